Background: an optimization exercise with open tools, aiming at small area. Do not read the settings as production practice. In this exercise RTL edits were held to simulation tests only and were not proved equivalent to the original. The runs stand in the order in which they began. Some may have run side by side, so a run need not build on the results above it, and the first need not be the original design. Some runs may be left out. An edit can pass the tests and still lose a function that they never use.

### design/flow/config.mk
export PLATFORM = sky130hd
export DESIGN_NAME = Tetris
export DESIGN_NICKNAME = Tetris
export VERILOG_FILES = /design/flow/design.v
export SDC_FILE = /design/flow/constraint.sdc
export NUM_CORES = 4
export LEC_CHECK = 0
export CAP_MARGIN = 20
export CORE_MARGIN = 2
export CORE_UTILIZATION = 40
export SLEW_MARGIN = 20
### design/flow/constraint.sdc
create_clock -name core_clock -period 10.0 [get_ports {clk}]
set_input_delay 2.0000 -clock core_clock [delete_from_list [all_inputs] [get_ports {clk}]]
set_output_delay 2.0000 -clock core_clock [all_outputs]
set_load 0.01 [all_outputs]
### design/flow/design.v
module Tetris(
    input wire clk,            
    input wire btn_left,       
    input wire btn_right,      
    input wire pause,          
    input wire btn_fast,       
	input wire btn_rotate,	   
	input reset,			   
    output reg [5:0] row,      
    output reg [5:0] col,      
    output reg [6:0] seg,	   
    output reg game_over,	   
    output reg LED,
    output LED_COM,
    output de1,
    output de2,
    output de3
);
    reg [2:0] dot_row;         
    reg [2:0] dot_col;         
    reg [5:0] count_0;         
    reg [1:0] count_1;         
	reg [2:0] count_2;		   
	reg [2:0] count_3;		   
    reg [5:0] state [5:0];     
    reg [2:0] scan_row;        
    reg clk_0;                 
    wire tick;                 
	reg k;					   
    reg [5:0] block_pattern[1:0];   
    reg [2:0] shape_counter;        
	reg [2:0] score;			    
	integer i;
	assign de1=1;
	assign de2=0;
	assign de3=1;
	assign LED_COM=1;
    assign tick = !pause && count_0 >= 63 && !clk_0;
    always @(posedge clk)
    begin
        if (reset)
        begin
            count_0 <= 0;
            clk_0 <= 0;
        end
        else if (!pause)
        begin
            count_0 <= count_0 + 6'b1;
            if (count_0 >= 63)
            begin
                count_0 <= 0;
                clk_0 <= ~clk_0;
			end
        end
    end
    always @(posedge clk)
	begin
		if(reset)
		begin
			state[0] <= 6'b000000;
			state[1] <= 6'b000000;
			state[2] <= 6'b000000;
			state[3] <= 6'b000000;
			state[4] <= 6'b000000;
			state[5] <= 6'b000000;
			dot_row <= 0;
			dot_col <= 3;
			score=0;
			game_over=0;
			LED <=0;
			shape_counter = 0;
			count_1 <= 0;
			count_2 <= 0;
			block_pattern[0] <= 6'b000011;
			block_pattern[1] <= 6'b000011;
			k = 0;
		end
		else if (tick)
		begin
		state[dot_row]   <= state[dot_row] | (block_pattern[0] << dot_col);
		state[dot_row+1] <= state[dot_row+1] | (block_pattern[1] << dot_col);
		count_2<=count_2+2'b1;
		if(count_2>3)
		begin
			count_1<=0;
			if(game_over)
			begin
				LED<=~LED;
			end
			if (state[2] == 6'b111111)
			begin
				score=score+1;
				for ( i=2 ;i>1 ; i=i-1)
				begin
					state[i]<=state[i-1];
				end
			end
			if (state[3] == 6'b111111)
			begin
				score=score+1;
				for ( i=3 ;i>1 ; i=i-1)
				begin
					state[i]<=state[i-1];
				end
			end
			if (state[4] == 6'b111111)
			begin
				score=score+1;
				for ( i=4 ;i>1 ; i=i-1)
				begin
					state[i]<=state[i-1];
				end
			end
			if (state[5] == 6'b111111)
			begin
				score=score+1;
				for ( i=5 ;i>1 ; i=i-1)
				begin
					state[i]<=state[i-1];
				end
			end
		end
        if (btn_left == 0 && dot_col > 0 && (state[dot_row + 1] & (block_pattern[1] << (dot_col - 1))) == 0)
		begin
			dot_col <= dot_col - 3'b1;
			state[dot_row]     <= state[dot_row]     & ~(block_pattern[0] << dot_col);
			state[dot_row + 1] <= state[dot_row + 1] & ~(block_pattern[1] << dot_col);
		end
		if (btn_right == 0 && dot_col < 4 && (state[dot_row + 1] & (block_pattern[1] << (dot_col + 1))) == 0)
		begin
			dot_col <= dot_col + 3'b1;
			state[dot_row]     <= state[dot_row]     & ~(block_pattern[0] << dot_col);
			state[dot_row + 1] <= state[dot_row + 1] & ~(block_pattern[1] << dot_col);
		end
		if(btn_rotate)
		begin
			case (shape_counter)
			1: begin  
				if(k)
				begin
					block_pattern[0] <= 6'b000001;
					block_pattern[1] <= 6'b000011;
				end
				else
				begin
					block_pattern[0] <= 6'b000010;
					block_pattern[1] <= 6'b000011;
				end
			end
			2: begin  
				if(k)
				begin
					block_pattern[0] <= 6'b000001;
					block_pattern[1] <= 6'b000001;
				end
				else
				begin
					block_pattern[0] <= 6'b000000;
					block_pattern[1] <= 6'b000011;
				end
			end
			3: begin  
				if(k)
				begin
					block_pattern[0] <= 6'b000000;
					block_pattern[1] <= 6'b000011;
				end
				else
				begin
					block_pattern[0] <= 6'b000001;
					block_pattern[1] <= 6'b000001;
				end
			end
			4: begin  
				if(k)
				begin
					block_pattern[0] <= 6'b000011;
					block_pattern[1] <= 6'b000001;
				end
				else
				begin
					block_pattern[0] <= 6'b000011;
					block_pattern[1] <= 6'b000010;
				end
			end
			endcase
			k=~k;
			state[dot_row]     <= state[dot_row]     & ~(block_pattern[0] << dot_col);
			state[dot_row + 1] <= state[dot_row + 1] & ~(block_pattern[1] << dot_col);
		end
		if(btn_fast)
		begin
			count_1<=2'b11;
		end
		else
		begin
			count_1<=count_1+2'b1;
		end
		if (count_1>=3)
		begin
			count_1<=0;
			if (dot_row <4 &&(state[dot_row + 2] & (block_pattern[1] << dot_col)) == 0)
			begin
				dot_row <= dot_row + 1;
				state[dot_row]     <= state[dot_row]     & ~(block_pattern[0] << dot_col);
				state[dot_row + 1] <= state[dot_row + 1] & ~(block_pattern[1] << dot_col);
			end
			else
			begin
				if(!dot_row)
				begin
					score=0;
					game_over=1;
				end
				dot_row <= 0;
				dot_col <= 3;
				shape_counter = (shape_counter + 3'b1) % 5;  
				k=0;
				case (shape_counter)
				0: begin  
					block_pattern[0] <= 6'b000011;
					block_pattern[1] <= 6'b000011;
				end
				1: begin  
					block_pattern[0] <= 6'b000001;
					block_pattern[1] <= 6'b000011;
				end
				2: begin  
					block_pattern[0] <= 6'b000001;
					block_pattern[1] <= 6'b000001;
				end
				3: begin  
					block_pattern[0] <= 6'b000000;
					block_pattern[1] <= 6'b000011;
				end
				4: begin  
					block_pattern[0] <= 6'b000011;
					block_pattern[1] <= 6'b000001;
				end
				endcase
			end
		end
		end
	end
	always @(score)
	begin
		case (score)  
			0 : seg = ~7'b0000001;  
			1 : seg = ~7'b1001111;
			2 : seg = ~7'b0010010;
			3 : seg = ~7'b0000110;
			4 : seg = ~7'b1001100;
			5 : seg = ~7'b0100100;
			6 : seg = ~7'b0100000;
			7 : seg = ~7'b0001111;
			8 : seg = ~7'b0000000;
			9 : seg = ~7'b0000100;
			default : seg = ~7'b1111111;
		endcase
	end
    always @(posedge clk) begin
        if (reset) begin
            row <= 0;
            col <= 0;
            scan_row <= 0;
            count_3 <= 0;
        end
        else begin
		if(&count_3) begin
			row <= 8'b1 << scan_row;    
			col <= (scan_row < 6) ? state[scan_row] : 6'b000000;     
			scan_row <= scan_row + 3'b1;
		end
		count_3 <= count_3 +3'b1;
        end
	end
endmodule
### design/flow/run.sh
#!/bin/bash
# synth_recipe.tcl (not shown) runs the flow's synth.tcl, then flattens the netlist and writes it again
# the make line also repeats each setting of config.mk as NAME=value (left out here)
make -C /OpenROAD-flow-scripts/flow DESIGN_CONFIG=/design/flow/config.mk WORK_HOME=/design/flow/orfs CLKGATE_MAP_FILE= SYNTH_SCRIPT=/design/flow/synth_recipe.tcl finish
==> qor.txt, run 1 <==
status = no timing/DRC/antenna violations
period utilization = 56.7%
clk buf depth = 2
min cycle time layout = 5670 ps
PortBufs = 27
mapped cell area = 8760 µm²
area leader, netlist = edfxtp_1
layout cells sized above 1 = 16.1%
Total Routing Usage GR = 22.7%
Routed WL = 26.3 mm
Synth area leaders = edfxtp_1, dfxtp_1, mux4_2
crit path DAT = 5750 ps
crit path capture type = register
setup tns final = 0 ps
setup repair after global routing missed its margin = false
Final ANT Viol Nets = 0
Slew headroom = 32.2%
Resized Gates After CTS = 0
CP Launch Type = input port
worst path required time = 10,090 ps
routing usage on met1 = 29.7%
DIE WIDTH = 152 µm
total CTS buffers = 17
core area = 21,700 µm²
CTS tree = done
area share of the largest cell type after synthesis = 16.5%
first-pass GRT wire length = 41.3 mm
drt drc = 0
Area Growth Syn to Fin = 11.3%
final slew viol count = 0
Starting DRT DRC Count = 883
#FFs+latches synth = 118
Die ar. = 23,100 µm²
number of H-tree levels = 4
Nets = 955
Die H = 152 µm
Root Driver = clkbuf_16
Synth Instances = 901
latest clock arrival within the worst-skew pair = 430 ps
# hold bufs at CTS = 0
largest net degree at the start of global routing = 64
sequential-to-total area share from yosys stat = 32.4%
max-cap violations = 0
initial antenna violation count = 0
Post-synth ARST share = 0%
Max FO, Critical Path = 24
wire per inst = 22.0 µm
clk_skew = 13.1 ps
count of cell types in the netlist = 84
met2 Track Usage GR = 35.4%
Vias = 7,275
Post-synth top flop = dfxtp_1
Avg Cell Area, Syn = 9.72 µm²
post-CTS setup repair buffer count = 0
clock-pin slew on the worst setup and hold paths = 60 ps
Final Wtd Congestion = 1.03
Starting Density = 40.4%
total gr overflow = 0
count of final setup violators = 0
row count = 54
I/O pin count = 32
dpl hpwl = 19.2 mm
M3 GR Usage = 6.96%
Max Clock Freq = 176 MHz
drt first pass iters = 7
Ys Warns = 2
number of synthesized flops with an enable pin = 48
DR vias/cell = 6.08
gr busiest metal = met2
most frequent cells in the layout = nor2_1, nand2_1, dfxtp_1
Final Hold Viols = 0
Clock Sink Count = 118
most common cell after layout, fill and taps aside = nor2_1
worst-margin pin slew = 1010 ps
critical path class = in2reg
worst hold path class = reg2reg
Filler cells = 2,072
number of global-route vias before repair = 7,146
[cell usage after synthesis (all sizes together) (8+ instances only)]
library cell / number
a31oi: 9
buf: 30
mux2: 25
a211oi: 10
ha: 46
nand3b: 12
nand2: 76
dfxtp: 70
xor2: 9
o22ai: 21
nor2: 99
nand3: 20
clkbuf: 25
nor3: 18
o21a: 8
inv: 32
o21ai: 33
and2: 9
nand2b: 15
mux2i: 56
a21oi: 47
xnor2: 9
edfxtp: 48
mux4: 45
nor2b: 21
[stage by stage]
step / worst slack (ps) / cells / hold WS [ps] / cell area (µm²) / util [%]
finish: 4330 / 1196 / 413 / 9750 / 45.0
global route: 4120 / 1195 / 447 / 9750 / 45.0
CTS: 4480 / 1195 / 417 / 9750 / 45.0
detailed placement: 4020 / 1163 / 408 / 9170 / 42.3
global placement: 4060 / 1163 / 399 / 9170 / 42.3
floorplan: 5340 / 903 / 390 / 8770 / -
[registers in the layout, summed over array words and instances (netlist names), 6 cells and up, named ones only]
signal         flops
seg                7
row                6
block_pattern     12
col                6
count_0            6
state             48
[path summary, 6_finish.rpt]
kind / endpoint / slack (ps) / startpoint / depth (start not counted)
hold / removal: count_3[0] / 410 / count_3[0] / 1
setup reg to reg: state[2][3] / 4370 / dot_row[0] / 13
setup / recovery: state[4][2] / 4330 / pause / 11
hold reg to reg: count_3[0] / 410 / count_3[0] / 1
[worst max-delay path: stages]
cell and delay [ps]:
clkdlybuf4s50_1 480, nand4b_1 330, nor3_2 210, buf_4 290
nand3b_1 260, nor3_1 860, a22oi_1 150, nor3_1 400
a21o_1 280, nor3_4 100, nand3b_1 380
[metal layers]
layer | share of wire [%] | routed length (µm)
met4 | 3.5 | 914
met2 | 45 | 11900
met5 | 0 | 0
met1 | 42 | 11000
met3 | 9.1 | 2400
[area by class of cell]
type / count / area [µm²] / share of cell area [%]
Clock buffer: 17 / 425 / 4.36
Multi-Input combinational cell: 696 / 5520 / 56.6
Tap cell: 280 / 350 / 3.59
Sequential cell: 118 / 2840 / 29.1
Inverter: 34 / 128 / 1.31
Clock inverter: 15 / 158 / 1.62
Antenna cell: 1 / 2.50 / 0.0257
Timing Repair Buffer: 35 / 325 / 3.34
[kinds of logic (layout without fill, tap and decap cells)]
group                      after synthesis  count (layout)  share of synthesized area [%]
adders and majority gates               46              46                           6.57
and+or+nand+nor                        313             313                           17.7
DFF                                    118             118                           32.4
other                                    2               5                         0.0857
xor gates and xnor gates                18              18                           1.80
buffers and inverters                   89             101                           4.60
muxes                                  126             126                           21.3
AOI/OAI and AO/OA                      189             189                           15.5
Power of run 1 is not shown: the default activity estimate is doubtful for this run.
==> run 2: changes to the inputs <==
==> design/flow/design.v (replaced) <==
module Tetris(
    input wire clk,            
    input wire btn_left,       
    input wire btn_right,      
    input wire pause,          
    input wire btn_fast,       
    input wire btn_rotate,     
    input reset,               
    output reg [5:0] row,      
    output reg [5:0] col,      
    output reg [6:0] seg,      
    output reg game_over,      
    output reg LED,
    output LED_COM,
    output de1,
    output de2,
    output de3
);
    assign de1 = 1'b1;
    assign de2 = 1'b0;
    assign de3 = 1'b1;
    assign LED_COM = 1'b1;
    reg [9:0] div;
    wire tick = !pause && (&div[6:0]);
    wire rm = div[9];             
    always @(posedge clk)
        if (reset)       div <= 10'd64;
        else if (!pause) div <= div + 10'd1;
    reg [5:0] scan;
    wire [2:0] scan_row = scan[5:3];
    always @(posedge clk)
        if (reset) scan <= 6'd0;
        else       scan <= scan + 6'd1;
    reg [2:0] dot_row, dot_col;
    reg [1:0] count_1;
    reg [2:0] shape;
    reg k;
    reg [2:0] score;
    reg [35:0] st;             
    wire [5:0] state [5:0];
    genvar g;
    generate
        for (g = 0; g < 6; g = g + 1) begin : view
            assign state[g] = st[6*g +: 6];
        end
    endgenerate
    reg [5:0] col_q;
    reg [1:0] p0, p1;
    always @* begin
        case (shape)
        3'd1: begin p0 = k ? 2'b10 : 2'b01; p1 = 2'b11; end
        3'd2: begin p0 = k ? 2'b00 : 2'b01; p1 = k ? 2'b11 : 2'b01; end
        3'd3: begin p0 = k ? 2'b01 : 2'b00; p1 = k ? 2'b01 : 2'b11; end
        3'd4: begin p0 = 2'b11; p1 = k ? 2'b10 : 2'b01; end
        default: begin p0 = 2'b11; p1 = 2'b11; end
        endcase
    end
    wire [5:0] m0 = {4'b0, p0} << dot_col;
    wire [5:0] m1 = {4'b0, p1} << dot_col;
    reg [5:0] r1, r2;
    always @* begin
        case (dot_row)
            3'd0: begin r1 = state[1]; r2 = state[2]; end
            3'd1: begin r1 = state[2]; r2 = state[3]; end
            3'd2: begin r1 = state[3]; r2 = state[4]; end
            3'd3: begin r1 = state[4]; r2 = state[5]; end
            default: begin r1 = state[5]; r2 = 6'd0; end
        endcase
    end
    wire blk_l = |(r1 & {1'b0, m1[5:1]});
    wire blk_r = |(r1 & {m1[4:0], 1'b0});
    wire blk_f = |(r2 & m1);
    wire mv_l = !btn_left && dot_col != 3'd0 && !blk_l;
    wire mv_r = !btn_right && dot_col != 3'd4 && !blk_r;
    wire fall = &count_1;
    wire fall_ok = fall && dot_row != 3'd4 && !blk_f;
    wire land = fall && !fall_ok;
    wire erase = mv_l || mv_r || btn_rotate || fall_ok;
    wire [5:2] full;
    assign full[2] = &state[2];
    assign full[3] = &state[3];
    assign full[4] = &state[4];
    assign full[5] = &state[5];
    wire [5:2] shift;
    assign shift[5] = rm && full[5];
    assign shift[4] = rm && (full[5] || full[4]);
    assign shift[3] = rm && (full[5] || full[4] || full[3]);
    assign shift[2] = rm && (|full);
    wire [2:0] nfull = full[2] + full[3] + full[4] + full[5];
    wire [5:0] nxt [5:0];
    generate
        for (g = 0; g < 6; g = g + 1) begin : rows
            wire s0 = dot_row == g;
            wire s1 = dot_row + 3'd1 == g;
            wire [5:0] mrow = s0 ? m0 : s1 ? m1 : 6'd0;
            if (g >= 2)
                assign nxt[g] = ((s0 || s1) && erase) ? (state[g] & ~mrow) :
                                shift[g] ? state[g-1] : (state[g] | mrow);
            else
                assign nxt[g] = ((s0 || s1) && erase) ? (state[g] & ~mrow) :
                                (state[g] | mrow);
            always @(posedge clk)
                if (reset)     st[6*g +: 6] <= 6'd0;
                else if (tick) st[6*g +: 6] <= nxt[g];
        end
    endgenerate
    always @(posedge clk) begin
        if (reset) begin
            dot_row <= 3'd0;
            dot_col <= 3'd3;
            count_1 <= 2'd0;
            shape <= 3'd0;
            k <= 1'b0;
            score <= 3'd0;
            game_over <= 1'b0;
            LED <= 1'b0;
        end else if (tick) begin
            if (rm && game_over) LED <= ~LED;
            count_1 <= fall ? 2'd0 : btn_fast ? 2'd3 : count_1 + 2'd1;
            if (land) begin
                dot_row <= 3'd0;
                dot_col <= 3'd3;
                shape <= (shape == 3'd4) ? 3'd0 : shape + 3'd1;
                k <= 1'b0;
            end else begin
                if (fall_ok) dot_row <= dot_row + 3'd1;
                if (mv_r) dot_col <= dot_col + 3'd1;
                else if (mv_l) dot_col <= dot_col - 3'd1;
                if (btn_rotate) k <= ~k;
            end
            if (land && dot_row == 3'd0) begin
                score <= 3'd0;
                game_over <= 1'b1;
            end else if (rm)
                score <= score + nfull;
        end
    end
    always @* begin
        case (score)
            3'd0: seg = ~7'b0000001;
            3'd1: seg = ~7'b1001111;
            3'd2: seg = ~7'b0010010;
            3'd3: seg = ~7'b0000110;
            3'd4: seg = ~7'b1001100;
            3'd5: seg = ~7'b0100100;
            3'd6: seg = ~7'b0100000;
            default: seg = ~7'b0001111;
        endcase
    end
    always @(posedge clk)
        if (&scan[2:0])
            col_q <= scan_row[2] ? (scan_row[0] ? state[5] : state[4]) : state[scan_row[1:0]];
    always @* begin
        case (scan_row)
            3'd1: row = 6'b000001;
            3'd2: row = 6'b000010;
            3'd3: row = 6'b000100;
            3'd4: row = 6'b001000;
            3'd5: row = 6'b010000;
            3'd6: row = 6'b100000;
            default: row = 6'b000000;
        endcase
        col = (row == 6'd0) ? 6'd0 : col_q;
    end
endmodule
==> qor.txt, run 2 <==
number of synthesized flops with an enable pin = 6
DR vias/cell = 6.17
number of H-tree levels = 3
leading post-synthesis cells by instance count = nor2_1, nand2_1, dfxtp_1
worst hold path class = reg2reg
I/O pin count = 32
Area Growth Syn to Fin = 11.7%
CTS tree = done
layout cells sized above 1 = 10.2%
Filler cells = 1,365
total CTS buffers = 9
largest net degree at the start of global routing = 56
clk_skew = 12.3 ps
Slew headroom = 30.7%
Finished Layout Cells = 878
FF/Latch Area = 1560 µm²
Synth area leaders = dfxtp_1, nor2_1, nand2_1
Total Routing Usage GR = 25.1%
total gr overflow = 0
Max Clock Freq = 225 MHz
clock-pin slew on the worst setup and hold paths = 60 ps
multi-input logic area = 3670 µm²
drt first pass iters = 6
critical path class = reg2out
Post-synth top flop = dfxtp_1
Ys Warns = 1
area share of the largest cell type after synthesis = 24.8%
worst path required time = 8000 ps
most frequent cells in the layout = nor2_1, nand2_1, dfxtp_1
setup repair after global routing missed its margin = false
latest clock arrival within the worst-skew pair = 350 ps
Starting Density = 40.5%
Post-synth ARST share = 0%
clk buf depth = 2
setup tns final = 0 ps
min cycle time layout = 4450 ps
row count = 43
post-CTS setup repair buffer count = 0
count of cell types in the netlist = 77
Root Driver = clkbuf_16
Max FO, Critical Path = 23
sequential-to-total area share from yosys stat = 28.1%
count of final setup violators = 0
status = no timing/DRC/antenna violations
ant diodes = 0
DIE WIDTH = 122 µm
Vias = 5,419
number of global-route vias before repair = 5,219
Avg Cell Area, Syn = 7.91 µm²
first-pass GRT wire length = 28.6 mm
most common cell after layout, fill and taps aside = nor2_1
Final ANT Viol Nets = 0
drt drc = 0
max-cap violations = 0
Die ar. = 14,900 µm²
wire per inst = 20.5 µm
Final Wtd Congestion = 0.972
# hold bufs at CTS = 0
Nets = 718
PortBufs = 27
initial antenna violation count = 0
Resized Gates After CTS = 0
Starting DRT DRC Count = 609
mapped cell area = 5560 µm²
area leader, netlist = dfxtp_1
Routed WL = 18.0 mm
final slew viol count = 0
most common cell in the synthesized netlist = nor2_1
Die H = 122 µm
worst-margin pin slew = 1040 ps
placed insts = 861
crit path capture type = primary output
CP Launch Type = register
period utilization = 44.5%
Clock Sink Count = 75
crit path DAT = 2450 ps
dpl hpwl = 12.9 mm
Final Hold Viols = 0
#FFs+latches synth = 75
Synth Instances = 703
core area = 13,700 µm²
## run 2: changes by cell type in the layout (fill, tap and decap cells not counted), sizes merged, moves of 10 or more
cell	change
nand3b	-10
o22ai	-10
ha	-32
nor3	+16
mux2	-23
mux2i	-36
a2111oi	+10
edfxtp	-42
inv	-15
nand2b	-11
mux4	-39
## run 2: final timing paths
check	start	to	slack, ps	depth (start not counted)
worst max-delay path	scan[3]	col[2]	5550	4
worst min-delay path	scan[0]	scan[0]	450	1
worst max register to register	dot_row[0]	st[14]	5710	11
worst min register to register	scan[0]	scan[0]	450	1
## run 2: critical path, cell delays in order, from the launching register on
cell	delay [ps]
dfxtp_1	1010
nor3_1	150
nor2_1	250
and2_1	170
clkdlybuf4s50_1	520
## run 2: logic make-up (layout without fill, tap and decap cells)
family	count (synthesis)	count (layout)	synth area share (%)
flops	75	75	28.1
fa+ha+maj	18	18	4.59
compound gates	205	205	27.9
buf+inv	81	74	6.32
mux	28	28	6.43
other cells	2	4	0.135
simple gates	279	279	24.2
xor+xnor	15	15	2.36
## run 2: through the flow
stage | area (µm²) | setup slack, ps | util, % | hold slack, ps
final | 6210 | 5550 | 45.3 | 451
after detailed placement | 5850 | 5330 | 42.6 | 441
after CTS | 6200 | 5500 | 45.2 | 455
after floorplan | 5570 | 6280 | - | 418
after global routing | 6210 | 5290 | 45.3 | 471
after global placement | 5850 | 5390 | 42.6 | 432
## run 2: area by class of cell
cell class / instances / area share (%)
repair buffers: 33 / 5.12
flip-flops and latches: 75 / 25.1
well taps: 180 / 3.63
clock inverters: 4 / 1.25
clock buffers: 12 / 4.31
inverters: 25 / 1.51
multi-input cells: 549 / 59.0
## run 2: per-layer routing
| layer | share of wire (%) | global-route usage (%) | wire length (µm) |
|---|---|---|---|
| met5 | 0 | 0 | 0 |
| met4 | 3.8 | 11.6 | 680 |
| met3 | 7.5 | 5.99 | 1350 |
| met2 | 45 | 38.8 | 8080 |
| met1 | 44 | 33.0 | 7870 |
Power of run 2 is not shown: the default activity estimate is doubtful for this run.
==> run 3: changes to the inputs <==
--- a/design/flow/design.v
+++ b/design/flow/design.v
@@ -31,7 +31,8 @@
     always @(posedge clk)
         if (reset) scan <= 6'd0;
         else       scan <= scan + 6'd1;
-    reg [2:0] dot_row, dot_col;
+    reg [4:0] dr;              
+    reg [2:0] dot_col;
     reg [1:0] count_1;
     reg [2:0] shape;
     reg k;
@@ -57,23 +58,17 @@
     end
     wire [5:0] m0 = {4'b0, p0} << dot_col;
     wire [5:0] m1 = {4'b0, p1} << dot_col;
-    reg [5:0] r1, r2;
-    always @* begin
-        case (dot_row)
-            3'd0: begin r1 = state[1]; r2 = state[2]; end
-            3'd1: begin r1 = state[2]; r2 = state[3]; end
-            3'd2: begin r1 = state[3]; r2 = state[4]; end
-            3'd3: begin r1 = state[4]; r2 = state[5]; end
-            default: begin r1 = state[5]; r2 = 6'd0; end
-        endcase
-    end
+    wire [5:0] r1 = ({6{dr[0]}} & state[1]) | ({6{dr[1]}} & state[2]) | ({6{dr[2]}} & state[3]) |
+                    ({6{dr[3]}} & state[4]) | ({6{dr[4]}} & state[5]);
+    wire [5:0] r2 = ({6{dr[0]}} & state[2]) | ({6{dr[1]}} & state[3]) | ({6{dr[2]}} & state[4]) |
+                    ({6{dr[3]}} & state[5]);
     wire blk_l = |(r1 & {1'b0, m1[5:1]});
     wire blk_r = |(r1 & {m1[4:0], 1'b0});
     wire blk_f = |(r2 & m1);
     wire mv_l = !btn_left && dot_col != 3'd0 && !blk_l;
     wire mv_r = !btn_right && dot_col != 3'd4 && !blk_r;
     wire fall = &count_1;
-    wire fall_ok = fall && dot_row != 3'd4 && !blk_f;
+    wire fall_ok = fall && !dr[4] && !blk_f;
     wire land = fall && !fall_ok;
     wire erase = mv_l || mv_r || btn_rotate || fall_ok;
     wire [5:2] full;
@@ -87,26 +82,31 @@
     assign shift[3] = rm && (full[5] || full[4] || full[3]);
     assign shift[2] = rm && (|full);
     wire [2:0] nfull = full[2] + full[3] + full[4] + full[5];
-    wire [5:0] nxt [5:0];
+    wire go = tick && !reset;
+    wire v = go && !erase;
+    genvar h;
     generate
         for (g = 0; g < 6; g = g + 1) begin : rows
-            wire s0 = dot_row == g;
-            wire s1 = dot_row + 3'd1 == g;
-            wire [5:0] mrow = s0 ? m0 : s1 ? m1 : 6'd0;
+            wire s0 = go && (g < 5 ? dr[g < 5 ? g : 0] : 1'b0);
+            wire s1 = go && (g > 0 ? dr[g > 0 ? g-1 : 0] : 1'b0);
+            wire sh;
             if (g >= 2)
-                assign nxt[g] = ((s0 || s1) && erase) ? (state[g] & ~mrow) :
-                                shift[g] ? state[g-1] : (state[g] | mrow);
+                assign sh = go && shift[g] && !((dr[g < 5 ? g : 0] && g < 5 || dr[g-1]) && erase);
             else
-                assign nxt[g] = ((s0 || s1) && erase) ? (state[g] & ~mrow) :
-                                (state[g] | mrow);
-            always @(posedge clk)
-                if (reset)     st[6*g +: 6] <= 6'd0;
-                else if (tick) st[6*g +: 6] <= nxt[g];
+                assign sh = 1'b0;
+            for (h = 0; h < 6; h = h + 1) begin : bits
+                wire m = reset || (s0 && m0[h]) || (s1 && m1[h]);
+                always @(posedge clk)
+                    if (sh)
+                        st[6*g+h] <= st[6*(g-1)+h];
+                    else if (m)
+                        st[6*g+h] <= v;
+            end
         end
     endgenerate
     always @(posedge clk) begin
         if (reset) begin
-            dot_row <= 3'd0;
+            dr <= 5'd1;
             dot_col <= 3'd3;
             count_1 <= 2'd0;
             shape <= 3'd0;
@@ -118,17 +118,17 @@
             if (rm && game_over) LED <= ~LED;
             count_1 <= fall ? 2'd0 : btn_fast ? 2'd3 : count_1 + 2'd1;
             if (land) begin
-                dot_row <= 3'd0;
+                dr <= 5'd1;
                 dot_col <= 3'd3;
                 shape <= (shape == 3'd4) ? 3'd0 : shape + 3'd1;
                 k <= 1'b0;
             end else begin
-                if (fall_ok) dot_row <= dot_row + 3'd1;
+                if (fall_ok) dr <= {dr[3:0], 1'b0};
                 if (mv_r) dot_col <= dot_col + 3'd1;
                 else if (mv_l) dot_col <= dot_col - 3'd1;
                 if (btn_rotate) k <= ~k;
             end
-            if (land && dot_row == 3'd0) begin
+            if (land && dr[0]) begin
                 score <= 3'd0;
                 game_over <= 1'b1;
             end else if (rm)
==> design/flow/flow/run.sh (new file) <==
#!/bin/bash
# Standard ORFS layout with smaller port buffers and a clock tree
# built without dummy loads.
export BUFFER_PORTS_ARGS="-buffer_cell sky130_fd_sc_hd__buf_1"
export CTS_ARGS="-sink_clustering_enable -repair_clock_nets -dont_use_dummy_load"
bash standard.sh > standard.log 2>&1
==> design/flow/standard.sh (new file) <==
#!/bin/bash
# synth_recipe.tcl (not shown) runs the flow's synth.tcl, then flattens the netlist and writes it again
# the make line also repeats each setting of config.mk as NAME=value (left out here)
make -C /OpenROAD-flow-scripts/flow DESIGN_CONFIG=/design/flow/config.mk WORK_HOME=/design/flow/orfs CLKGATE_MAP_FILE= SYNTH_SCRIPT=/design/flow/synth_recipe.tcl "${@:-finish}"
removed: design/flow/run.sh
==> qor.txt, run 3 <==
post-CTS setup repair buffer count = 0
Routed WL = 14.3 mm
crit-path max cell delay = 510 ps
count of final setup violators = 0
total gr overflow = 0
most common cell in the synthesized netlist = nor2_1
area leader, netlist = edfxtp_1
Final Wtd Congestion = 0.986
Die H = 116 µm
Ys Warns = 7
Root Driver = clkbuf_16
Clock Sink Count = 77
row count = 40
Final Hold Viols = 0
clk buf depth = 2
Vias = 4,399
final slew viol count = 0
Biggest register = st
WL met2 = 6.49 mm
leading post-synthesis cells by instance count = nor2_1, nand2_1, a22oi_1, edfxtp_1, dfxtp_1
Filler cells = 1,239
Max Clock Freq = 225 MHz
most frequent cells in the layout = nor2_1, nand2_1, a22oi_1, edfxtp_1, dfxtp_1
number of H-tree levels = 3
setup ws final = 5560 ps
number of global-route vias before repair = 4,022
clock-pin slew on the worst setup and hold paths = 60 ps
I/O pin count = 32
placed insts = 720
# hold bufs at CTS = 0
Avg Cell Area, Syn = 8.83 µm²
dpl hpwl = 10.4 mm
number of synthesized flops with an enable pin = 42
first-pass GRT wire length = 22.4 mm
pre-CTS setup slack = 5270 ps
CP Launch Type = input port
max-cap violations = 0
top sig layer = met4
clk_skew = 9.52 ps
DIE WIDTH = 116 µm
Slew headroom = 33.0%
hold depth = 1
critical-path cell list = buf_1, and4b_1, nand4_1, nor2_1, o211ai_1, o21ai_0, o21a_1, or3_1
critical path class = in2reg
metal3 WL = 955 µm
ant diodes = 0
largest net degree at the start of global routing = 49
period utilization = 44.4%
setup repair after global routing missed its margin = false
Total Routing Usage GR = 22.4%
crit path capture type = register
worst-margin pin slew = 1000 ps
Starting DRT DRC Count = 454
drt drc = 0
most common cell after layout, fill and taps aside = nor2_1
drt first pass iters = 7
Largest register FFs = 36
worst path required time = 10,070 ps
core area = 12,100 µm²
setup tns final = 0 ps
Resized Gates After CTS = 0
Area Growth Syn to Fin = 7.00%
Post-synth top flop = edfxtp_1
layout cells sized above 1 = 4.81%
latest clock arrival within the worst-skew pair = 350 ps
design area = 5340 µm²
status = no timing/DRC/antenna violations
mapped cell area = 4990 µm²
Synth area leaders = edfxtp_1, dfxtp_1, a22oi_1
initial antenna violation count = 0
min cycle time layout = 4440 ps
Post-synth ARST share = 0%
#FFs+latches synth = 77
Starting Density = 41.2%
crit path DAT = 4500 ps
DR vias/cell = 6.03
Placed Area = 5110 µm²
Synth Instances = 565
total CTS buffers = 9
wl on met1 = 6.26 mm
Worst R2R Path Depth = 9
PortBufs = 27
slowest CP cell = nor2_1
Nets = 583
Final ANT Viol Nets = 0
area share of the largest cell type after synthesis = 25.3%
worst hold path class = reg2reg
Finished Layout Cells = 729
wire per inst = 19.6 µm
count of cell types in the netlist = 63
CTS tree = done
sequential-to-total area share from yosys stat = 39.3%
Die ar. = 13,400 µm²
Max FO, Critical Path = 12
-- run 3: metrics by stage --
step | hold WS [ps] | utilization [%]
after floorplan | 418 | -
after global placement | 430 | 42.2
after detailed placement | 440 | 42.2
after CTS | 453 | 44.1
after global routing | 473 | 44.1
final | 448 | 44.1
-- run 3: path summary, 6_finish.rpt --
check        startpoint  endpoint  slack (ps)
min             scan[0]   scan[0]         450
min reg2reg     scan[0]   scan[0]         450
max               pause    st[15]        5560
max reg2reg    shape[2]    st[29]        6320
-- run 3: logic make-up after synthesis --
family / synth area share, %
xor gates and xnor gates: 2.81
muxes: 2.48
buffers and inverters: 5.52
and+or+nand+nor: 21.9
AOI/OAI and AO/OA: 24.0
adders and majority gates: 3.86
other: 0.151
DFF: 39.3
-- run 3: layout make-up --
type / count / area, µm² / share of cell area [%]
Timing Repair Buffer: 31 / 133 / 2.49
Inverter: 13 / 48.8 / 0.914
Multi-Input combinational cell: 431 / 2760 / 51.7
Clock buffer: 9 / 225 / 4.22
Sequential cell: 77 / 1960 / 36.8
Tap cell: 168 / 210 / 3.94
-- run 3: per-layer routing --
metal | GRT usage (%) | vias to the layer above
li1 | - | 2072
met3 | 3.97 | 46
met1 | 30.0 | 2077
met2 | 34.7 | 204
met5 | 0 | -
met4 | 11.7 | 0
-- run 3: worst max-delay path, delay by kind of cell --
| kind | cells | cell delay, ps |
|---|---|---|
| AOI/OAI and AO/OA | 3 | 960 |
| buffers and inverters | 1 | 140 |
| and+or+nand+nor | 4 | 1390 |
Power of run 3 is not shown: the default activity estimate is doubtful for this run.
==> run 4: changes to the inputs <==
==> design/flow/run.sh (new file) <==
#!/bin/bash
# synth_recipe.tcl (not shown) runs the flow's synth.tcl, then flattens the netlist and writes it again
# the make line also repeats each setting of config.mk as NAME=value (left out here)
make -C /OpenROAD-flow-scripts/flow DESIGN_CONFIG=/design/flow/config.mk WORK_HOME=/design/flow/orfs CLKGATE_MAP_FILE= SYNTH_SCRIPT=/design/flow/synth_recipe.tcl finish
removed: design/flow/flow/run.sh
removed: design/flow/standard.sh
==> qor.txt, run 4 <==
WP buf/inv = 1
setup ws final = 5130 ps
DIE WIDTH = 116 µm
Clock Sink Count = 77
worst-margin pin slew = 1100 ps
drt first pass iters = 5
design area = 5590 µm²
crit path capture type = register
Max Clock Freq = 205 MHz
Post-synth ARST share = 0%
clock-pin slew on the worst setup and hold paths = 60 ps
setup tns final = 0 ps
number of synthesized flops with an enable pin = 42
clk_skew = 7.29 ps
setup repair after global routing missed its margin = false
Total Routing Usage GR = 22.2%
# hold bufs at CTS = 0
Starting DRT DRC Count = 500
crit path DAT = 4940 ps
CP Launch Type = input port
mapped cell area = 4990 µm²
Nets = 581
Final Wtd Congestion = 0.924
most frequent cells in the layout = nor2_1, nand2_1, a22oi_1, edfxtp_1, dfxtp_1
DR vias/cell = 6.00
Crit path depth = 8
worst path required time = 10,070 ps
ant diodes = 0
crit-path max cell delay = 530 ps
number of global-route vias before repair = 4,155
Core Util, Final = 46.2%
Starting Density = 41.2%
max-cap violations = 0
status = no timing/DRC/antenna violations
initial antenna violation count = 0
most common cell in the synthesized netlist = nor2_1
count of final setup violators = 0
sequential-to-total area share from yosys stat = 39.3%
dpl hpwl = 10.0 mm
area leader, netlist = edfxtp_1
row count = 40
count of cell types in the netlist = 63
Filler cells = 1,177
slowest CP cell = nor2_1
Worst Hold Endpoint = scan[0]
critical path class = in2reg
Die H = 116 µm
total gr overflow = 0
first-pass GRT wire length = 22.5 mm
clk buf depth = 2
total CTS buffers = 9
hold depth = 1
Area Growth Syn to Fin = 12.1%
Placed Area = 5260 µm²
Final Hold Viols = 0
Die ar. = 13,400 µm²
Root Driver = clkbuf_16
largest net degree at the start of global routing = 49
Worst R2R Path Depth = 9
min cycle time layout = 4870 ps
Ys Warns = 7
area share of the largest cell type after synthesis = 25.3%
I/O pin count = 32
period utilization = 48.7%
core area = 12,100 µm²
launching point of the worst reg2reg path = shape[2]
Synth Instances = 565
most common cell after layout, fill and taps aside = nor2_1
number of H-tree levels = 3
drt drc = 0
Vias = 4,406
final slew viol count = 0
leading post-synthesis cells by instance count = nor2_1, nand2_1, a22oi_1, edfxtp_1, dfxtp_1
CTS tree = done
post-CTS setup repair buffer count = 0
Synth area leaders = edfxtp_1, dfxtp_1, a22oi_1
worst hold path class = reg2reg
wire per inst = 19.3 µm
pre-CTS setup slack = 4860 ps
Max FO, Critical Path = 12
worst hold start = scan[0]
Avg Cell Area, Syn = 8.83 µm²
PortBufs = 27
layout cells sized above 1 = 5.30%
#FFs+latches synth = 77
delay-heaviest family, CP = simple AND/OR/NAND/NOR gates
Routed WL = 14.1 mm
setup slack, reg-to-reg = 6270 ps
Final ANT Viol Nets = 0
reg2reg end = st[25]
Slew headroom = 26.7%
Resized Gates After CTS = 0
Largest register FFs = 36
Biggest register = st
critical-path cell list = clkdlybuf4s50_1, and4b_1, nand4_1, nor2_1, o211ai_1, o21ai_0, o21a_1, or3_1
Post-synth top flop = edfxtp_1
latest clock arrival within the worst-skew pair = 350 ps
==> run 4: cell counts after synthesis <==
No cell type changed its count.
==> run 4: worst reg2reg max path, stage by stage (launching register included) <==
cell     delay [ps]
dfxtp_1         570
inv_1            90
ha_1            290
or4_4           550
nand4_1         140
nand2_1         250
a221o_1         520
a31oi_1         600
nor2_1          240
a21o_1          240
==> run 4: final cells by class <==
cell class                 instances  area, µm²  share of cell area (%)
inverter                          13       48.8                   0.872
clock buffer                      11        275                    4.92
timing repair buffer              29        285                    5.10
multi-input combinational        431       2760                    49.3
clock inverter                     5       53.8                   0.962
sequential                        77       1960                    35.1
tap                              168        210                    3.76
==> run 4: routing by layer <==
layer  wire length, µm  track usage, %
met4               582            12.2
met3              1100            3.14
met5                 0               0
met2              6530            34.7
met1              5920            29.8
==> run 4: through the flow <==
stage	hold slack, ps	instances
floorplan	418	567
global placement	429	718
detailed placement	441	718
CTS	451	734
global route	481	734
finish	447	734
==> run 4: kinds of logic after synthesis <==
logic type                 after synthesis  share of synthesized area (%)
DFF                                     77                           39.3
AOI/OAI and AO/OA                      167                           24.0
adders and majority gates               13                           3.86
and+or+nand+nor                        220                           21.9
other                                    2                          0.151
muxes                                   11                           2.48
buffers and inverters                   59                           5.52
xor gates and xnor gates                16                           2.81
==> run 4: worst max path at each step <==
stage	startpoint	end	slack, ps
2_1_floorplan	btn_left	st[19]	6240
3_3_place_gp	pause	st[17]	4930
3_5_place_dp	pause	st[17]	4860
4_1_cts	pause	st[21]	5230
5_1_grt	pause	st[21]	4830
6_report	pause	st[17]	5130
Power of run 4 is not shown: the default activity estimate is doubtful for this run.
==> run 5: changes to the inputs <==
==> design/flow/flow/run.sh (new file) <==
#!/bin/bash
# Standard ORFS layout, with three changes in how it is made:
#  - after the standard synthesis, the combinational logic is re-mapped
#    for area (registers untouched, see remap.sh);
#  - ports are buffered with buf_1;
#  - the clock tree uses clkbuf_8 and no dummy loads.
set -euo pipefail
export BUFFER_PORTS_ARGS="-buffer_cell sky130_fd_sc_hd__buf_1"
export CTS_ARGS="-sink_clustering_enable -repair_clock_nets -dont_use_dummy_load -buf_list sky130_fd_sc_hd__clkbuf_8"
R=orfs/results/sky130hd/Tetris/base
bash standard.sh synth > synth.log 2>&1
cp $R/1_2_yosys.v standard_netlist.v
bash flow/remap.sh $PWD/standard_netlist.v $PWD/remapped.v $PWD/remap.log > remap_stdout.log 2>&1
cp remapped.v $R/1_2_yosys.v
rm -f $R/1_synth.odb $R/1_synth.sdc
bash standard.sh > layout.log 2>&1
==> design/flow/flow/remap.abc (new file) <==
strash
dch
amap
strash
dch -f
amap
strash
dch -f
amap
==> design/flow/flow/remap.sh (new file) <==
#!/bin/bash
# Re-map the combinational logic of the standard synthesis netlist for
# area. Flip-flop cells are kept as black boxes, so every register keeps
# its instance name and cell type.
# usage: remap.sh NETLIST_IN NETLIST_OUT LOG
set -euo pipefail
HERE=$(cd "$(dirname "$0")" && pwd)
PLAT=$FLOW_HOME/platforms/sky130hd
LIB=$PLAT/lib/sky130_fd_sc_hd__tt_025C_1v80.lib
YOSYS=yosys
[ -x "$FLOW_HOME/../tools/install/yosys/bin/yosys" ] && YOSYS=$FLOW_HOME/../tools/install/yosys/bin/yosys
DU=$(sed -n '/^export DONT_USE_CELLS/,/^$/p' $PLAT/config.mk | grep -o 'sky130_fd_sc_hd__[a-z0-9_]*' | sed 's/^/-dont_use /' | tr '\n' ' ')
FFS=$(grep -o 'sky130_fd_sc_hd__[a-z0-9_]*' "$1" | sort -u | grep -E '__(e?dfx|dfr|dfs|dfb|sdf|edfx|dlx|dlr)' | tr '\n' ' ')
cat > remap.ys <<EOY
read_liberty -ignore_miss_func $LIB
blackbox $FFS
read_verilog $1
hierarchy -top Tetris
flatten
opt -purge
abc -liberty $LIB $DU -script $HERE/remap.abc
opt_clean -purge
hilomap -singleton -hicell sky130_fd_sc_hd__conb_1 HI -locell sky130_fd_sc_hd__conb_1 LO
insbuf -buf sky130_fd_sc_hd__buf_4 A X
splitnets
opt_clean -purge
rename -hide w:*.*
stat -liberty $LIB
write_verilog -noattr -noexpr -nohex -nodec -selected $2
EOY
$YOSYS -l "$3" -q remap.ys
==> design/flow/standard.sh (new file) <==
#!/bin/bash
# synth_recipe.tcl (not shown) runs the flow's synth.tcl, then flattens the netlist and writes it again
# the make line also repeats each setting of config.mk as NAME=value (left out here)
make -C /OpenROAD-flow-scripts/flow DESIGN_CONFIG=/design/flow/config.mk WORK_HOME=/design/flow/orfs CLKGATE_MAP_FILE= SYNTH_SCRIPT=/design/flow/synth_recipe.tcl "${@:-finish}"
removed: design/flow/run.sh
==> qor.txt, run 5 <==
critical path class = in2reg
count of final setup violators = 0
wl on met1 = 6.04 mm
Nets = 587
Clock Sink Count = 77
Final Wtd Congestion = 0.979
wire per inst = 18.9 µm
dpl hpwl = 10.3 mm
Synth Instances = 543
launching point of the worst reg2reg path = shape[0]
largest net degree at the start of global routing = 25
setup tns final = 0 ps
CP Launch Type = input port
metal3 WL = 1.07 mm
Max FO, Critical Path = 12
# hold bufs at CTS = 0
hold depth = 1
period utilization = 55.4%
reg2reg end = st[26]
min cycle time layout = 5540 ps
max-cap violations = 0
CP Launch Point = pause
layout cells sized above 1 = 1.73%
Max Clock Freq = 181 MHz
Avg Cell Area, Syn = 7.89 µm²
DR vias/cell = 6.02
first-pass GRT wire length = 21.2 mm
WL met2 = 6.04 mm
Total Routing Usage GR = 24.3%
drt drc = 0
setup slack, reg-to-reg = 5250 ps
clk buf depth = 2
worst hold path class = reg2reg
Largest register FFs = 36
core area = 10,400 µm²
crit path capture type = register
Biggest register = st
total CTS buffers = 9
worst-margin pin slew = 1040 ps
Root Driver = clkbuf_8
final slew viol count = 0
DIE WIDTH = 108 µm
post-CTS setup repair buffer count = 0
Die H = 108 µm
Worst R2R Path Depth = 14
Starting Density = 41.3%
CTS tree = done
mapped cell area = 4290 µm²
Worst Setup EP = st[13]
status = no timing/DRC/antenna violations
setup repair after global routing missed its margin = false
crit path DAT = 5570 ps
slowest CP cell = nor2_1
drt first pass iters = 5
Ys Warns = 7
Routed WL = 13.5 mm
most frequent cells in the layout = nor2_1, o21ai_0, clkinv_1
most common cell after layout, fill and taps aside = nor2_1
number of global-route vias before repair = 3,929
latest clock arrival within the worst-skew pair = 360 ps
ant diodes = 0
PortBufs = 27
critical-path cell list = buf_1, nor2b_1, and3_1, and3_1, nand2_1, nor2_1, clkinv_1, nor2_1, nand2_1, a21oi_1, clkinv_1, o21ai_0, o21ai_0, nand2_1, nor2_1, o21ai_0
Starting DRT DRC Count = 519
top sig layer = met4
Final Hold Viols = 0
initial antenna violation count = 0
I/O pin count = 32
Slew headroom = 28.8%
clk_skew = 21.4 ps
crit-path max cell delay = 540 ps
number of H-tree levels = 3
clock-pin slew on the worst setup and hold paths = 80 ps
Final ANT Viol Nets = 0
total gr overflow = 0
Vias = 4,295
Die ar. = 11,600 µm²
row count = 37
Area Growth Syn to Fin = 8.88%
Resized Gates After CTS = 0
worst path required time = 10,040 ps
## run 5: changes by cell type in the layout (fill, tap and decap cells not counted), sizes merged, moves of 13 or more
cell           change
o21ai             +61
a21o              -25
clkdlybuf4s50     -27
nor3              +16
buf               +26
nor2              +34
clkinv            +65
a22oi             -36
nand3             -14
inv               -13
## run 5: worst min path at each step
stage,startpoint,end,slack [ps]
2_1_floorplan,scan[0],scan[0],390
3_3_place_gp,scan[0],scan[0],400
3_5_place_dp,scan[0],scan[0],420
4_1_cts,scan[0],scan[0],430
5_1_grt,scan[0],scan[0],450
6_report,scan[0],scan[0],430
## run 5: routing by layer
layer  track usage, %  vias up
li1                 -     2034
met1             32.9     2025
met2             37.0      203
met3             5.99       33
met4             9.80        0
met5                0        -
## run 5: area by class of cell
cell class / count / area (µm²)
Clock buffer: 9 / 124
Tap cell: 136 / 170
Multi-Input combinational cell: 397 / 2050
Fill cell: 1048 / 5700
Inverter: 67 / 251
Timing Repair Buffer: 28 / 109
Sequential cell: 77 / 1960
## run 5: per-stage QoR
stage	setup slack, ps	instances	hold slack [ps]	utilization (%)	area (µm²)
2_1_floorplan	5020	545	395	-	4290
3_3_place_gp	4300	705	405	43.8	4540
3_5_place_dp	4150	705	417	43.8	4540
4_1_cts	4500	714	431	45.0	4670
5_1_grt	3920	714	446	45.0	4670
6_report	4460	714	434	45.0	4670
## run 5: worst max-delay path, delay by kind of cell
family,cells,cell delay [ps]
AOI/OAI and AO/OA,4,670
buffers and inverters,3,580
and+or+nand+nor,9,2330
Power of run 5 is not shown: the default activity estimate is doubtful for this run.
==> run 6: changes to the inputs <==
==> design/flow/flow/remap.abc (replaced) <==
strash
&get -n
&deepsyn -T 60
&put
dch -f
amap -F 20 -A 40
==> qor.txt, run 6 <==
Routed WL = 13.3 mm
# hold bufs at CTS = 0
drt drc = 0
Final Wtd Congestion = 1.02
Starting DRT DRC Count = 561
crit path DAT = 4660 ps
largest net degree at the start of global routing = 24
hold depth = 1
number of global-route vias before repair = 3,711
Synth Instances = 472
setup ws final = 5410 ps
layout cells sized above 1 = 1.97%
wire per inst = 20.8 µm
most frequent cells in the layout = clkinv_1, o21ai_0, nor2_1
Vias = 4,060
FF/Latch Area = 1960 µm²
Max FO, Critical Path = 11
DIE WIDTH = 105 µm
Worst R2R Path Depth = 17
ant diodes = 0
multi-input logic area = 1880 µm²
max-cap violations = 0
initial antenna violation count = 0
first-pass GRT wire length = 20.6 mm
reg2reg end = st[28]
Nets = 516
count of final setup violators = 0
worst hold path class = reg2reg
PortBufs = 27
final slew viol count = 0
Avg Cell Area, Syn = 8.70 µm²
Slew headroom = 39.2%
critical path class = in2reg
latest clock arrival within the worst-skew pair = 370 ps
crit path capture type = register
Root Driver = clkbuf_8
setup slack, reg-to-reg = 5430 ps
Die H = 105 µm
Final ANT Viol Nets = 0
Clock Sink Count = 77
row count = 36
number of H-tree levels = 3
Largest register FFs = 36
min cycle time layout = 4590 ps
pre-CTS setup slack = 5130 ps
clk buf depth = 2
clock-pin slew on the worst setup and hold paths = 80 ps
drt first pass iters = 7
Filler cells = 984
status = no timing/DRC/antenna violations
worst-margin pin slew = 912 ps
clk_skew = 14.0 ps
dpl hpwl = 9.88 mm
total CTS buffers = 9
core area = 9860 µm²
Die ar. = 11,100 µm²
post-CTS setup repair buffer count = 0
Max Clock Freq = 218 MHz
total gr overflow = 0
period utilization = 45.9%
Starting Density = 41.6%
I/O pin count = 32
Total Routing Usage GR = 24.4%
DR vias/cell = 6.34
setup tns final = 0 ps
Area Growth Syn to Fin = 9.17%
launching point of the worst reg2reg path = shape[0]
Worst Hold Endpoint = scan[0]
Resized Gates After CTS = 0
Biggest register = st
Ys Warns = 7
Final Hold Viols = 0
mapped cell area = 4110 µm²
worst hold start = scan[0]
worst path required time = 10,070 ps
CP Launch Type = input port
setup repair after global routing missed its margin = false
most common cell after layout, fill and taps aside = clkinv_1
CTS tree = done
-- run 6: per-layer routing --
| metal | global-route usage, % | up-vias | wire length (µm) |
|---|---|---|---|
| met2 | 36.2 | 260 | 5740 |
| li1 | - | 1870 | - |
| met1 | 35.0 | 1887 | 5740 |
| met3 | 3.71 | 43 | 1410 |
| met5 | 0 | - | 0 |
| met4 | 10.8 | 0 | 428 |
-- run 6: worst max-delay path by stage --
stage / startpoint / to / slack, ps
floorplan: pause / st[26] / 5730
detailed placement: pause / st[26] / 5130
CTS: pause / st[26] / 5490
global placement: pause / st[28] / 5320
global route: shape[0] / st[28] / 4970
finish: pause / st[28] / 5410
-- run 6: metrics by stage --
stage | cell area, µm² | hold WS [ps] | util [%] | instances
floorplan | 4110 | 416 | - | 474
CTS | 4480 | 459 | 45.4 | 640
global route | 4480 | 479 | 45.4 | 640
global placement | 4360 | 425 | 44.2 | 631
finish | 4480 | 459 | 45.4 | 640
detailed placement | 4360 | 441 | 44.2 | 631
-- run 6: critical path, cell delays in order --
cell and delay (ps):
buf_1 90, clkinv_1 100, and3_1 190, and3_1 210
and3_1 180, nand2_1 220, clkinv_1 330, nand3_1 240
o21ai_0 190, o211ai_1 270, nor2b_1 430, o221ai_1 210
-- run 6: area by class of cell --
type | count | area share [%]
Clock buffer | 9 | 2.76
Inverter | 63 | 5.28
Multi-Input combinational cell | 330 | 42.0
Sequential cell | 77 | 43.8
Tap cell | 133 | 3.71
Timing Repair Buffer | 28 | 2.43
Power of run 6 is not shown: the default activity estimate is doubtful for this run.
==> run 7: changes to the inputs <==
--- a/design/flow/design.v
+++ b/design/flow/design.v
@@ -37,7 +37,8 @@
     reg [2:0] shape;
     reg k;
     reg [2:0] score;
-    reg [35:0] st;             
+    reg [35:0] stn;            
+    wire [35:0] st = ~stn;
     wire [5:0] state [5:0];
     genvar g;
     generate
@@ -48,16 +49,16 @@
     reg [5:0] col_q;
     reg [1:0] p0, p1;
     always @* begin
-        case (shape)
-        3'd1: begin p0 = k ? 2'b10 : 2'b01; p1 = 2'b11; end
-        3'd2: begin p0 = k ? 2'b00 : 2'b01; p1 = k ? 2'b11 : 2'b01; end
-        3'd3: begin p0 = k ? 2'b01 : 2'b00; p1 = k ? 2'b01 : 2'b11; end
-        3'd4: begin p0 = 2'b11; p1 = k ? 2'b10 : 2'b01; end
+        casez (shape)
+        3'b1??: begin p0 = 2'b11; p1 = k ? 2'b10 : 2'b01; end
+        3'b001: begin p0 = k ? 2'b10 : 2'b01; p1 = 2'b11; end
+        3'b010: begin p0 = k ? 2'b00 : 2'b01; p1 = k ? 2'b11 : 2'b01; end
+        3'b011: begin p0 = k ? 2'b01 : 2'b00; p1 = k ? 2'b01 : 2'b11; end
         default: begin p0 = 2'b11; p1 = 2'b11; end
         endcase
     end
-    wire [5:0] m0 = {4'b0, p0} << dot_col;
-    wire [5:0] m1 = {4'b0, p1} << dot_col;
+    wire [5:0] m0 = dot_col[2] ? {p0, 4'b0} : ({4'b0, p0} << dot_col[1:0]);
+    wire [5:0] m1 = dot_col[2] ? {p1, 4'b0} : ({4'b0, p1} << dot_col[1:0]);
     wire [5:0] r1 = ({6{dr[0]}} & state[1]) | ({6{dr[1]}} & state[2]) | ({6{dr[2]}} & state[3]) |
                     ({6{dr[3]}} & state[4]) | ({6{dr[4]}} & state[5]);
     wire [5:0] r2 = ({6{dr[0]}} & state[2]) | ({6{dr[1]}} & state[3]) | ({6{dr[2]}} & state[4]) |
@@ -66,7 +67,7 @@
     wire blk_r = |(r1 & {m1[4:0], 1'b0});
     wire blk_f = |(r2 & m1);
     wire mv_l = !btn_left && dot_col != 3'd0 && !blk_l;
-    wire mv_r = !btn_right && dot_col != 3'd4 && !blk_r;
+    wire mv_r = !btn_right && !dot_col[2] && !blk_r;
     wire fall = &count_1;
     wire fall_ok = fall && !dr[4] && !blk_f;
     wire land = fall && !fall_ok;
@@ -82,25 +83,23 @@
     assign shift[3] = rm && (full[5] || full[4] || full[3]);
     assign shift[2] = rm && (|full);
     wire [2:0] nfull = full[2] + full[3] + full[4] + full[5];
-    wire go = tick && !reset;
-    wire v = go && !erase;
     genvar h;
     generate
         for (g = 0; g < 6; g = g + 1) begin : rows
-            wire s0 = go && (g < 5 ? dr[g < 5 ? g : 0] : 1'b0);
-            wire s1 = go && (g > 0 ? dr[g > 0 ? g-1 : 0] : 1'b0);
-            wire sh;
-            if (g >= 2)
-                assign sh = go && shift[g] && !((dr[g < 5 ? g : 0] && g < 5 || dr[g-1]) && erase);
-            else
-                assign sh = 1'b0;
+            wire s0 = (g < 5) && dr[g < 5 ? g : 0];
+            wire s1 = (g > 0) && dr[g > 0 ? g-1 : 0];
             for (h = 0; h < 6; h = h + 1) begin : bits
-                wire m = reset || (s0 && m0[h]) || (s1 && m1[h]);
-                always @(posedge clk)
-                    if (sh)
-                        st[6*g+h] <= st[6*(g-1)+h];
-                    else if (m)
-                        st[6*g+h] <= v;
+                wire m = (s0 && m0[h]) || (s1 && m1[h]);
+                if (g >= 2) begin : sh_row
+                    wire sh = shift[g] && !((s0 || s1) && erase);
+                    always @(posedge clk)
+                        if (reset)     stn[6*g+h] <= 1'b1;
+                        else if (tick) stn[6*g+h] <= sh ? stn[6*(g-1)+h] : m ? erase : stn[6*g+h];
+                end else begin : top_row
+                    always @(posedge clk)
+                        if (reset)     stn[6*g+h] <= 1'b1;
+                        else if (tick) stn[6*g+h] <= m ? erase : stn[6*g+h];
+                end
             end
         end
     endgenerate
@@ -120,7 +119,7 @@
             if (land) begin
                 dr <= 5'd1;
                 dot_col <= 3'd3;
-                shape <= (shape == 3'd4) ? 3'd0 : shape + 3'd1;
+                shape <= shape[2] ? 3'd0 : shape + 3'd1;
                 k <= 1'b0;
             end else begin
                 if (fall_ok) dr <= {dr[3:0], 1'b0};
@@ -148,8 +147,9 @@
         endcase
     end
     always @(posedge clk)
-        if (&scan[2:0])
-            col_q <= scan_row[2] ? (scan_row[0] ? state[5] : state[4]) : state[scan_row[1:0]];
+        if (reset) col_q <= 6'd0;
+        else if (&scan[2:0])
+            col_q <= (scan_row[2] & scan_row[1]) ? 6'd0 : scan_row[2] ? (scan_row[0] ? state[5] : state[4]) : state[scan_row[1:0]];
     always @* begin
         case (scan_row)
             3'd1: row = 6'b000001;
@@ -160,6 +160,6 @@
             3'd6: row = 6'b100000;
             default: row = 6'b000000;
         endcase
-        col = (row == 6'd0) ? 6'd0 : col_q;
+        col = col_q;
     end
 endmodule
==> qor.txt, run 7 <==
Total Routing Usage GR = 25.3%
multi-input logic area = 2260 µm²
number of H-tree levels = 3
clk buf depth = 2
crit path capture type = register
Die ar. = 11,000 µm²
wire per inst = 19.4 µm
Routed WL = 13.6 mm
clk_skew = 19.9 ps
Clock Sink Count = 77
worst path required time = 10,230 ps
CP Launch Point = pause
Root Driver = clkbuf_8
crit path DAT = 4670 ps
Area Growth Syn to Fin = 8.85%
dpl hpwl = 10.1 mm
launching point of the worst reg2reg path = shape[1]
clock-pin slew on the worst setup and hold paths = 60 ps
PortBufs = 27
row count = 36
Resized Gates After CTS = 0
worst hold start = LED
total gr overflow = 0
latest clock arrival within the worst-skew pair = 370 ps
first-pass GRT wire length = 21.7 mm
Final Wtd Congestion = 0.982
Starting DRT DRC Count = 385
worst hold path class = reg2reg
final slew viol count = 0
ant diodes = 0
DIE WIDTH = 105 µm
post-CTS setup repair buffer count = 0
drt first pass iters = 7
Synth Instances = 537
Avg Cell Area, Syn = 7.61 µm²
Starting Density = 41.4%
drt drc = 0
max-cap violations = 0
Slew headroom = 41.2%
Nets = 579
min cycle time layout = 4450 ps
Max Clock Freq = 225 MHz
Filler cells = 995
Ys Warns = 1
Final ANT Viol Nets = 0
setup tns final = 0 ps
FF/Latch Area = 1540 µm²
period utilization = 44.5%
CP Launch Type = input port
most frequent cells in the layout = dfxtp_1, nor2_1, clkinv_1
I/O pin count = 32
Vias = 4,366
mapped cell area = 4090 µm²
Biggest register = stn
# hold bufs at CTS = 0
most common cell after layout, fill and taps aside = dfxtp_1
critical path class = in2reg
DR vias/cell = 6.21
layout cells sized above 1 = 2.46%
count of final setup violators = 0
number of global-route vias before repair = 4,031
status = no timing/DRC/antenna violations
largest net degree at the start of global routing = 41
initial antenna violation count = 0
core area = 9860 µm²
Die H = 105 µm
setup repair after global routing missed its margin = false
Max FO, Critical Path = 10
total CTS buffers = 9
CTS tree = done
Largest register FFs = 36
worst-margin pin slew = 879 ps
Final Hold Viols = 0
==> run 7: through the flow <==
step	utilization [%]	worst slack, ps	std cells	hold WS, ps	area (µm²)
finish	45.1	5550	703	454	4450
global route	45.1	5180	703	476	4450
CTS	45.1	5560	703	454	4450
detailed placement	43.8	5190	694	443	4320
global placement	43.8	5130	694	431	4320
floorplan	-	5790	539	419	4090
==> run 7: final cells by class <==
type | instances | share of cell area (%)
Clock buffer | 9 | 2.79
Inverter | 58 | 4.90
Multi-Input combinational cell | 394 | 50.8
Sequential cell | 77 | 34.7
Tap cell | 133 | 3.74
Timing Repair Buffer | 32 | 3.12
==> run 7: worst paths after layout <==
path / endpoint / slack [ps] / cells past startpoint
worst max-delay path: stn[24] / 5550 / 13
worst min-delay path: LED / 450 / 1
worst max register to register: stn[18] / 5860 / 19
worst min register to register: LED / 450 / 1
==> run 7: per-layer routing <==
layer / up-vias / wire [µm] / global-route usage [%]
met2: 204 / 5920 / 38.8
met4: 0 / 361 / 10.6
met3: 29 / 950 / 4.43
met5: - / 0 / 0
met1: 2040 / 6420 / 35.0
li1: 2093 / - / -
==> run 7: worst max-delay path, stage by stage <==
cell	delay (ps)
buf_1	80
nor2_1	150
and2_0	220
and3_1	230
and3_1	180
nand2_1	210
nor2_1	310
clkinv_1	200
nor2_1	240
o21ai_0	320
or2_0	350
nor2_1	110
a211oi_1	60
Power of run 7 is not shown: the default activity estimate is doubtful for this run.
==> run 8: changes to the inputs <==
==> design/flow/flow/remap.sh (replaced) <==
#!/bin/bash
# Re-map the combinational logic of the standard synthesis netlist for
# area. Flip-flop cells are kept as black boxes, so every register keeps
# its instance name and cell type. ABC's deepsyn is run with several
# seeds (two rounds, the second starting from the first round's best);
# the smallest netlist is kept.
# usage: remap.sh NETLIST_IN NETLIST_OUT LOG
set -euo pipefail
HERE=$(cd "$(dirname "$0")" && pwd)
IN=$1; OUT=$2; LOG=$3
PLAT=$FLOW_HOME/platforms/sky130hd
LIB=$PLAT/lib/sky130_fd_sc_hd__tt_025C_1v80.lib
YOSYS=yosys
[ -x "$FLOW_HOME/../tools/install/yosys/bin/yosys" ] && YOSYS=$FLOW_HOME/../tools/install/yosys/bin/yosys
DU=$(sed -n '/^export DONT_USE_CELLS/,/^$/p' $PLAT/config.mk | grep -o 'sky130_fd_sc_hd__[a-z0-9_]*' | sed 's/^/-dont_use /' | tr '\n' ' ')
FFS=$(grep -o 'sky130_fd_sc_hd__[a-z0-9_]*' "$IN" | sort -u | grep -E '__(e?dfx|dfr|dfs|dfb|sdf|edfx|dlx|dlr)' | tr '\n' ' ')
J=${NUM_CORES:-4}
mkdir -p remap_runs
: > "$LOG"

# one ABC run: remap_one SEED NETLIST_IN TAG
remap_one() {
  local S=$1 SRC=$2 TAG=$3
  printf '%s\n' strash '&get -n' "&deepsyn -T 30 -S $S" '&put' 'dch -f' 'amap -F 20 -A 40' > remap_runs/$TAG.abc
  cat > remap_runs/$TAG.ys <<EOY
read_liberty -ignore_miss_func $LIB
blackbox $FFS
read_verilog $SRC
hierarchy -top Tetris
flatten
opt -purge
abc -liberty $LIB $DU -script remap_runs/$TAG.abc
opt_clean -purge
hilomap -singleton -hicell sky130_fd_sc_hd__conb_1 HI -locell sky130_fd_sc_hd__conb_1 LO
insbuf -buf sky130_fd_sc_hd__buf_4 A X
splitnets
opt_clean -purge
rename -hide w:*.*
tee -o remap_runs/$TAG.stat stat -liberty $LIB
write_verilog -noattr -noexpr -nohex -nodec -selected remap_runs/$TAG.v
EOY
  $YOSYS -q -l remap_runs/$TAG.log remap_runs/$TAG.ys > /dev/null 2>&1 || true
}

area_of() { grep -h "Chip area" remap_runs/$1.stat 2>/dev/null | awk '{print $NF}' | tail -1; }

best_tag=""; best_area=""
pick_best() {
  for t in "$@"; do
    a=$(area_of $t)
    [ -z "$a" ] && continue
    echo "$t $a" >> "$LOG"
    if [ -z "$best_area" ] || awk "BEGIN{exit !($a < $best_area)}"; then best_area=$a; best_tag=$t; fi
  done
}

# round 1: seeds 1..8 from the standard netlist
tags=()
for S in 1 2 3 4 5 6 7 8; do
  remap_one $S "$IN" r1_s$S &
  tags+=(r1_s$S)
  while [ $(jobs -r | wc -l) -ge $J ]; do sleep 1; done
done
wait
pick_best "${tags[@]}"
[ -n "$best_tag" ] || { echo "no remap result" >> "$LOG"; exit 1; }
first=$best_tag
# round 2: seeds 11..14 from round 1's best
tags=()
for S in 11 12 13 14; do
  remap_one $S "$PWD/remap_runs/$first.v" r2_s$S &
  tags+=(r2_s$S)
  while [ $(jobs -r | wc -l) -ge $J ]; do sleep 1; done
done
wait
pick_best "${tags[@]}"
echo "best $best_tag $best_area" >> "$LOG"
cp remap_runs/$best_tag.v "$OUT"
removed: design/flow/flow/remap.abc
==> qor.txt, run 8 <==
worst-margin pin slew = 927 ps
Final Wtd Congestion = 0.972
DIE WIDTH = 105 µm
launching point of the worst reg2reg path = shape[0]
Total Routing Usage GR = 25.5%
wire per inst = 19.9 µm
critical path class = reg2reg
latest clock arrival within the worst-skew pair = 370 ps
dpl hpwl = 10.4 mm
CTS tree = done
# hold bufs at CTS = 0
initial antenna violation count = 0
layout cells sized above 1 = 2.27%
Starting Density = 41.2%
most frequent cells in the layout = dfxtp_1, nor2_1, clkinv_1
Area Growth Syn to Fin = 8.59%
Vias = 4,356
period utilization = 50.1%
DR vias/cell = 6.18
worst path required time = 10,230 ps
post-CTS setup repair buffer count = 0
Largest register FFs = 36
PortBufs = 27
Ys Warns = 1
worst hold path class = reg2reg
number of H-tree levels = 3
first-pass GRT wire length = 21.9 mm
design area = 4400 µm²
Resized Gates After CTS = 0
I/O pin count = 32
Starting DRT DRC Count = 596
Placed Area = 4270 µm²
max-cap violations = 0
total gr overflow = 0
Die ar. = 10,900 µm²
worst hold start = div[8]
ant diodes = 0
setup tns final = 0 ps
crit path capture type = register
Worst Hold Endpoint = div[8]
hold depth = 1
clk buf depth = 2
largest net degree at the start of global routing = 46
number of global-route vias before repair = 3,915
CP Launch Type = register
Nets = 581
Max FO, Critical Path = 13
Worst R2R Path Depth = 15
pre-CTS setup slack = 5000 ps
min cycle time layout = 5010 ps
clock-pin slew on the worst setup and hold paths = 90 ps
clk_skew = 27.7 ps
Die H = 105 µm
Avg Cell Area, Syn = 7.48 µm²
core area = 9820 µm²
Clock Sink Count = 77
row count = 36
mapped cell area = 4050 µm²
count of final setup violators = 0
most common cell after layout, fill and taps aside = dfxtp_1
setup slack, reg-to-reg = 4990 ps
setup repair after global routing missed its margin = false
drt first pass iters = 6
Final Hold Viols = 0
Root Driver = clkbuf_8
status = no timing/DRC/antenna violations
Biggest register = stn
crit path DAT = 5230 ps
total CTS buffers = 9
Final ANT Viol Nets = 0
drt drc = 0
Slew headroom = 37.7%
reg2reg end = stn[12]
setup ws final = 4990 ps
final slew viol count = 0
Synth Instances = 541
Max Clock Freq = 200 MHz
Routed WL = 14.0 mm
## run 8: worst max path at each step
stage	start	to	slack, ps	cells after the start
6_report	shape[0]	stn[12]	4990	15
3_5_place_dp	btn_right	stn[12]	5000	12
4_1_cts	shape[0]	stn[16]	5150	15
2_1_floorplan	pause	stn[26]	5860	11
5_1_grt	shape[0]	stn[12]	4500	15
3_3_place_gp	pause	stn[29]	5100	12
## run 8: area by class of cell
class                   count  area, µm²
repair buffers             30        125
inverters                  63        236
fillers                  1059       5420
well taps                 133        166
multi-input cells         393       2200
clock buffers               9        124
flip-flops and latches     77       1540
## run 8: worst max-delay path, stage by stage, from the launching register on
cell      delay (ps)
dfxtp_1          360
clkinv_1         100
nor3_1           210
a31oi_1           90
o22ai_1          370
a211oi_1         160
o22a_1           230
or2_0            400
o221ai_1         360
o21ai_0          190
nor3_1           740
clkinv_1         430
nor2_1           770
nand2_1          220
o21ai_0          140
a21oi_1           90
## run 8: per-layer routing
metal / global-route usage, % / share of wire (%) / vias up
met2: 39.4 / 44 / 230
met3: 6.24 / 9.6 / 40
met1: 34.8 / 44 / 1999
li1: - / - / 2087
met4: 9.05 / 2.7 / 0
met5: 0 / 0 / -
## run 8: per-stage QoR
stage                     hold WS [ps]  cells  utilization, %
after floorplan                    415    543               -
after global placement             429    696            43.5
after detailed placement           443    696            43.5
after CTS                          461    705            44.8
after global routing               483    705            44.8
final                              453    705            44.8
Power of run 8 is not shown: the default activity estimate is doubtful for this run.
==> run 9: changes to the inputs <==
--- a/design/flow/flow/run.sh
+++ b/design/flow/flow/run.sh
@@ -1,12 +1,14 @@
 #!/bin/bash
-# Standard ORFS layout, with three changes in how it is made:
+# Standard ORFS layout, with these changes in how it is made:
 #  - after the standard synthesis, the combinational logic is re-mapped
 #    for area (registers untouched, see remap.sh);
+#  - the constant outputs share one tie cell (no tie fanout repair);
 #  - ports are buffered with buf_1;
 #  - the clock tree uses clkbuf_8 and no dummy loads.
 set -euo pipefail
 export BUFFER_PORTS_ARGS="-buffer_cell sky130_fd_sc_hd__buf_1"
 export CTS_ARGS="-sink_clustering_enable -repair_clock_nets -dont_use_dummy_load -buf_list sky130_fd_sc_hd__clkbuf_8"
+export SKIP_REPAIR_TIE_FANOUT=1
 R=orfs/results/sky130hd/Tetris/base
 bash standard.sh synth > synth.log 2>&1
 cp $R/1_2_yosys.v standard_netlist.v
==> design/flow/flow/one_tie.py (new file) <==
#!/usr/bin/env python3
"""Merge the tie-high and tie-low conb_1 cells of a netlist into one cell
(conb_1 has both a HI and a LO output). usage: one_tie.py IN.v OUT.v"""
import re, sys
src = open(sys.argv[1]).read()
pat = re.compile(r'  sky130_fd_sc_hd__conb_1 (\S+) \(\s*\.(HI|LO)\(([^)]*)\)\s*\);\n')
ties = list(pat.finditer(src))
hi = [m for m in ties if m.group(2) == 'HI']
lo = [m for m in ties if m.group(2) == 'LO']
if len(hi) == 1 and len(lo) == 1:
    merged = '  sky130_fd_sc_hd__conb_1 %s (\n    .HI(%s),\n    .LO(%s)\n  );\n' % (hi[0].group(1), hi[0].group(3), lo[0].group(3))
    out = src.replace(lo[0].group(0), '').replace(hi[0].group(0), merged)
    print('one_tie: merged %s and %s' % (hi[0].group(1), lo[0].group(1)))
else:
    out = src
    print('one_tie: %d HI and %d LO tie cells, left unchanged' % (len(hi), len(lo)))
open(sys.argv[2], 'w').write(out)
--- a/design/flow/flow/remap.sh
+++ b/design/flow/flow/remap.sh
@@ -1,10 +1,4 @@
 #!/bin/bash
-# Re-map the combinational logic of the standard synthesis netlist for
-# area. Flip-flop cells are kept as black boxes, so every register keeps
-# its instance name and cell type. ABC's deepsyn is run with several
-# seeds (two rounds, the second starting from the first round's best);
-# the smallest netlist is kept.
-# usage: remap.sh NETLIST_IN NETLIST_OUT LOG
 set -euo pipefail
 HERE=$(cd "$(dirname "$0")" && pwd)
 IN=$1; OUT=$2; LOG=$3
@@ -64,15 +58,18 @@
 wait
 pick_best "${tags[@]}"
 [ -n "$best_tag" ] || { echo "no remap result" >> "$LOG"; exit 1; }
-first=$best_tag
-# round 2: seeds 11..14 from round 1's best
-tags=()
-for S in 11 12 13 14; do
-  remap_one $S "$PWD/remap_runs/$first.v" r2_s$S &
-  tags+=(r2_s$S)
-  while [ $(jobs -r | wc -l) -ge $J ]; do sleep 1; done
+# rounds 2 and 3: four seeds each from the best netlist so far
+for R in 2 3; do
+  from=$best_tag
+  tags=()
+  for S in 1 2 3 4; do
+    S2=$((R * 10 + S))
+    remap_one $S2 "$PWD/remap_runs/$from.v" r${R}_s$S2 &
+    tags+=(r${R}_s$S2)
+    while [ $(jobs -r | wc -l) -ge $J ]; do sleep 1; done
+  done
+  wait
+  pick_best "${tags[@]}"
 done
-wait
-pick_best "${tags[@]}"
 echo "best $best_tag $best_area" >> "$LOG"
-cp remap_runs/$best_tag.v "$OUT"
+python3 "$HERE/one_tie.py" remap_runs/$best_tag.v "$OUT" >> "$LOG"
==> qor.txt, run 9 <==
Slew headroom = 29.3%
Ys Warns = 1
total gr overflow = 0
row count = 36
crit-path max cell delay = 840 ps
clk_skew = 26.5 ps
critical-path cell list = buf_1, clkinv_1, and3_1, and3_1, and3_1, nand2_1, nor2_1, clkinv_1, nor3_1, nor2_1, o21ai_0
dpl hpwl = 9.93 mm
PortBufs = 27
Starting Density = 41.1%
largest net degree at the start of global routing = 40
Clock Sink Count = 77
drt first pass iters = 5
wire per inst = 19.7 µm
ant diodes = 0
final slew viol count = 0
crit path capture type = register
setup repair after global routing missed its margin = false
setup tns final = 0 ps
min cycle time layout = 4540 ps
Die H = 104 µm
crit path DAT = 4830 ps
Largest register FFs = 36
Avg Cell Area, Syn = 7.58 µm²
CTS tree = done
Total Routing Usage GR = 25.4%
core area = 9730 µm²
WP buf/inv = 3
worst path required time = 10,280 ps
DIE WIDTH = 104 µm
Max FO, Critical Path = 13
post-CTS setup repair buffer count = 0
Filler cells = 1,037
mapped cell area = 4000 µm²
pre-CTS setup slack = 5180 ps
Synth Instances = 528
delay-heaviest family, CP = simple AND/OR/NAND/NOR gates
Routed WL = 13.6 mm
max-cap violations = 0
Resized Gates After CTS = 0
Vias = 4,419
most common cell after layout, fill and taps aside = dfxtp_1
slowest CP cell = nor3_1
DR vias/cell = 6.40
Root Driver = clkbuf_8
Final Wtd Congestion = 0.968
most frequent cells in the layout = dfxtp_1, o22ai_1, clkinv_1
period utilization = 45.4%
number of H-tree levels = 3
worst-margin pin slew = 1050 ps
CP Launch Type = input port
Area Growth Syn to Fin = 8.69%
Core Util, Final = 44.7%
status = no timing/DRC/antenna violations
initial antenna violation count = 0
Biggest register = stn
clock-pin slew on the worst setup and hold paths = 90 ps
Nets = 568
Final ANT Viol Nets = 0
setup ws final = 5460 ps
critical path class = in2reg
most used cell, CP = and3_1
first-pass GRT wire length = 21.7 mm
I/O pin count = 32
number of global-route vias before repair = 4,114
Starting DRT DRC Count = 445
Final Hold Viols = 0
Die ar. = 10,800 µm²
worst hold path class = reg2reg
drt drc = 0
total CTS buffers = 9
clk buf depth = 2
# hold bufs at CTS = 0
count of final setup violators = 0
Max Clock Freq = 220 MHz
latest clock arrival within the worst-skew pair = 370 ps
layout cells sized above 1 = 2.51%
## run 9: worst paths after layout
kind                 start  slack [ps]  cells after the start       to
hold / removal         LED         450                      1      LED
hold reg to reg        LED         450                      1      LED
setup reg to reg  shape[0]        6040                     15  stn[29]
setup / recovery     pause        5460                     11  stn[23]
## run 9: worst reg2reg max path, cell delays in order, from the launching register on
cell,delay [ps]
dfxtp_1,350
clkinv_1,90
nor2_1,200
nand2_1,120
o221ai_1,140
o22ai_1,130
or3_1,510
o221ai_1,370
o21ai_0,190
nor3_1,160
buf_4,260
nor2_1,100
nor3_1,460
clkinv_1,400
a31oi_1,270
o21ai_0,100
## run 9: routing by layer
layer | vias up | GRT usage [%] | part of all wire, %
met5 | - | 0 | 0
met4 | 0 | 12.3 | 4.7
met3 | 53 | 5.51 | 9.0
met2 | 242 | 40.3 | 44
met1 | 2044 | 32.7 | 42
li1 | 2080 | - | -
## run 9: per-stage QoR
| stage | hold slack, ps | cells | instance area (µm²) |
|---|---|---|---|
| floorplan | 420 | 528 | 4000 |
| global placement | 434 | 682 | 4230 |
| detailed placement | 437 | 682 | 4230 |
| CTS | 451 | 691 | 4350 |
| global route | 475 | 691 | 4350 |
| finish | 449 | 691 | 4350 |
## run 9: layout make-up
class,instances,area (µm²),share of cell area [%]
repair buffers,31,133,3.05
well taps,133,166,3.83
clock buffers,9,124,2.85
multi-input cells,375,2140,49.1
inverters,66,248,5.70
flip-flops and latches,77,1540,35.4
Power of run 9 is not shown: the default activity estimate is doubtful for this run.
==> run 10: changes to the inputs <==
==> design/flow/config.mk (replaced) <==
export PLATFORM = sky130hd
export DESIGN_NAME = Tetris
export DESIGN_NICKNAME = Tetris
export VERILOG_FILES = /design/flow/design.v
export SDC_FILE = /design/flow/constraint.sdc
export NUM_CORES = 4
export LEC_CHECK = 0
export CAP_MARGIN = 0
export CORE_MARGIN = 2
export CORE_UTILIZATION = 65
export SLEW_MARGIN = 0
==> qor.txt, run 10 <==
Avg Cell Area, Syn = 7.58 µm²
post-CTS setup repair buffer count = 0
Starting DRT DRC Count = 767
Final Wtd Congestion = 1.12
largest net degree at the start of global routing = 40
Resized Gates After CTS = 0
setup tns final = 0 ps
number of H-tree levels = 3
Die H = 82.5 µm
CTS tree = done
layout cells sized above 1 = 2.16%
CP Launch Type = input port
Final Hold Viols = 0
Biggest register = stn
DIE WIDTH = 82.5 µm
Die ar. = 6800 µm²
Hold WS = 461 ps
Starting Density = 67.6%
Ys Warns = 1
most frequent cells in the layout = dfxtp_1, o22ai_1, clkinv_1
critical-path cell list = buf_1, clkinv_1, and3_1, and3_1, and3_1, nand2_1, nor2_1, clkinv_1, nor3_1, nor3_1, a21oi_1, o21ai_0
top sig layer = met4
multi-input logic area = 2140 µm²
Vias = 4,610
Max FO, Critical Path = 13
Largest register FFs = 36
crit-path max cell delay = 680 ps
wl on met1 = 5.12 mm
most used cell, CP = and3_1
max-cap violations = 0
min cycle time layout = 4390 ps
Filler cells = 480
dpl hpwl = 9.70 mm
Total Routing Usage GR = 41.3%
Final ANT Viol Nets = 0
# hold bufs at CTS = 0
PortBufs = 27
clk_skew = 24.2 ps
Max Clock Freq = 228 MHz
latest clock arrival within the worst-skew pair = 360 ps
wire per inst = 21.6 µm
setup slack, reg-to-reg = 6030 ps
final slew viol count = 0
WL met2 = 5.75 mm
Slew headroom = 40.4%
initial antenna violation count = 0
Area Growth Syn to Fin = 6.50%
clk buf depth = 2
count of final setup violators = 0
Clock Sink Count = 77
setup repair after global routing missed its margin = false
number of global-route vias before repair = 3,994
worst path required time = 10,240 ps
crit path capture type = register
critical path class = in2reg
drt first pass iters = 7
Root Driver = clkbuf_8
Routed WL = 13.6 mm
status = no timing/DRC/antenna violations
delay-heaviest family, CP = simple AND/OR/NAND/NOR gates
WP buf/inv = 3
mapped cell area = 4000 µm²
crit path DAT = 4630 ps
slowest CP cell = nor3_1
Nets = 566
DR vias/cell = 7.31
row count = 28
total CTS buffers = 9
ant diodes = 0
most common cell after layout, fill and taps aside = dfxtp_1
I/O pin count = 32
clock-pin slew on the worst setup and hold paths = 80 ps
drt drc = 0
FF/Latch Area = 1540 µm²
metal3 WL = 1.86 mm
first-pass GRT wire length = 20.6 mm
core area = 5920 µm²
worst-margin pin slew = 892 ps
total gr overflow = 0
period utilization = 43.9%
worst hold path class = reg2reg
Synth Instances = 528
## run 10: changes by cell type in the layout (fill, tap and decap cells not counted), sizes merged
cell	delta
buf	-2
## run 10: worst register-to-register path, cell delays in order, from the launching register on
cell      delay (ps)
dfxtp_1          360
clkinv_1         100
nor2_1           180
o221ai_1         210
clkinv_1         110
nor2_1            50
a21oi_1          670
o22ai_1          210
nor4_1           230
o221ai_1         260
o21ai_0          210
nor3_1            80
buf_4            230
nor2_1           220
or3_1            270
o21ai_0          160
o31a_1           320
## run 10: final timing paths
check	startpoint	cells past startpoint	endpoint
max	pause	12	stn[23]
min	LED	1	LED
min reg2reg	LED	1	LED
max reg2reg	shape[0]	16	stn[34]
## run 10: metrics by stage
| step | instances | instance area [µm²] | worst slack, ps | util [%] |
|---|---|---|---|---|
| floorplan | 528 | 4000 | 5880 | - |
| global placement | 622 | 4140 | 5420 | 69.9 |
| detailed placement | 622 | 4140 | 5310 | 69.9 |
| CTS | 631 | 4260 | 5690 | 72.0 |
| global route | 631 | 4260 | 5300 | 72.0 |
| finish | 631 | 4260 | 5610 | 72.0 |
## run 10: layout make-up
cell class,instances,area share (%)
repair buffers,29,2.76
multi-input cells,375,50.1
inverters,66,5.81
clock buffers,9,2.91
well taps,75,2.20
flip-flops and latches,77,36.2
## run 10: routing by layer
metal  global-route usage [%]  up-vias
met2                     60.4      359
met1                     52.2     2084
met5                        0        -
met4                     24.2        0
li1                         -     2072
met3                     14.7       95
Power of run 10 is not shown: the default activity estimate is doubtful for this run.

[what the ideal ports hide]
In the flow no input, the clock included, has a driving cell. The finished layouts below were timed again as built, in two steps.
Step 1 sets driving cells, clkbuf_16 on the clock port and buf_2 on the other inputs (assumed; they add their load-dependent delay and slew).
Step 2 moves the port delays by t, midway between the first and last clock arrival at a register: inputs arrive t later, outputs are due t later. That takes back most of the time a late clock gives input paths.
Slacks: ideal / step 1 / step 2; pairs: ideal / step 1.
run	t (ns)	slack for setup (ns)	worst data-port slew with drivers (ns)
run 1	0.471	4.334 / 4.358 / 3.887	0.03
run 2	0.391	5.547 / 5.500 / 5.347	0.03
run 3	0.386	5.562 / 5.585 / 5.199	0.03
run 4	0.383	5.128 / 5.144 / 4.762	0.04
run 5	0.389	4.465 / 4.480 / 4.092	0.03
run 6	0.391	5.414 / 5.423 / 5.032	0.03
run 7	0.397	5.553 / 5.567 / 5.170	0.03
run 8	0.386	4.991 / 4.991 / 4.873	0.03
run 9	0.386	5.457 / 5.471 / 5.085	0.03
run 10	0.381	5.612 / 5.623 / 5.242	0.03
After both steps every run listed still meets setup and hold. The setup slack of run 1, which loses most, moves by +0.024 ns with the drivers and by -0.447 ns with both steps.
